Source: an optimization exercise on an open RTL-to-GDS flow (aim: small area, a short achievable clock period and few clock cycles). Production flows keep margins and buffers that such runs may drop. In this exercise RTL edits were held to simulation tests only and were not proved equivalent to the original. Runs are listed by start time; runs that overlapped did not see each other's results, and the first one shown may already differ from the original design. The series may have gaps, and a smaller design here may also do less where the tests do not look. Power is estimated from default activity; no workload was simulated.

$ cat flow/run.sh
#!/bin/bash
# synth_recipe.tcl (not shown) runs the flow's synth.tcl, then flattens the netlist and writes it again
# the make line also repeats each setting of config.mk as NAME=value (left out here)
make -C /OpenROAD-flow-scripts/flow DESIGN_CONFIG=/design/flow/config.mk WORK_HOME=/design/flow/orfs CLKGATE_MAP_FILE= SYNTH_SCRIPT=/design/flow/synth_recipe.tcl finish
$ cat flow/config.mk
export PLATFORM = sky130hd
export DESIGN_NAME = riscv_pipeline
export DESIGN_NICKNAME = riscv_pipeline
export VERILOG_FILES = /design/flow/design.v
export SDC_FILE = /design/flow/constraint.sdc
export NUM_CORES = 8
export LEC_CHECK = 0
export CAP_MARGIN = 20
export CORE_MARGIN = 2
export CORE_UTILIZATION = 40
export PLACE_DENSITY = 0.6
export SLEW_MARGIN = 20
$ cat flow/constraint.sdc
create_clock -name core_clock -period 10.0 [get_ports {i_clk}]
set_input_delay 2.0000 -clock core_clock [delete_from_list [all_inputs] [get_ports {i_clk}]]
set_output_delay 2.0000 -clock core_clock [all_outputs]
set_load 0.01 [all_outputs]
$ cat flow/design.v
module first_reg (
    input  logic         i_clk,
    input  logic         i_rst,
    input  logic         StallD,
    input  logic         FlushD,
    input  logic [31:0]  instr,        
    input  logic [31:0]  pc,           
    input  logic [31:0]  pc_four,      
    output logic [31:0]  instr_D,       
    output logic [31:0]  pc_D,          
    output logic [31:0]  pc_four_D      
);
    always @(posedge i_clk or negedge i_rst) begin
        if (!i_rst) begin
            instr_D    <= 32'd0;
            pc_D       <= 32'd0;
            pc_four_D  <= 32'd0;
        end
        else if (StallD) begin
            instr_D    <= instr_D;
            pc_D       <= pc_D;
            pc_four_D  <= pc_four_D;
        end
        else if (FlushD) begin
            instr_D    <= 32'd0;
            pc_D       <= 32'd0;
            pc_four_D  <= 32'd0;
        end
        else begin
            instr_D    <= instr;
            pc_D       <= pc;
            pc_four_D  <= pc_four;
        end
    end
endmodule
module second_reg	 (
  input  logic         i_clk        ,
  input  logic         i_rst        ,
  input  logic [31:0]  pc_D         ,   
  input  logic [31:0]  pc_four_D    ,   
  input  logic [31:0]  ImmExtD      ,   
  input  logic [31:0]  rs1_data_D   ,   
  input  logic [31:0]  rs2_data_D   ,   
  input  logic [ 4:0]  rd_addr_D    ,   
  input  logic [ 4:0]  rs1_addr_D   ,   
  input  logic [ 4:0]  rs2_addr_D   ,   
  input  logic [ 2:0]  funct3_D     ,   
  input  logic [ 3:0]  alu_op_D     ,   
  input  logic [ 1:0]  wb_sel_D     ,   
  input  logic         mem_wren_D   ,   
  input  logic 		  br_sel       ,
  input  logic [ 6:0]  OP_D         ,
  input  logic         rd_wren_D    ,   
  input  logic         br_unsigned_D,   
  input  logic         op_a_sel_D   ,   
  input  logic         op_b_sel_D   ,   
  input  logic         slti_sel_D   ,   
  input  logic         FlushE       ,   
  output logic [31:0]  pc_E         ,
  output logic [31:0]  pc_four_E    ,
  output logic [31:0]  ImmExtE      ,
  output logic [31:0]  rs1_data_E   ,
  output logic [31:0]  rs2_data_E   ,
  output logic [ 4:0]  rd_addr_E    ,
  output logic [ 4:0]  rs1_addr_E   ,
  output logic [ 4:0]  rs2_addr_E   ,
  output logic [ 2:0]  funct3_E     ,
  output logic [ 3:0]  alu_op_E     ,
  output logic [ 1:0]  wb_sel_E     ,
  output logic         mem_wren_E   ,
  output logic         rd_wren_E    ,
  output logic 		  br_sel_E     ,
  output logic [ 6:0]  OP_E         ,
  output logic         br_unsigned_E,
  output logic         op_a_sel_E   ,
  output logic         op_b_sel_E   ,
  output logic         slti_sel_E
);
  always @(posedge i_clk or negedge i_rst) begin
    if (!i_rst) begin
      pc_E           <= 32'b0;
      pc_four_E      <= 32'b0;
      ImmExtE        <= 32'b0;
      rs1_data_E     <= 32'b0;
      rs2_data_E     <= 32'b0;
      rd_addr_E      <= 5'b0;
      rs1_addr_E     <= 5'b0;
      rs2_addr_E     <= 5'b0;
      funct3_E       <= 3'b0;
      alu_op_E       <= 4'b0;
      wb_sel_E       <= 2'b0;
      mem_wren_E     <= 1'b0;
      rd_wren_E      <= 1'b0;
      br_unsigned_E  <= 1'b0;
      op_a_sel_E     <= 1'b0;
      op_b_sel_E     <= 1'b0;
      br_sel_E       <= 1'b0;
		OP_E           <= 7'b0;
      slti_sel_E     <= 1'b0;
    end else if (FlushE) begin
      pc_E           <= 32'b0;
      pc_four_E      <= 32'b0;
      ImmExtE        <= 32'b0;
      rs1_data_E     <= 32'b0;
      rs2_data_E     <= 32'b0;
      rd_addr_E      <= 5'b0;
      rs1_addr_E     <= 5'b0;
      rs2_addr_E     <= 5'b0;
      funct3_E       <= 3'b0;
      alu_op_E       <= 4'b0;
      wb_sel_E       <= 2'b0;
      mem_wren_E     <= 1'b0;
      rd_wren_E      <= 1'b0;
      br_unsigned_E  <= 1'b0;
      op_a_sel_E     <= 1'b0;
      op_b_sel_E     <= 1'b0;
      br_sel_E       <= 1'b0;
		OP_E           <= 7'b0;
      slti_sel_E     <= 1'b0;
    end else begin
      pc_E           <= pc_D;
      pc_four_E      <= pc_four_D;
      ImmExtE        <= ImmExtD;
      rs1_data_E     <= rs1_data_D;
      rs2_data_E     <= rs2_data_D;
      rd_addr_E      <= rd_addr_D;
      rs1_addr_E     <= rs1_addr_D;
      rs2_addr_E     <= rs2_addr_D;
      funct3_E       <= funct3_D;
      alu_op_E       <= alu_op_D;
      wb_sel_E       <= wb_sel_D;
      mem_wren_E     <= mem_wren_D;
      rd_wren_E      <= rd_wren_D;
      br_unsigned_E  <= br_unsigned_D;
      op_a_sel_E     <= op_a_sel_D;
      br_sel_E       <= br_sel;
		OP_E           <= OP_D;
      op_b_sel_E     <= op_b_sel_D;
      slti_sel_E     <= slti_sel_D;
    end
  end
endmodule
module third_reg (
  input  logic         i_clk     ,
  input  logic         i_rst     ,
  input  logic [31:0]  alu_data_E,   
  input  logic [31:0]  pc_four_E ,   
  input  logic [ 2:0]  funct3_E  ,   
  input  logic         mem_wren_E,   
  input  logic [ 1:0]  wb_sel_E  ,   
  input  logic         rd_wren_E ,   
  input  logic [ 4:0]  rd_addr_E ,   
  input  logic [31:0]  ld_data_E ,   
  output logic [31:0]  alu_data_M,   
  output logic [31:0]  pc_four_M ,   
  output logic [ 2:0]  funct3_M  ,   
  output logic [ 4:0]  rd_addr_M ,   
  output logic         mem_wren_M,   
  output logic [ 1:0]  wb_sel_M  ,   
  output logic         rd_wren_M ,   
  output logic [31:0]  ld_data_M     
);
  always_ff @(posedge i_clk or negedge i_rst) begin
    if (!i_rst) begin
      alu_data_M      <= 32'b0;
      pc_four_M       <= 32'b0;
      funct3_M        <= 3'b0;
      mem_wren_M      <= 1'b0;
      wb_sel_M        <= 2'b0;
      rd_wren_M       <= 1'b0;
      rd_addr_M       <= 5'b0;
      ld_data_M       <= 32'b0;
    end else begin
      alu_data_M      <= alu_data_E;
      pc_four_M       <= pc_four_E;
      funct3_M        <= funct3_E;
      mem_wren_M      <= mem_wren_E;
      wb_sel_M        <= wb_sel_E;
      rd_wren_M       <= rd_wren_E;
      rd_addr_M       <= rd_addr_E;
      ld_data_M       <= ld_data_E;
    end
  end
endmodule
module fourth_reg	 (
  input  logic [31:0]  alu_data_M ,   
  input  logic [31:0]  read_data_M,   
  input  logic [31:0]  pc_four_M  ,   
  input  logic [ 4:0]  rd_addr_M  ,   
  input  logic	        i_rst      ,   
  input  logic	        i_clk      ,   
  input  logic [ 1:0]  wb_sel_M   ,   
  input  logic	        rd_wren_M  ,   
  output logic [31:0]  alu_data_W ,   
  output logic [31:0]  read_data_W,   
  output logic [31:0]  pc_four_W  ,   
  output logic [ 4:0]  rd_addr_W  ,   
  output logic [ 1:0]  wb_sel_W   ,   
  output logic 		  rd_wren_W      
);
  always_ff @(posedge i_clk or negedge i_rst) begin
    if (!i_rst) begin
      alu_data_W  <= 32'd0;
      read_data_W <= 32'd0;
      pc_four_W   <= 32'd0;
      rd_addr_W   <=  5'd0;
      wb_sel_W    <=  2'd0;
      rd_wren_W   <=  1'b0;
    end else begin
      alu_data_W  <= alu_data_M ;
      read_data_W <= read_data_M;
      pc_four_W   <= pc_four_M  ;
      rd_addr_W   <= rd_addr_M  ;
      wb_sel_W    <= wb_sel_M   ;
      rd_wren_W   <= rd_wren_M  ;
    end
  end
endmodule
module Address_Generator (
  input  logic         i_rst  ,
  input  logic         i_clk  ,
  input  logic         br_sel ,
  input  logic         StallF ,   
  input  logic [31:0]  pc_four,
  input  logic [31:0]  pc_bru ,
  output logic [31:0]  pc
);
  logic [31:0] nxt_pc;
  always_comb begin
    nxt_pc = br_sel ? pc_bru : pc_four;
  end
  always_ff @(posedge i_clk or negedge i_rst) begin
    if (!i_rst) begin
      pc <= 32'd0;  
    end else if(StallF) begin
      pc <= pc;   
    end else begin
      pc <= nxt_pc;
    end
  end
endmodule
module PCPlus4(
	input  logic [31:0]  pc,
	output logic [31:0]  pc_four
);
  always_comb begin
	 pc_four = pc + 4;
  end
endmodule
module ImmGen (
	input  logic [24:0]   imm    ,
	input  logic [ 2:0]   ImmSel ,
	output logic [31:0]   ImmExtD
);
  always_comb begin
    casex(ImmSel)
      3'b000:  ImmExtD = {{20{imm[24]}}, imm[24:13]};                             
		3'b001:  ImmExtD = {{20{imm[24]}}, imm[24:18], imm[4:0]};                   
		3'b010:  ImmExtD = {{20{imm[24]}}, imm[0],  imm[23:18], imm[4:1], 1'b0};    
		3'b011:  ImmExtD = {{12{imm[24]}}, imm[12:5],  imm[13], imm[23:14], 1'b0};  
		3'b100:  ImmExtD = {imm[24:5], 12'b000000000000 };                          
		default: ImmExtD = 32'd0;                                                   
    endcase
  end
endmodule
module decoder (
  input  logic [31:0]  instr_D ,
  output logic [ 4:0]  rs1_addr,
  output logic [ 4:0]  rs2_addr,
  output logic [ 4:0]  rd_addr ,
  output logic [ 6:0]  OP      ,
  output logic [ 2:0]  funct3  ,
  output logic         funct7  ,
  output logic         OPb5    ,
  output logic [24:0]  imm     ,
  output logic [ 6:0]  funct77
);
  always_comb begin
    rs1_addr = instr_D[19:15];
	 rs2_addr = instr_D[24:20];
	 rd_addr  = instr_D[11:7];
	 OP       = instr_D[6:0];
	 OPb5	 	 = instr_D[5];
	 funct3   = instr_D[14:12];
	 funct7   = instr_D[30];
	 imm      = instr_D[31:7];
	 funct77  = instr_D[31:25];
  end
endmodule
module Controller (
  input  logic [31:0]  instr_D    ,
  input  logic [ 6:0]  OP         ,
  input  logic [ 6:0]  funct77    ,
  input  logic [ 2:0]  funct3     ,
  input  logic         funct7     ,
  input	logic			  OPb5       ,
  output logic         mem_wren   ,
  output logic         rd_wren    ,
  output logic 		  op_a_sel   ,
  output logic 		  op_b_sel   ,
  output logic 		  br_sel     ,
  output logic	 		  br_unsigned,
  output logic 		  slti_sel   ,
  output logic 		  insn_vld   ,
  output logic [ 3:0]  alu_op     ,
  output logic [ 1:0]  wb_sel     ,
  output logic [ 2:0]  ImmSel     ,
  input  logic  i_clk,
  input  logic  i_rst,
  output logic [10:0]  cnt,
  output logic [10:0]  cnt_instr
);
  logic [1:0] alu_control;
  logic 		  br_sel_tmp;
  always_comb begin
    if (instr_D == 32'b0) begin
      insn_vld = 0;   
    end else begin
      case (OP)
        7'b0000011: insn_vld = 1;  
		  7'b0100011: insn_vld = 1;  
		  7'b0110011: insn_vld = 1;  
	     7'b1100011: insn_vld = 1;  
		  7'b0010011: insn_vld = 1;  
		  7'b1101111: insn_vld = 1;  
		  7'b1100111: insn_vld = 1;  
		  7'b0110111: insn_vld = 1;  
        7'b0010111: insn_vld = 1;  
        default: insn_vld = 0;   
      endcase
    end
  end
  assign cnt = 11'd0;
  assign cnt_instr = 11'd0;
  always_comb begin
    br_unsigned = 0;
    slti_sel = 0;
    if (OP == 7'b1100011) begin
      case(funct3)
	     3'b000:   br_unsigned =  0;  
		  3'b001:   br_unsigned =  0;  
		  3'b100:   br_unsigned =  0;   
		  3'b101:   br_unsigned =  0;   
		  3'b110:   br_unsigned =  1;   
		  3'b111:   br_unsigned =  1;  
		  default : br_unsigned =  0;
	   endcase
    end else if (OP == 7'b0110011) begin
		case(funct3)
		  3'b010:   br_unsigned =  0;  
		  3'b011:   br_unsigned =  1;  
		  default: br_unsigned = 0;
		endcase
    end else if (OP == 7'b0010011) begin
		case(funct3)
		  3'b010: begin
		    slti_sel = 1;
			 br_unsigned = 0;	 
		  end
		  3'b011: begin
		    slti_sel = 1;
		    br_unsigned = 1;	 
		  end
		  default: begin
		    slti_sel = 0;
		    br_unsigned = 0;
		  end
      endcase
    end else begin
      br_unsigned = 0;
    end
  end	
  always_comb begin
    casex (OP)
	   7'b0000011: begin         
		  mem_wren = 1'b0;
		  rd_wren = 1'b1;
		  op_a_sel = 1'b0;
		  op_b_sel = 1'b1;
		  br_sel = 1'b0;
		  wb_sel = 2'b01;
		  alu_control= 2'b00;
		  ImmSel    = 3'b000;
      end 
      7'b0100011: begin   
		  mem_wren = 1'b1;
		  rd_wren = 1'b0;
		  op_a_sel = 1'b0;
		  op_b_sel = 1'b1;
		  br_sel = 1'b0;
		  wb_sel = 2'b00;
		  alu_control= 2'b00;
		  ImmSel    = 3'b001;
      end
		7'b0110011: begin   
		  mem_wren = 1'b0;
		  rd_wren = 1'b1;
		  op_a_sel = 1'b0;
		  op_b_sel = 1'b0;
		  br_sel = 1'b0;
		  wb_sel = 2'b00;
		  alu_control= 2'b10;
		  ImmSel    = 3'b000;
      end
      7'b1100011: begin   
		  mem_wren = 1'b0;
		  rd_wren = 1'b0;
		  op_a_sel = 1'b1;
		  op_b_sel = 1'b1;
		  br_sel = 1'b0;
		  wb_sel = 2'b00;
		  alu_control= 2'b00;  
		  ImmSel    = 3'b010;
      end
      7'b0010011: begin   
		  mem_wren = 1'b0;
		  rd_wren = 1'b1;
		  op_a_sel = 1'b0;
		  op_b_sel = 1'b1;
		  br_sel = 1'b0;
		  wb_sel = 2'b00;
		  alu_control= 2'b10;
		  ImmSel    = 3'b000;
      end
      7'b1101111: begin  
		  mem_wren = 1'b0;
		  rd_wren = 1'b1;
		  op_a_sel = 1'b1;
		  op_b_sel = 1'b1;
		  br_sel = 1'b1;
		  wb_sel = 2'b11;
		  alu_control= 2'b11;
		  ImmSel    = 3'b011;
	   end
      7'b1100111: begin  
		  mem_wren = 1'b0;	
		  rd_wren = 1'b1;
		  op_a_sel = 1'b0;
		  op_b_sel = 1'b1;
		  br_sel = 1'b1;
		  wb_sel = 2'b11;
		  alu_control= 2'b11;
		  ImmSel    = 3'b000;
      end
      7'b0110111: begin  
		  mem_wren = 1'b0;
		  rd_wren = 1'b1;
		  op_a_sel = 1'b0;
		  op_b_sel = 1'b1;
		  br_sel = 1'b0;
		  wb_sel = 2'b00;
		  alu_control= 2'b01;
		  ImmSel = 3'b100;
      end
      7'b0010111: begin  
		  mem_wren = 1'b0;
		  rd_wren = 1'b1;
		  op_a_sel = 1'b1;
		  op_b_sel = 1'b1;
		  br_sel = 1'b0;
		  wb_sel = 2'b00;
		  alu_control= 2'b00;
		  ImmSel = 3'b100;
      end 
      default: begin
		  mem_wren = 1'b0;
		  rd_wren = 1'b0;
		  op_a_sel = 1'b0;
		  op_b_sel = 1'b0;
		  br_sel = 1'b0;
		  wb_sel = 2'b00;
		  alu_control= 2'b00;
		  ImmSel    = 3'b000;
		end 
    endcase
  end
  logic RtypeSub;
  assign RtypeSub = funct7 & OPb5;  
  always @ (*) begin
    case(alu_control)
      2'b00: alu_op = 4'b0000;  
		2'b01: alu_op = 4'b1100;  
		2'b11: alu_op = 4'b0000;  
	   default: begin
		  case(funct3)  
		    3'b000: 
			   if (RtypeSub)
				  alu_op = 4'b0001;  
				else
				  alu_op = 4'b0000;  
	       3'b001: alu_op = 4'b0100;  
			 3'b010: alu_op = 4'b0101;  
			 3'b011: alu_op = 4'b1000;  
			 3'b100: alu_op = 4'b1010;  
			 3'b101: 
			   if (~funct7)
				  alu_op = 4'b1011;	 
				else
				  alu_op = 4'b0111;   
			 3'b110: alu_op = 4'b0011;  
			 3'b111: alu_op = 4'b0010;  
			 default: alu_op = 4'b0000;  
			endcase
      end		
    endcase
	end
endmodule
module regfile (
  input  logic [ 4:0]  i_rs1_addr,
  input  logic [ 4:0]  i_rs2_addr,
  input  logic [ 4:0]  i_rd_addr ,
  input  logic [31:0]  i_rd_data ,
  input  logic         i_clk     ,
  input  logic         i_rd_wren ,
  input  logic         i_rst     ,
  output logic [31:0]  o_rs1_data,
  output logic [31:0]  o_rs2_data,
  output logic [31:0]  checkx1   ,   
  output logic [31:0]  checkx2   ,
  output logic [31:0]  checkx3   ,
  output logic [31:0]  checkx4   ,
  output logic [31:0]  checkx5   ,
  output logic [31:0]  checkx6   ,
  output logic [31:0]  checkx7
);
  logic [31:0] Registers[31:0];
  integer j;
  always_comb begin
    o_rs1_data = Registers[i_rs1_addr];
    o_rs2_data = Registers[i_rs2_addr];
    checkx1 = Registers[1];
    checkx2 = Registers[2];
    checkx3 = Registers[3];
    checkx4 = Registers[4];
    checkx5 = Registers[5];
    checkx6 = Registers[6];
	 checkx7 = Registers[7];
  end
  always_ff @(negedge i_clk or negedge i_rst) begin
    if (!i_rst) begin
      for(j = 0; j < 32;j = j + 1) begin
        Registers[j] <= 32'd0;
      end
    end else if (i_rd_wren && (|i_rd_addr)) begin     
      Registers[i_rd_addr] <= i_rd_data;
    end
  end
endmodule
module alu(
  input  logic [31:0]  i_operand_a, i_operand_b,   
  input  logic			  op_a_sel, op_b_sel      ,	
  input  logic [31:0]  pc                      ,
  input	logic	[31:0]  ImmExtE                 ,
  input  logic [ 3:0]  i_alu_op                ,   
  input	logic			  br_less                 ,
  input  logic         br_equal                ,
  input  logic         br_sel                  ,
  input  logic [ 6:0]  OP                      ,
  input  logic [ 2:0]  funct3                  ,
  output logic [31:0]  operand_a, operand_b    ,
  output logic         o_br_sel_final          ,
  output logic         is_branch               ,   
  output logic         is_jump                 ,   
  output logic [31:0]  o_alu_data  			         
);
  logic [31:0]   o_alu_data_temp;
  logic [31:0]   shift_temp;	
  assign operand_a = (op_a_sel)? pc : i_operand_a;
  assign operand_b = (op_b_sel)? ImmExtE : i_operand_b;
  always_comb begin
    is_branch = 1'b0;
	 is_jump = 1'b0;
	 o_br_sel_final = 1'b0;
    if (OP == 7'b1100011) begin  
	   is_branch = 1'b1;
		is_jump = 1'b0;
      case(funct3)
	     3'b000:   o_br_sel_final = (br_equal)? 1'b1 : 1'b0;  
		  3'b001:   o_br_sel_final = (~br_equal)? 1'b1 : 1'b0;  
		  3'b100:   o_br_sel_final = (br_less)? 1'b1 : 1'b0;   
		  3'b101:   o_br_sel_final = (!br_less | br_equal)? 1'b1 : 1'b0;   
		  3'b110:   o_br_sel_final = (br_less)? 1'b1 : 1'b0;   
		  3'b111:   o_br_sel_final = (!br_less | br_equal)? 1'b1 : 1'b0;  
		  default : o_br_sel_final =  1'b0;
      endcase
	 end else if ((OP == 7'b1101111) | (OP == 7'b1100111)) begin  
	   is_branch = 1'b0;
		is_jump = 1'b1;
	   o_br_sel_final = br_sel;
	 end else begin
	   is_branch = 1'b0;
		is_jump = 1'b0;
	   o_br_sel_final = br_sel;
	 end
  end
  always_comb begin
    shift_temp = operand_a;  
      case(i_alu_op)
        4'b0000: o_alu_data_temp =   operand_a + operand_b;   
        4'b0001: o_alu_data_temp =   operand_a + ~operand_b + 1;   
        4'b0010: o_alu_data_temp =   operand_a & operand_b;	   
        4'b0011: o_alu_data_temp =   operand_a | operand_b;    
		  4'b0100: begin    
		    if (operand_b[0]) shift_temp = {shift_temp[30:0], 1'b0};
          if (operand_b[1]) shift_temp = {shift_temp[29:0], 2'b00};
          if (operand_b[2]) shift_temp = {shift_temp[27:0], 4'b0000};
          if (operand_b[3]) shift_temp = {shift_temp[23:0], 8'b00000000};
          if (operand_b[4]) shift_temp = {shift_temp[15:0], 16'b0000000000000000};
          o_alu_data_temp = shift_temp;
        end 
        4'b0101: o_alu_data_temp =	(br_less) ? 32'd1 : 32'd0 ;  
		  4'b0111: begin
		    if (operand_b[0]) shift_temp = {shift_temp[31], shift_temp[31:1]};
          if (operand_b[1]) shift_temp = {{2{shift_temp[31]}}, shift_temp[31:2]};
          if (operand_b[2]) shift_temp = {{4{shift_temp[31]}}, shift_temp[31:4]};
          if (operand_b[3]) shift_temp = {{8{shift_temp[31]}}, shift_temp[31:8]};
          if (operand_b[4]) shift_temp = {{16{shift_temp[31]}}, shift_temp[31:16]};
          o_alu_data_temp = shift_temp;
		  end
        4'b1000: o_alu_data_temp =   (br_less) ? 32'd1 : 32'd0;  
        4'b1010: o_alu_data_temp =   operand_a ^ operand_b;  
        4'b1011: begin
		    if (operand_b[0]) shift_temp = {1'b0, shift_temp[31:1]};
          if (operand_b[1]) shift_temp = {2'b00, shift_temp[31:2]};
          if (operand_b[2]) shift_temp = {4'b0000, shift_temp[31:4]};
          if (operand_b[3]) shift_temp = {8'b00000000, shift_temp[31:8]};
          if (operand_b[4]) shift_temp = {16'b0000000000000000, shift_temp[31:16]};
          o_alu_data_temp = shift_temp;
		  end
		  4'b1100: o_alu_data_temp = operand_b;  
        default:  o_alu_data_temp = 32'b0;
		endcase
	end
	always_comb begin
	  o_alu_data = o_alu_data_temp;
	end
endmodule 
module brc(
  input  logic [31:0]  i_rs1_data,       
  input  logic [31:0]  i_rs2_data,       
  input  logic         i_br_un   ,       
  input  logic [31:0]  ImmExtE   ,
  input  logic			  i_slti_sel,
  output logic         o_br_less ,       
  output logic         o_br_equal        
);
  logic [31:0] eq_bits;              
  logic [32:0] sub_result;           
  logic [31:0] i_rs2_data_tmp;
  assign i_rs2_data_tmp = (i_slti_sel)? ImmExtE : i_rs2_data;
  assign eq_bits = ~(i_rs1_data ^ i_rs2_data_tmp);
  assign o_br_equal = &eq_bits;
  always_comb begin
    sub_result = {1'b0, i_rs1_data} + {1'b0, ~i_rs2_data_tmp} + 1;
    if (i_br_un) begin
      o_br_less = !sub_result[32];  
    end else begin
      o_br_less = (i_rs1_data[31] ^ i_rs2_data_tmp[31]) ? i_rs1_data[31] : sub_result[31];
    end
  end
endmodule
module branch_prediction (
  input  logic         i_clk           ,
  input  logic         i_rst           ,
  input  logic [31:0]  i_PC_F          ,   
  output logic         o_prediction    ,   
  output logic [31:0]  o_PCTarget_F    ,   
  input  logic [ 1:0]  i_index_D       ,
  input  logic [31:0]  i_PC_D          ,
  input  logic [31:0]  i_instr_D       ,
  input  logic [ 1:0]  i_index_E       ,   
  input  logic [27:0]  i_tag_E         ,   
  input  logic [31:0]  i_PCTarget_E    ,   
  input  logic         i_branch_E      ,   
  input  logic         i_branch_taken_E,   
  input  logic         i_jump_E        ,   
  input  logic [31:0]  i_pc_four_E     ,
  output logic         o_mispredict
);
  localparam INDEX_BITS = 2;           
  localparam TAG_BITS = 28;            
  localparam logic [1:0] STRONG_NOT_TAKEN = 2'b00;
  localparam logic [1:0] WEAK_NOT_TAKEN   = 2'b01;
  localparam logic [1:0] WEAK_TAKEN       = 2'b10;
  localparam logic [1:0] STRONG_TAKEN     = 2'b11;
  logic [TAG_BITS-1:0] BTB_tag    [0:(1 << INDEX_BITS)-1];   
  logic [31:0]         BTB_target [0:(1 << INDEX_BITS)-1];   
  logic [1:0]          BTB_state  [0:(1 << INDEX_BITS)-1];   
  logic [INDEX_BITS-1:0] index;
  logic [TAG_BITS-1:0] tag, i_tag_D;
  logic is_branch_D;
  assign index = i_PC_F[3:2];                  
  assign tag = i_PC_F[31:4];                   
  assign is_branch_D = (i_instr_D[6:0] == 7'b1100011);
  assign i_tag_D = i_PC_D[31:4]; 
  integer i;
  assign o_mispredict = ((i_tag_E == BTB_tag[i_index_E]) && i_branch_taken_E != BTB_state[i_index_E][1]) | i_jump_E ;
  always_comb begin
    o_prediction = 1'b0;                   
	 o_PCTarget_F = 32'h00000000;            
	   if (o_mispredict) begin
		  o_prediction = 1'b1;
		if (i_branch_taken_E)
		  o_PCTarget_F = i_PCTarget_E;
		else 
		  o_PCTarget_F = i_pc_four_E;
	   end else if ((BTB_tag[index] == tag)) begin
		  case (BTB_state[index])
		    STRONG_NOT_TAKEN, WEAK_NOT_TAKEN: o_prediction = 1'b0;
			 WEAK_TAKEN, STRONG_TAKEN: o_prediction = 1'b1;
		  endcase
		  if (o_prediction)
		    o_PCTarget_F = BTB_target[index];
		end
  end
  logic [1:0] state_num;
  always_ff @(posedge i_clk or negedge i_rst) begin
    if (!i_rst) begin
	   for (i = 0; i < (1 << INDEX_BITS); i = i + 1) begin
		  BTB_tag[i] <= {TAG_BITS{1'b0}};
		  BTB_target[i] <= 32'h00000000;
		  BTB_state[i] <= STRONG_NOT_TAKEN;
      end
	 end else if (is_branch_D) begin
	   if (BTB_tag[i_index_D] != i_tag_D) begin
	     BTB_tag[i_index_D] <= i_PC_D[31:4];  
	     BTB_state[i_index_D] <= STRONG_NOT_TAKEN;
		end  
	 end else if (i_branch_E) begin
	   state_num = BTB_state[i_index_E];
		case (state_num)
		  STRONG_NOT_TAKEN: begin
		    if (i_branch_taken_E) begin
			   state_num = state_num + 2'b01;
			 end else begin
				state_num = STRONG_NOT_TAKEN;
			 end
		  end
		  WEAK_NOT_TAKEN: begin
		    if (i_branch_taken_E) begin
		      state_num = state_num + 2'b01;
			 end else begin
				state_num = state_num - 2'b01;
			 end
		  end
		  WEAK_TAKEN: begin
		    if (i_branch_taken_E) begin
			   state_num = state_num + 2'b01;
			 end else begin
			   state_num = state_num - 2'b01;
			 end
		  end
		  STRONG_TAKEN: begin
		    if (i_branch_taken_E) begin
			   state_num = STRONG_TAKEN;
			 end else begin
			   state_num = state_num - 2'b01;
			 end
		  end
		  default: begin
		    state_num = STRONG_NOT_TAKEN;
			end
		 endcase
		 BTB_state[i_index_E] <= state_num;
		 if (i_branch_taken_E) begin
		   BTB_target[i_index_E] <= i_PCTarget_E;
		 end
	  end
  end
endmodule
module hazard (
  input  logic        i_rst      ,
  input  logic [4:0]  rs1_addr_E ,   
  input  logic [4:0]  rs2_addr_E ,   
  input  logic [4:0]  rd_addr_M  ,   
  input  logic [4:0]  rd_addr_W  ,   
  input  logic [4:0]  rs1_addr_D ,   
  input  logic [4:0]  rs2_addr_D ,   
  input  logic [4:0]  rd_addr_E  ,   
  input  logic [1:0]  wb_sel_E   ,   
  input  logic        rd_wren_M  ,   
  input  logic        rd_wren_W  ,   
  input  logic        br_sel     ,   
  input  logic        mispredict ,   
  output logic        StallF     ,   
  output logic        StallD     ,   
  output logic        FlushE     ,   
  output logic        FlushD     ,   
  output logic [1:0]  forward_A_E,   
  output logic [1:0]  forward_B_E    
);
  logic lw_stall;
   assign forward_A_E = (i_rst == 1'b0) ? 2'b00 : 
                         ((rd_wren_M == 1'b1) && (rd_addr_M != 5'h00) && (rd_addr_M == rs1_addr_E)) ? 2'b10 :
                         ((rd_wren_W == 1'b1) && (rd_addr_W != 5'h00) && (rd_addr_W == rs1_addr_E)) ? 2'b01 : 
                         2'b00;
  assign forward_B_E = (i_rst == 1'b0) ? 2'b00 : 
                         ((rd_wren_M == 1'b1) && (rd_addr_M != 5'h00) && (rd_addr_M == rs2_addr_E)) ? 2'b10 :
                         ((rd_wren_W == 1'b1) && (rd_addr_W != 5'h00) && (rd_addr_W == rs2_addr_E)) ? 2'b01 : 
                         2'b00;
  always_comb begin
      lw_stall = ((wb_sel_E == 2'b01) & ((rs1_addr_D == rd_addr_E) | (rs2_addr_D == rd_addr_E)));
      StallF  = lw_stall;
      StallD  = lw_stall;
      FlushE  = lw_stall | mispredict;
      FlushD  = mispredict;
  end
endmodule
module mux_1(
  input  logic [31:0] 	pc_four  ,
  input 	logic	[31:0] 	alu_data ,
  input 	logic	[31:0] 	ld_data_2,
  input 	logic	[ 1:0] 	wb_sel   ,
  output logic [31:0] 	wb_data
);
  always_comb begin
    case (wb_sel)
      2'b00: 	wb_data 	= alu_data;
	   2'b01: 	wb_data 	= ld_data_2;
		default: wb_data 	= pc_four;
	 endcase
  end
endmodule	
module mux5 #
(
  parameter WIDTH = 32
)
(
  input  logic [WIDTH-1:0] rs1_data_E ,   
  input  logic [WIDTH-1:0] wb_data_W  ,   
  input  logic [WIDTH-1:0] alu_data_M ,   
  input  logic [1:0]       forward_A_E,   
  output logic [WIDTH-1:0] src_A_E        
);
  assign src_A_E = forward_A_E[1] ? alu_data_M : 
                   (forward_A_E[0] ? wb_data_W : rs1_data_E);
endmodule
module mux4 #
(
  parameter WIDTH = 32
) 
(
  input  logic [WIDTH-1:0] rs2_data_E,    
  input  logic [WIDTH-1:0] wb_data_W,     
  input  logic [WIDTH-1:0] alu_data_M,    
  input  logic [1:0]       forward_B_E,   
  output logic [WIDTH-1:0] write_data_E   
);
  assign write_data_E = forward_B_E[1] ? alu_data_M : 
                          (forward_B_E[0] ? wb_data_W : rs2_data_E);
endmodule
module lsu (
  input  logic           i_clk      ,   
  input  logic           i_rst      ,   
  input  logic [31:0]    i_st_data  ,   
  input  logic [31:0]    i_lsu_addr ,   
  input  logic           i_lsu_wren ,   
  input  logic [2:0]     funct3     ,
  output logic [31:0]    o_ld_data  ,   
  input  logic [31:0]    i_mem_rdata,   
  output logic [31:0]    o_mem_addr ,   
  output logic           o_mem_we   ,   
  output logic [31:0]    o_mem_wdata    
);
  logic [31:0] sram_ld_data;
  logic [31:0] sram_st_data;
  logic [1:0]  byte_offset;
  localparam [31:0] SDRAM_START      = 32'h2000, SDRAM_END     = 32'h3FFF;
  localparam F3_B   = 3'b000;   
  localparam F3_H   = 3'b001;   
  localparam F3_W   = 3'b010;   
  localparam F3_BU  = 3'b100;   
  localparam F3_HU  = 3'b101;   
  assign byte_offset = i_lsu_addr[1:0];
  assign sram_ld_data = i_mem_rdata;
  assign o_mem_addr   = i_lsu_addr;
  assign o_mem_we     = i_lsu_wren && (i_lsu_addr >= SDRAM_START && i_lsu_addr <= SDRAM_END);
  assign o_mem_wdata  = sram_st_data;
  logic [31:0] ld_data;
  always_comb begin 
    case(i_lsu_addr[1:0]) 
      2'b00: ld_data = sram_ld_data;
      2'b01: ld_data = {8'b0, sram_ld_data[31:8]};
      2'b10: ld_data = {16'b0, sram_ld_data[31:16]};
      2'b11: ld_data = {24'b0, sram_ld_data[31:24]};
    endcase
  end
  always_comb begin
    o_ld_data = 32'b0;
      if (!i_lsu_wren) begin
		  if (i_lsu_addr >= SDRAM_START && i_lsu_addr <= SDRAM_END) begin
		    o_ld_data = ld_data;
			 case (funct3)
			   F3_W: begin  
				o_ld_data = ld_data;
			 end
			 F3_H: begin  
				if (byte_offset != 2'b11)
				  o_ld_data = {{16{ld_data[15]}},ld_data[15:0]};
				else
				  o_ld_data = 32'b0;  
			 end
			 F3_B: begin  
			   o_ld_data = {{24{ld_data[7]}},ld_data[7:0]};
			 end
			 F3_BU: begin  
			   o_ld_data = {24'b0,ld_data[7:0]};
			 end
			 F3_HU: begin  
			   if (byte_offset != 2'b11)
				  o_ld_data = {16'b0,ld_data[15:0]};
				else
				  o_ld_data = 32'b0;  
			 end
			 default : o_ld_data = 32'b0;  
		  endcase	
		  end else begin
		    o_ld_data = 32'b0;
		  end
	  end
  end
	 always_comb begin
		sram_st_data = sram_ld_data;
		if (i_lsu_addr >= SDRAM_START && i_lsu_addr <= SDRAM_END) begin
			case (byte_offset)
				2'b00: begin
					case (funct3)
						F3_W: begin  
							sram_st_data = i_st_data;
						end
						F3_H: begin  
							sram_st_data [15:0] = i_st_data [15:0];
						end
						F3_B: begin  
							sram_st_data [7:0] = i_st_data [7:0];
						end
						default: ; 
					endcase
				end
				2'b01: begin
					case (funct3)
						F3_W: begin  
							sram_st_data [31:8] = i_st_data [23:0];
						end
						F3_H: begin  
							sram_st_data [23:8] = i_st_data [15:0];
						end
						F3_B: begin  
							sram_st_data [15:8] = i_st_data [7:0];
						end
						default: ; 
					endcase
				end
				2'b10: begin
					case (funct3)
						F3_W: begin  
							sram_st_data [31:16] = i_st_data [15:0];
						end
						F3_H: begin  
							sram_st_data [31:16] = i_st_data [15:0];
						end
						F3_B: begin  
							sram_st_data [23:16] = i_st_data [7:0];
						end
						default: ; 
					endcase
				end
				2'b11: begin
					case (funct3)
						F3_W: begin  
							sram_st_data [31:24] = i_st_data [7:0];
						end
						F3_H: begin  
							sram_st_data [31:24] = i_st_data [7:0];
						end
						F3_B: begin  
							sram_st_data [31:24] = i_st_data [7:0];
						end
						default: ; 
					endcase
				end
			endcase
		end
	 end
endmodule
module riscv_pipeline(
	input  logic         i_clk,
	input  logic         i_rst,
	output logic [31:0]  o_imem_addr,
	input  logic [31:0]  i_imem_rdata,
	output logic [31:0]  o_dmem_addr,
	input  logic [31:0]  i_dmem_rdata,
	output logic         o_dmem_we,
	output logic [31:0]  o_dmem_wdata
);
	logic [10:0] cnt, cnt_instr;
	logic [ 3:0]  alu_op_E;
	logic         br_sel_final, br_unsigned_E, br_less;
	logic [ 4:0]  rd_addr_W;
	logic [ 1:0]  forward_A_E;
	logic [ 1:0]  forward_B_E;
	logic [31:0]  instr;
	logic [31:0]  pc;
	logic         prediction, mispredict, is_jump, flush_E, flush_D;
	logic [31:0]  PCTargetF;
	logic         stall_F;
	logic [ 1:0]  wb_sel_E, wb_sel;
	logic [ 4:0]  rs1_addr_E, rs2_addr_E;
	logic [31:0]  alu_data_E;
	logic [31:0]  checkx3;
	logic [31:0]  checkx1;  
   logic [31:0]  checkx2;
   logic [31:0]  checkx4;
   logic [31:0]  checkx5;  
	logic [31:0]  src_A_E, operand_a, rs1_data, rs2_data;
	logic [31:0]  write_data_E, operand_b;
	logic [31:0] pc_four, instr_D, pc_D, pc_four_D,instr_debug;
    logic [31:0] rs1_data_E , rs2_data_E, ImmExtD, ImmExtE, alu_data_W;
    logic [31:0] alu_data_M, pc_E, pc_M, pc_four_E, pc_four_M, pc_four_W;
    logic [31:0] wb_data, wb_data_W, ld_data_E, ld_data_M, read_data_M,read_data_W;
    logic [4:0]  rs1_addr, rs2_addr, rd_addr, rd_addr_E, rd_addr_M;
    logic [6:0]  OP, OP_E, funct77;
    logic [2:0]  funct3, ImmSel, funct3_E, funct3_M;
    logic [24:0] imm;
    logic        funct7, OPb5, br_equal, mem_wren, rd_wren;
    logic        op_a_sel, op_a_selD, op_a_selE, op_b_selE, op_b_selD, br_sel, br_sel_E, br_unsigned, slti_sel,slti_sel_E, insn_vld;
    logic [3:0]  alu_op;
    logic [1:0]   wb_sel_M, wb_sel_W;
    logic        mem_wren_E, mem_wren_M, rd_wren_E, rd_wren_M, rd_wren_W;
    logic        stall_D;
	 logic        is_branch;  
	 branch_prediction br_predict(
	   .i_clk           (i_clk       ),
		.i_rst           (i_rst       ),
		.i_PC_F          (pc          ),
		.o_PCTarget_F    (PCTargetF   ),
		.i_index_D       (pc_D[3:2]   ),
		.i_PC_D          (pc_D        ),
		.i_instr_D       (instr_D     ),
		.i_index_E       (pc_E[3:2]   ),
      .i_tag_E         (pc_E[31:4]  ),		
		.i_PCTarget_E    (alu_data_E  ),  
		.i_branch_E      (is_branch   ),    
		.i_branch_taken_E(br_sel_final),  
		.i_jump_E        (is_jump     ),        
		.o_prediction 	  (prediction  ),
		.i_pc_four_E     (pc_four_E   ),
		.o_mispredict    (mispredict  )
	 );
	 Address_Generator addr_gen (
        .i_rst(i_rst),
        .i_clk(i_clk),
        .br_sel(prediction),     
        .pc_four(pc_four),
        .pc_bru(PCTargetF),      
		  .StallF(stall_F),
        .pc(pc)
    );
    PCPlus4 pc_plus4 (
        .pc(pc),
        .pc_four(pc_four)
    );
    assign o_imem_addr = pc;
    assign instr = i_imem_rdata;
    assign instr_debug = instr;
    first_reg first_reg1 (
        .i_clk(i_clk),
        .i_rst(i_rst),
        .StallD(stall_D),     
        .FlushD(flush_D),     
        .instr(instr),
        .pc(pc),
        .pc_four(pc_four),
        .instr_D(instr_D),
        .pc_D(pc_D),
        .pc_four_D(pc_four_D)
    );
    decoder dec (
        .instr_D(instr_D),
        .rs1_addr(rs1_addr),
        .rs2_addr(rs2_addr),
        .rd_addr(rd_addr),
        .OP(OP),
        .funct3(funct3),
        .funct7(funct7),
        .OPb5(OPb5),
        .imm(imm),
        .funct77(funct77)
    );
    ImmGen imm_gen (
        .imm(imm),
        .ImmSel(ImmSel),
        .ImmExtD(ImmExtD)
    );
    regfile rf (
        .i_rs1_addr(rs1_addr),
        .i_rs2_addr(rs2_addr),
        .i_rd_addr(rd_addr_W),
        .i_rd_data(wb_data),
        .i_clk(i_clk),
        .i_rd_wren(rd_wren_W),
        .i_rst(i_rst),
        .o_rs1_data(rs1_data),
        .o_rs2_data(rs2_data),
		  .checkx1(checkx1),
		  .checkx2(checkx2),
		  .checkx3(checkx3),
		  .checkx4(checkx4),
		  .checkx5(checkx5)
    );
    Controller ctrl (
        .instr_D(instr_D),
        .OP(OP),
        .funct77(funct77),
        .funct3(funct3),
        .funct7(funct7),
        .OPb5(OPb5),
        .mem_wren(mem_wren),
        .rd_wren(rd_wren),
        .op_a_sel(op_a_selD),
        .op_b_sel(op_b_selD),
        .br_sel(br_sel),
        .br_unsigned(br_unsigned),
        .slti_sel(slti_sel),
        .insn_vld(insn_vld),
        .alu_op(alu_op),
        .wb_sel(wb_sel),
        .ImmSel(ImmSel),
		  .i_clk(i_clk),
		  .i_rst (i_rst),
		  .cnt(cnt),
		  .cnt_instr (cnt_instr)
    );
    second_reg second_reg2 (
        .i_clk(i_clk),
        .i_rst(i_rst),
		  .OP_D (OP),
        .pc_D(pc_D),
        .pc_four_D(pc_four_D),
        .ImmExtD(ImmExtD),
        .rs1_data_D(rs1_data),
        .rs2_data_D(rs2_data),
        .rd_addr_D(rd_addr),
        .rs1_addr_D(rs1_addr),
        .rs2_addr_D(rs2_addr),
        .funct3_D(funct3),
        .alu_op_D(alu_op),
        .wb_sel_D(wb_sel),
        .mem_wren_D(mem_wren),
        .rd_wren_D(rd_wren),
		  .br_sel(br_sel),
        .br_unsigned_D(br_unsigned),
        .op_a_sel_D(op_a_selD),
        .op_b_sel_D(op_b_selD),
        .slti_sel_D(slti_sel),
        .FlushE(flush_E),
        .pc_E(pc_E),
        .pc_four_E(pc_four_E),
        .ImmExtE(ImmExtE),
        .rs1_data_E(rs1_data_E),
        .rs2_data_E(rs2_data_E),
        .rd_addr_E(rd_addr_E),
        .rs1_addr_E(rs1_addr_E),
        .rs2_addr_E(rs2_addr_E),
        .funct3_E(funct3_E),
        .alu_op_E(alu_op_E),
        .wb_sel_E(wb_sel_E),
        .mem_wren_E(mem_wren_E),
        .rd_wren_E(rd_wren_E),
        .br_unsigned_E(br_unsigned_E),
		  .br_sel_E(br_sel_E),
		  .OP_E (OP_E),
        .op_a_sel_E(op_a_selE),
        .op_b_sel_E(op_b_selE),
        .slti_sel_E(slti_sel_E)
    );
    mux5 mux_a (
        .rs1_data_E(rs1_data_E),
        .wb_data_W(wb_data),
        .alu_data_M(alu_data_M),
        .forward_A_E(forward_A_E),
        .src_A_E(src_A_E)
    );
    mux4 mux_b (
        .rs2_data_E(rs2_data_E),
        .wb_data_W(wb_data),
        .alu_data_M(alu_data_M),
        .forward_B_E(forward_B_E),
        .write_data_E(write_data_E)
    );
    brc branch_comp (
        .i_rs1_data(src_A_E),
        .i_rs2_data(write_data_E),
        .i_br_un(br_unsigned_E),
        .ImmExtE(ImmExtE),
        .i_slti_sel(slti_sel_E),
        .o_br_less(br_less),
        .o_br_equal(br_equal)
    );
    alu alu_unit (
        .i_operand_a(src_A_E),
        .i_operand_b(write_data_E),
        .op_a_sel(op_a_selE),
        .op_b_sel(op_b_selE),
        .pc(pc_E),
        .ImmExtE(ImmExtE),
        .i_alu_op(alu_op_E),
        .br_less(br_less),
		  .br_equal (br_equal),
		  .br_sel (br_sel_E),
		  .OP (OP_E),
		  .funct3 (funct3_E),
		  .operand_a (operand_a),
		  .operand_b (operand_b),
        .o_br_sel_final (br_sel_final),
		  .is_branch (is_branch),   
		  .is_jump (is_jump),       
		  .o_alu_data(alu_data_E)
    );
    hazard hazard_unit (
		  .i_rst(i_rst),
        .rs1_addr_E(rs1_addr_E),
        .rs2_addr_E(rs2_addr_E),
        .rd_addr_M(rd_addr_M),
        .rd_addr_W(rd_addr_W),
        .rs1_addr_D(rs1_addr),
        .rs2_addr_D(rs2_addr),
        .rd_addr_E(rd_addr_E),
        .wb_sel_E(wb_sel_E),
        .rd_wren_M(rd_wren_M),
        .rd_wren_W(rd_wren_W),
        .br_sel(br_sel_final),
		  .mispredict(mispredict),  
        .StallF(stall_F),
        .StallD(stall_D),
        .FlushE(flush_E),
        .FlushD(flush_D),
        .forward_A_E(forward_A_E),
        .forward_B_E(forward_B_E)
    );
    third_reg third_reg1 (
        .i_clk(i_clk),
        .i_rst(i_rst),
        .alu_data_E(alu_data_E),
		  .rd_addr_E(rd_addr_E),
        .pc_four_E(pc_four_E),
        .funct3_E(funct3_E),
        .mem_wren_E(mem_wren_E),
        .wb_sel_E(wb_sel_E),
        .rd_wren_E(rd_wren_E),
        .rd_addr_M(rd_addr_M),
        .alu_data_M(alu_data_M),
        .pc_four_M(pc_four_M),
        .funct3_M(funct3_M),
		  .ld_data_E(write_data_E),
		  .ld_data_M(ld_data_M),
        .mem_wren_M(mem_wren_M),
        .wb_sel_M(wb_sel_M),
        .rd_wren_M(rd_wren_M)
    );
    lsu load_store_unit (
        .i_clk(i_clk),
        .i_rst(i_rst),
        .i_st_data(ld_data_M),   
        .i_lsu_addr(alu_data_M),    
        .i_lsu_wren(mem_wren_M),    
        .funct3(funct3_M),          
        .o_ld_data(read_data_M),    
		  .i_mem_rdata(i_dmem_rdata),
		  .o_mem_addr(o_dmem_addr),
		  .o_mem_we(o_dmem_we),
		  .o_mem_wdata(o_dmem_wdata)
    );
    fourth_reg fourth_reg1 (
        .alu_data_M(alu_data_M),
        .read_data_M(read_data_M),
        .pc_four_M(pc_four_M),
        .rd_addr_M(rd_addr_M),
        .i_rst(i_rst),
        .i_clk(i_clk),
        .wb_sel_M(wb_sel_M),
        .rd_wren_M(rd_wren_M),
        .alu_data_W(alu_data_W),
        .read_data_W(read_data_W),
        .pc_four_W(pc_four_W),
        .rd_addr_W(rd_addr_W),
        .wb_sel_W(wb_sel_W),
        .rd_wren_W(rd_wren_W)
    );
	  mux_1 wb_mux (
        .pc_four(pc_four_W),           
        .alu_data(alu_data_W),         
        .ld_data_2(read_data_W),       
        .wb_sel(wb_sel_W),             
        .wb_data(wb_data)              
    );
endmodule
==> results.json, run 1 <==
{
  "syn_area_um2": 96500,
  "core_area_um2": 240000,
  "cts_root_buffer": "clkbuf_16",
  "finalHoldViolCount": 0,
  "num_rows": 180,
  "rsz0062_at_grt": "no",
  "async_flop_share_pct": 100,
  "yosysSeqAreaShare_pct": 46.8,
  "worst_pin_slew_ns": 1.35,
  "crit_cells": 32,
  "htreeDepth": 4,
  "grt_usage_pct": 41.1,
  "antenna_found_initial": 45,
  "drc": 0,
  "synth_area_per_cell_um2": 9.51,
  "cts_tree": "built",
  "skew_ns": 0.146,
  "max_stage_delay_ns": 0.82,
  "cts_setup_buffers": 0,
  "cp-startpoint": "i_rst",
  "ys.flop_type": "dfrtn_1",
  "place_congestion": 1.06,
  "synth_edf_count": 0,
  "netlist_top_cells_area": "dfrtn_1 27%, dfrtp_1 20%, o21ai_0 6.7%",
  "grt_max_degree": 177,
  "worst-path-buf-inv": 3,
  "ios": 163,
  "grt_pass1_vias": 87200,
  "path_clk_slew_ns": 0.06,
  "dr_total_vias": 93800,
  "area_growth_pct": 13.9,
  "clock_path_buffers": 3,
  "vias_per_cell": 7.03,
  "drt-initial-drc-count": 16700,
  "drt-pass1-iter-count": 12,
  "yosysWarningCount": 20,
  "reg_top3": "rf.Registers x1024, br_predict.BTB_target x128, br_predict.BTB_tag x112",
  "grt_overflow": 0,
  "maxCapViolCount": 0,
  "finalSetupViolCount": 0,
  "antenna_left": 0,
  "synth_common_cells": "1552 x nand2_1, 1289 x o21ai_0, 1024 x dfrtn_1",
  "post-synth-top-area-cell": "dfrtn_1",
  "largest_reg_flops": 1024,
  "cp_slowest_cell": "nor3_2",
  "hold_path_class": "reg -> reg",
  "die-area_um2": 245000,
  "cts.sinks": 1805,
  "slew_violations": 0,
  "grt_pass1_wl_um": 708000,
  "wl_um": 516000,
  "cts_buffers": 193,
  "wl_per_cell_um": 38.7,
  "crit_path_end": "second_reg2.slti_sel_E",
  "tns_ns": 0,
  "crit_required_ns": 10.72,
  "fmax_mhz": 113,
  "critical_path_class": "in -> reg",
  "critPathTopFamily": "compound AO/OA/AOI/OAI gates",
  "end_kind": "flip-flop",
  "met2_usage_pct": 54.5,
  "synth_top_area_share_pct": 26.6,
  "port_buffers": 162,
  "reg2reg_setup_slack_ns": 1.29,
  "synthCells": 10100,
  "worstPathArrival_ns": 9.58,
  "synthDistinctLibCells": 98,
  "cts_resized": 0,
  "grt_use_met1_pct": 55.5,
  "busiest_layer": "met1",
  "regToRegStartpoint": "fourth_reg1.rd_addr_W[3]",
  "largest_register": "rf.Registers",
  "finalCriticalPeriod_ns": 8.86,
  "start_kind": "primary input",
  "r2r_end": "second_reg2.slti_sel_E",
  "period_share_pct": 88.6,
  "cp_max_fo": 65,
  "floorplan.initialDensity_pct": 40.2,
  "ys_seq_elements": 1805,
  "die-width_um": 495,
  "status": "complete, no violations",
  "dp_hpwl_um": 336000,
  "max_slew_margin_pct": 9.98,
  "yosys.cell_count.top_type": "nand2_1",
  "clk-insertion-delay-late_ns": 0.88,
  "die_h_um": 495,
  "globalRouteMet3Util_pct": 18.1,
  "nets": 10200,
  "reg2reg_depth": 30,
  "hold_buffers": 0,
  "drive_gt1_share_pct": 13.2
}
-- cell usage in the layout (no fill, tap or decap), types with 39 or more instances in the layout --
cell type / instances
ha_1: 131
a31oi_1: 46
a21oi_1: 344
mux2i_1: 207
a221oi_1: 349
a22oi_1: 367
a222oi_1: 64
clkbuf_8: 39
nand2_1: 1528
o31ai_1: 59
xnor2_1: 118
o32ai_1: 69
nand2b_1: 42
nand4_1: 183
clkbuf_16: 198
mux4_2: 135
a211oi_1: 53
nand3_1: 147
nor3_1: 96
nor2_4: 64
and2_1: 117
nor2_1: 412
buf_4: 369
clkdlybuf4s50_1: 161
a22o_1: 331
mux2_2: 244
xor2_1: 42
inv_1: 187
o211ai_1: 86
dfrtn_1: 1024
dfrtp_1: 772
o21ai_0: 1286
a21o_1: 48
-- through the flow --
| step | worst slack, ns | instances | hold WS [ns] | util (%) | instance area, um2 |
|---|---|---|---|---|---|
| after floorplan | 2.20 | 10100 | 0.331 | - | 96500 |
| after global placement | 0.552 | 12900 | 0.334 | 42.7 | 103000 |
| after detailed placement | 0.554 | 12900 | 0.335 | 42.7 | 103000 |
| after CTS | 1.38 | 13300 | 0.302 | 45.7 | 110000 |
| after global routing | 0.745 | 13300 | 0.319 | 45.7 | 110000 |
| final | 1.14 | 13300 | 0.301 | 45.7 | 110000 |
-- layer usage --
layer | up-vias | wire length [um]
met5 | - | 303
met4 | 40 | 35400
met3 | 2145 | 79100
met2 | 8014 | 200000
met1 | 46500 | 201000
li1 | 37100 | -
-- kinds of logic after synthesis --
kind of cell / count (synthesis) / share of synthesized area [%]
adders and majority gates: 139 / 1.82
xor gates and xnor gates: 160 / 1.45
AOI/OAI and AO/OA: 3471 / 24.1
buffers and inverters: 1135 / 4.58
muxes: 591 / 8.20
DFF: 1805 / 46.8
and+or+nand+nor: 2845 / 13.0
-- area by class of cell --
class | count | area, um2
fill | 22600 | 130000
sequential | 1805 | 45200
multi-input combinational | 7206 | 48000
antenna | 34 | 85.1
clock inverter | 95 | 1430
clock buffer | 266 | 5600
tap | 3185 | 3990
timing repair buffer | 561 | 4910
inverter | 194 | 731
-- worst min path at each step --
stage / start / end / slack [ns] / depth (start not counted)
after floorplan: third_reg1.pc_four_M[0] / fourth_reg1.pc_four_W[0] / 0.33 / 0
after global placement: third_reg1.pc_four_M[27] / fourth_reg1.pc_four_W[27] / 0.33 / 0
after detailed placement: third_reg1.pc_four_M[12] / fourth_reg1.pc_four_W[12] / 0.33 / 0
after CTS: third_reg1.pc_four_M[18] / fourth_reg1.pc_four_W[18] / 0.30 / 0
after global routing: third_reg1.pc_four_M[18] / fourth_reg1.pc_four_W[18] / 0.32 / 0
final: third_reg1.pc_four_M[18] / fourth_reg1.pc_four_W[18] / 0.30 / 0
-- worst reg2reg max path, delay by kind of cell, from the launching register on --
kind / cells / cell delay, ns
fa+ha+maj: 2 / 0.63
compound gates: 11 / 2.81
flops: 1 / 0.76
simple gates: 14 / 3.57
buf+inv: 3 / 0.85
Testbench counts, summed over its fixed seeds: cycles 40,750.
Power of run 1 is not shown: the default activity estimate is doubtful for this run.
==> inputs of run 2 (changes only) <==
==> flow/design.v (replaced) <==
module riscv_pipeline(
	input  logic         i_clk,
	input  logic         i_rst,
	output logic [31:0]  o_imem_addr,
	input  logic [31:0]  i_imem_rdata,
	output logic [31:0]  o_dmem_addr,
	input  logic [31:0]  i_dmem_rdata,
	output logic         o_dmem_we,
	output logic [31:0]  o_dmem_wdata
);
	logic [31:2] pc;
	logic        x_kill;    
	logic        x_wen;     
	logic        x_ld;      
	logic        x_st;      
	logic        x_br;      
	logic        x_jalr;    
	logic        x_link;    
	logic        x_alu;     
	logic        x_pred;    
	logic        x_sra;     
	logic        x_inv;     
	logic        x_fa, x_fb, x_fc;    
	logic [4:0]  x_rd;
	logic [2:0]  x_f3;
	logic [31:0] x_a, x_b, x_c;
	logic        m_wen, m_ld, m_st, m_sub, m_win;
	logic [4:0]  m_rd;
	logic [2:0]  m_f3;
	logic [31:0] m_res;     
	logic [31:0] m_c;       
	logic        s_pend;
	logic [12:2] s_addr;
	logic [31:0] rf [1:31];
	logic [31:1] rf_v;
	logic [31:0] ld_w, ld_r, m_result;
	assign ld_w = i_dmem_rdata >> {m_res[1:0], 3'b000};
	always_comb begin
		case (m_f3[1:0])
			2'b00:   ld_r = {{24{~m_f3[2] & ld_w[7]}}, ld_w[7:0]};
			2'b01:   ld_r = {{16{~m_f3[2] & ld_w[15]}}, ld_w[15:0]};
			default: ld_r = ld_w;
		endcase
	end
	assign m_result = m_ld ? ld_r : m_res;
	logic [3:0] mask;
	logic [31:0] merged;
	always_comb begin
		case (m_f3[1:0])
			2'b00:   mask = 4'b0001 << m_res[1:0];
			default: mask = m_res[1] ? 4'b1100 : 4'b0011;
		endcase
		for (int k = 0; k < 4; k++)
			merged[8*k +: 8] = mask[k] ? m_c[8*k +: 8] : i_dmem_rdata[8*k +: 8];
	end
	assign o_dmem_addr  = s_pend ? {19'd1, s_addr, 2'b00} : m_res;
	assign o_dmem_we    = s_pend | (m_st & ~m_sub & m_win);
	assign o_dmem_wdata = m_c;
	logic xv_wen, xv_ld, xv_st, xv_br, xv_jalr;
	assign xv_wen  = x_wen  & ~x_kill;
	assign xv_ld   = x_ld   & ~x_kill;
	assign xv_st   = x_st   & ~x_kill;
	assign xv_br   = x_br   & ~x_kill;
	assign xv_jalr = x_jalr & ~x_kill;
	logic [31:0] a, bf, b, cf;
	assign a  = x_fa ? m_res : x_a;
	assign bf = x_fb ? m_res : x_b;
	assign b  = bf ^ {32{x_inv}};
	assign cf = x_fc ? m_res : x_c;
	logic [32:0] sum;
	assign sum = {1'b0, a} + {1'b0, b} + {32'b0, x_inv};
	logic        c13, win0, win1;
	logic [31:13] ah, bh, kx0, kx1, g0, g1;
	assign c13 = ({1'b0, a[12:0]} + {1'b0, b[12:0]} + {13'b0, x_inv}) >> 13;
	assign ah  = a[31:13];
	assign bh  = b[31:13];
	always_comb begin
		for (int i = 13; i < 32; i++) begin
			kx0[i] = ah[i] ^ bh[i] ^ (i == 13);
			kx1[i] = ah[i] ^ bh[i] ^ (i == 13);
			if (i == 13) begin
				g0[i] = 1'b0;
				g1[i] = 1'b1;
			end else begin
				g0[i] = (ah[i-1] & bh[i-1]) | ((ah[i-1] | bh[i-1]) & ~(i-1 == 13));
				g1[i] = g0[i];
			end
		end
	end
	assign win0 = (kx0 == g0);
	assign win1 = (kx1 == g1);
	logic eq, lt_u, lt_s;
	assign eq   = (a == bf);
	assign lt_u = ~sum[32];
	assign lt_s = (a[31] ^ bf[31]) ? a[31] : sum[31];
	logic [31:0] sh_in, sh_r, sh_out;
	logic        left;
	assign left = ~x_f3[2];
	always_comb begin
		for (int i = 0; i < 32; i++) sh_in[i] = left ? a[31 - i] : a[i];
	end
	logic [63:0] sh_x;
	assign sh_x = {{32{x_sra & a[31]}}, sh_in} >> bf[4:0];
	assign sh_r = sh_x[31:0];
	always_comb begin
		for (int i = 0; i < 32; i++) sh_out[i] = left ? sh_r[31 - i] : sh_r[i];
	end
	logic [31:0] alu_r, res_x;
	always_comb begin
		case (x_f3)
			3'b000:  alu_r = sum[31:0];
			3'b010:  alu_r = {31'b0, lt_s};
			3'b011:  alu_r = {31'b0, lt_u};
			3'b100:  alu_r = a ^ bf;
			3'b110:  alu_r = a | bf;
			3'b111:  alu_r = a & bf;
			default: alu_r = sh_out;    
		endcase
	end
	assign res_x = x_link ? x_c : x_alu ? alu_r : sum[31:0];
	logic [31:0] c_rep;
	always_comb begin
		case (x_f3[1:0])
			2'b00:   c_rep = {4{cf[7:0]}};
			2'b01:   c_rep = {2{cf[15:0]}};
			default: c_rep = cf;
		endcase
	end
	logic taken, redirect;
	logic [31:2] target;
	always_comb begin
		case (x_f3[2:1])
			2'b00:   taken = eq ^ x_f3[0];
			2'b10:   taken = lt_s ^ x_f3[0];
			2'b11:   taken = lt_u ^ x_f3[0];
			default: taken = 1'b0;
		endcase
	end
	assign redirect = (xv_br & (taken ^ x_pred)) | xv_jalr;
	assign target   = x_jalr ? sum[31:2] : x_c[31:2];
	logic [31:0] ins;
	assign ins = i_imem_rdata;
	assign o_imem_addr = {pc, 2'b00};
	logic [4:0] rs1, rs2, rd;
	logic [2:0] f3;
	assign rs1 = ins[19:15];
	assign rs2 = ins[24:20];
	assign rd  = ins[11:7];
	assign f3  = ins[14:12];
	logic d_lui, d_auipc, d_jal, d_jalr, d_br, d_ld, d_st, d_opi, d_op;
	logic q;
	assign q       = ins[1] & ins[0];
	assign d_lui   = q & (ins[6:2] == 5'b01101);
	assign d_auipc = q & (ins[6:2] == 5'b00101);
	assign d_jal   = q & (ins[6:2] == 5'b11011);
	assign d_jalr  = q & (ins[6:2] == 5'b11001);
	assign d_br    = q & (ins[6:2] == 5'b11000);
	assign d_ld    = q & (ins[6:2] == 5'b00000);
	assign d_st    = q & (ins[6:2] == 5'b01000);
	assign d_opi   = q & (ins[6:2] == 5'b00100);
	assign d_op    = q & (ins[6:2] == 5'b01100);
	logic use1, use2;
	assign use1 = d_jalr | d_br | d_ld | d_st | d_opi | d_op;
	assign use2 = d_br | d_st | d_op;
	logic [31:0] imm_i, imm_s, imm_b, imm_u, imm_j;
	assign imm_i = {{20{ins[31]}}, ins[31:20]};
	assign imm_s = {{20{ins[31]}}, ins[31:25], ins[11:7]};
	assign imm_b = {{19{ins[31]}}, ins[31], ins[7], ins[30:25], ins[11:8], 1'b0};
	assign imm_u = {ins[31:12], 12'b0};
	assign imm_j = {{11{ins[31]}}, ins[31], ins[19:12], ins[20], ins[30:21], 1'b0};
	logic [31:0] rv1, rv2;
	always_comb begin
		rv1 = 32'b0;
		rv2 = 32'b0;
		for (int r = 1; r < 32; r++) begin
			if (rs1 == r[4:0] && rf_v[r]) rv1 = rf[r];
			if (rs2 == r[4:0] && rf_v[r]) rv2 = rf[r];
		end
		if (m_wen && m_rd == rs1) rv1 = m_result;
		if (m_wen && m_rd == rs2) rv2 = m_result;
	end
	logic fa, fb, fc;
	assign fa = use1 & xv_wen & (x_rd == rs1);
	assign fb = (d_op | d_br) & xv_wen & (x_rd == rs2);
	assign fc = d_st & xv_wen & (x_rd == rs2);
	logic stall;
	assign stall = (xv_ld & xv_wen & ((use1 & (x_rd == rs1)) | (use2 & (x_rd == rs2))))
	             | ((d_ld | d_st) & xv_st & (x_f3[1:0] != 2'b10));
	logic inv;
	assign inv = (d_op & ((f3 == 3'b000 & ins[30]) | f3 == 3'b010 | f3 == 3'b011))
	           | (d_opi & (f3 == 3'b010 | f3 == 3'b011))
	           | d_br;
	logic [31:0] a_d, b_d, c_d;
	assign a_d = (d_auipc | d_jal) ? {pc, 2'b00} : d_lui ? 32'b0 : rv1;
	always_comb begin
		if (d_op | d_br)          b_d = rv2;
		else if (d_st)            b_d = imm_s;
		else if (d_lui | d_auipc) b_d = imm_u;
		else if (d_jal)           b_d = imm_j;
		else                      b_d = imm_i;
	end
	logic [31:2] pc4, pc_b;
	logic        pred;
	assign pc4   = pc + 30'd1;
	assign pred  = d_br & (ins[31] | f3 == 3'b001);
	assign pc_b  = pc + imm_b[31:2];
	always_comb begin
		if (d_st)              c_d = rv2;
		else if (d_br & ~pred) c_d = {pc_b, 2'b00};
		else                   c_d = {pc4, 2'b00};
	end
	logic br_nop;
	assign br_nop = (imm_b == 32'd4);
	logic issue;
	assign issue = ~stall;
	logic [31:2] pc_next;
	always_comb begin
		if (redirect)           pc_next = target;
		else if (stall)         pc_next = pc;
		else if (pred)          pc_next = pc_b;
		else                    pc_next = pc4;
	end
	always_ff @(posedge i_clk or negedge i_rst) begin
		if (!i_rst) begin
			pc     <= '0;
			x_kill <= 1'b0;
			x_wen  <= 1'b0;
			x_ld   <= 1'b0;
			x_st   <= 1'b0;
			x_br   <= 1'b0;
			x_jalr <= 1'b0;
			m_wen  <= 1'b0;
			m_st   <= 1'b0;
			s_pend <= 1'b0;
		end else begin
			pc     <= pc_next;
			x_kill <= redirect;
			x_wen  <= issue & (d_lui | d_auipc | d_jal | d_jalr | d_ld | d_opi | d_op) & (rd != 5'd0);
			x_ld   <= issue & d_ld;
			x_st   <= issue & d_st;
			x_br   <= issue & d_br & ~br_nop;
			x_jalr <= issue & (d_jal | d_jalr);
			m_wen  <= xv_wen;
			m_st   <= xv_st;
			s_pend <= m_st & m_sub & m_win;
		end
	end
	always_ff @(posedge i_clk) begin
		x_link <= d_jal | d_jalr;
		x_alu  <= d_op | d_opi;
		x_pred <= pred;
		x_sra  <= ins[30];
		x_inv  <= inv;
		x_fa   <= fa;
		x_fb   <= fb;
		x_fc   <= fc;
		x_rd   <= rd;
		x_f3   <= f3;
		x_a    <= a_d;
		x_b    <= b_d;
		x_c    <= c_d;
		m_ld   <= x_ld;
		m_sub  <= x_f3[1:0] != 2'b10;
		m_win  <= c13 ? win1 : win0;
		m_rd   <= x_rd;
		m_f3   <= x_f3;
		m_res  <= res_x;
		m_c    <= (m_st & m_sub & m_win) ? merged : c_rep;
		s_addr <= m_res[12:2];
	end
	always_ff @(posedge i_clk or negedge i_rst) begin
		if (!i_rst) rf_v <= '0;
		else if (m_wen) rf_v[m_rd] <= 1'b1;
	end
	always_ff @(posedge i_clk) begin
		if (m_wen) rf[m_rd] <= m_result;
	end
endmodule
--- a/flow/config.mk
+++ b/flow/config.mk
@@ -7,6 +7,10 @@
 export LEC_CHECK = 0
-export CAP_MARGIN = 20
+export CAP_MARGIN = 30
 export CORE_MARGIN = 2
-export CORE_UTILIZATION = 40
-export PLACE_DENSITY = 0.6
-export SLEW_MARGIN = 20
+export CORE_UTILIZATION = 55
+export CTS_BUF_LIST = sky130_fd_sc_hd__clkbuf_16
+export CTS_CLUSTER_DIAMETER = 80
+export CTS_CLUSTER_SIZE = 25
+export PLACE_DENSITY = 0.65
+export SETUP_SLACK_MARGIN = 5
+export SLEW_MARGIN = 30
==> run 2 against run 1 <==
Clock-buffer cell count fell by 194; wire length fell by 37%; first-iteration DRC count fell by 26%; cell area fell by 34%; critical path type unchanged; critical endpoint is now x_b[25]; largest cell class is now registers.
==> results.json, run 2 <==
{
  "whs_path_depth": 0,
  "vias_per_cell": 8.05,
  "hold_path_class": "reg -> reg",
  "regToRegStartpoint": "m_res[13]",
  "worst_pin_slew_ns": 1.19,
  "async_flop_share_pct": 5.56,
  "synthCells": 5752,
  "tns_ns": 0,
  "placedCellCount": 7195,
  "antenna_found_initial": 20,
  "port_buffers": 160,
  "clk-insertion-delay-late_ns": 0.71,
  "wl_per_cell_um": 44.0,
  "total_power_uw": 12100,
  "finalSetupViolCount": 0,
  "reg2reg_depth": 17,
  "slew_violations": 0,
  "fillerInstances": 9562,
  "netlist_top_cells_area": "edfxtp_1 47%, dfxtp_1 5.1%, a22oi_1 3.9%",
  "antenna_left": 0,
  "synth_edf_count": 1024,
  "largest_reg_flops": 992,
  "die-area_um2": 121000,
  "fmax_mhz": 192,
  "ys.flop_type": "edfxtp_1",
  "drt-initial-drc-count": 12400,
  "synth_top_area_share_pct": 47.1,
  "clock_path_buffers": 3,
  "drc": 0,
  "skew_ns": 0.0520,
  "crit_required_ns": 10.55,
  "reg2reg_setup_slack_ns": 4.95,
  "synth_common_cells": "1024 x edfxtp_1, 384 x clkbuf_1, 367 x nor2_1",
  "path_clk_slew_ns": 0.10,
  "pre_cts_slack_ns": 3.13,
  "ios": 163,
  "grt_usage_pct": 51.9,
  "grt_pass1_vias": 54800,
  "cts.sinks": 1260,
  "worstHoldEndpoint": "m_ld",
  "mostFrequentLayoutCell": "edfxtp_1",
  "layout_common_cells": "1024 x edfxtp_1, 342 x nand2_1, 340 x nor2_1",
  "setup_slack_ns": 4.80,
  "floorplan.initialDensity_pct": 55.4,
  "synthDistinctLibCells": 90,
  "wl_um": 324000,
  "die_h_um": 349,
  "final_cells": 7365,
  "maxCapViolCount": 0,
  "hold_buffers": 0,
  "post-synth-top-area-cell": "edfxtp_1",
  "path_cells": "clkdlybuf4s15_2, nor2b_1, buf_4, and3_1, buf_4, nor2_2, a21oi_1, o21ai_0, nand4_1, a21oi_1, o21ai_0",
  "dr_total_vias": 59300,
  "critical_path_class": "in -> reg",
  "hp-start": "x_ld",
  "grt_pass1_wl_um": 436000,
  "max_slew_margin_pct": 20.8,
  "rsz0062_at_grt": "yes",
  "start_kind": "primary input",
  "drt-pass1-iter-count": 13,
  "finalHoldViolCount": 0,
  "yosys.cell_count.top_type": "edfxtp_1",
  "finalCriticalPeriod_ns": 5.20,
  "cts_root_buffer": "clkbuf_16",
  "placed_area_um2": 68900,
  "ys_seq_elements": 1260,
  "largest_register": "rf",
  "max_stage_delay_ns": 0.96,
  "period_share_pct": 52.0,
  "place_congestion": 1.09,
  "nets": 6003,
  "multi_input_area_um2": 28200,
  "worstPathArrival_ns": 5.75,
  "cp_max_fo": 15,
  "cts_tree": "built",
  "num_rows": 126,
  "yosysWarningCount": 1,
  "regArea_um2": 35900,
  "end_kind": "flip-flop",
  "yosysSeqAreaShare_pct": 54.9,
  "die-width_um": 349,
  "cts_buffers": 70,
  "htreeDepth": 3,
  "grt_max_degree": 70,
  "p_leak_uw": 0.0252,
  "area_growth_pct": 11.0,
  "powerDensity_nw_per_um2": 166,
  "drive_gt1_share_pct": 12.3,
  "grt_overflow": 0,
  "ir_worst_vdd_v": 0.000173,
  "r2r_end": "pc[2]",
  "status": "complete, no violations",
  "syn_area_um2": 65300,
  "synth_area_per_cell_um2": 11.3,
  "cp_slowest_cell": "nor2_2",
  "core_area_um2": 118000,
  "dp_hpwl_um": 207000,
  "final_cell_area_um2": 72500
}
run 2: cell count changes after synthesis, moves of 127 or more:
cell      before   now
nand2_1     1552   345
dfrtn_1     1024     0
edfxtp_1       0  1024
o21ai_0     1289   286
dfrtp_1      781    70
clkbuf_1     803   384
a22o_1       332   128
a221oi_1     349   157
mux2_2       244    53
dfxtp_1        0   166
o22ai_1       37   164
run 2: layout make-up:
class	count	area share (%)
Sequential cell	1260	49.5
Inverter	144	0.763
Clock inverter	35	0.530
Antenna cell	14	0.0483
Tap cell	1536	2.65
Multi-Input combinational cell	3890	38.9
Clock buffer	72	2.49
Timing Repair Buffer	414	5.17
run 2: power by group:
part,internal (uW),switching (uW)
Sequential,6000,458
Combinational,851,1470
Clock,1380,1900
Total,8220,3830
run 2: routing by layer:
layer | vias up | track usage, % | part of all wire (%)
met4 | 24 | 44.4 | 12
met1 | 28500 | 59.6 | 32
met2 | 6052 | 75.6 | 41
met3 | 1983 | 20.6 | 15
met5 | - | 0.720 | 0.11
li1 | 22800 | - | -
run 2: critical path: cells and delay by family:
family	cells	cell delay [ns]
compound gates	4	1.39
buf+inv	3	0.79
simple gates	4	1.51
run 2: how the worst max path moves through the flow:
stage | start | end | slack (ns) | cells after the start
3_3_place_gp | i_imem_rdata[21] | x_b[3] | 3.27 | 13
6_report | i_imem_rdata[22] | x_b[25] | 4.80 | 11
4_1_cts | x_fa | pc[2] | 4.86 | 18
5_1_grt | i_imem_rdata[22] | x_c[11] | 4.94 | 15
3_5_place_dp | i_imem_rdata[21] | x_b[3] | 3.13 | 13
2_1_floorplan | x_fb | pc[2] | 5.15 | 17
run 2: cell families after synthesis:
family	Yosys count	synth area share (%)
AO/OA/AOI/OAI	1949	21.1
XOR/XNOR	154	2.07
adder cells (fa/ha/maj)	157	3.04
buffers and inverters	604	3.63
flip-flops	1260	54.9
multiplexers	300	5.61
other	1	0.00574
AND/OR/NAND/NOR	1327	9.68
run 2: through the flow:
stage               hold slack [ns]  utilization [%]
floorplan                     0.329                -
global placement              0.356             58.4
detailed placement            0.358             58.5
CTS                           0.381             60.7
global route                  0.390             61.4
finish                        0.382             61.5
run 2: timing repair:
action	4_1_cts	5_1_grt
gates resized for setup	118	124
endpoints found under the setup margin	135	128
setup buffers	14	28
pin swaps	3	9
gates cloned	0	4
Testbench counts for the RTL of run 2, summed over its fixed seeds: cycles 35,767.
==> inputs of run 3 (changes only) <==
--- a/flow/design.v
+++ b/flow/design.v
@@ -170,13 +170,16 @@
 	assign imm_j = {{11{ins[31]}}, ins[31], ins[19:12], ins[20], ins[30:21], 1'b0};
-	logic [31:0] rv1, rv2;
-	always_comb begin
-		rv1 = 32'b0;
-		rv2 = 32'b0;
+	logic [991:0] rf_all;
+	logic [30:0]  sel1, sel2;
+	logic [31:0]  rd1, rd2, rv1, rv2;
+	always_comb begin
 		for (int r = 1; r < 32; r++) begin
-			if (rs1 == r[4:0] && rf_v[r]) rv1 = rf[r];
-			if (rs2 == r[4:0] && rf_v[r]) rv2 = rf[r];
+			rf_all[32*(r-1) +: 32] = rf[r];
+			sel1[r-1] = (rs1 == r[4:0]) & rf_v[r];
+			sel2[r-1] = (rs2 == r[4:0]) & rf_v[r];
 		end
-		if (m_wen && m_rd == rs1) rv1 = m_result;
-		if (m_wen && m_rd == rs2) rv2 = m_result;
-	end
+	end
+	rf_read read1 (.d(rf_all), .s(sel1), .q(rd1));
+	rf_read read2 (.d(rf_all), .s(sel2), .q(rd2));
+	assign rv1 = (m_wen && m_rd == rs1) ? m_result : rd1;
+	assign rv2 = (m_wen && m_rd == rs2) ? m_result : rd2;
 	logic fa, fb, fc;
@@ -203,5 +206,13 @@
 	logic        pred;
-	assign pc4   = pc + 30'd1;
+	logic [31:13] pc_hi_inc, pc_hi_dec;
+	logic [11:0]  lo_b;
+	assign pc_hi_inc = pc[31:13] + 19'd1;
+	assign pc_hi_dec = pc[31:13] - 19'd1;
+	assign pc4[12:2] = pc[12:2] + 11'd1;
+	assign pc4[31:13] = (&pc[12:2]) ? pc_hi_inc : pc[31:13];
 	assign pred  = d_br & (ins[31] | f3 == 3'b001);
-	assign pc_b  = pc + imm_b[31:2];
+	assign lo_b  = {1'b0, pc[12:2]} + {1'b0, imm_b[12:2]};
+	assign pc_b[12:2]  = lo_b[10:0];
+	assign pc_b[31:13] = ins[31] ? (lo_b[11] ? pc[31:13] : pc_hi_dec)
+	                             : (lo_b[11] ? pc_hi_inc : pc[31:13]);
 	always_comb begin
@@ -278 +289,11 @@
 endmodule
+module rf_read(
+	input  logic [991:0] d,
+	input  logic [30:0]  s,
+	output logic [31:0]  q
+);
+	always_comb begin
+		q = 32'b0;
+		for (int r = 0; r < 31; r++) q = q | (d[32*r +: 32] & {32{s[r]}});
+	end
+endmodule
==> flow/flow/run.sh (new file) <==
#!/bin/bash
set -euo pipefail
bash standard.sh \
	"BUFFER_PORTS_ARGS=-buffer_cell sky130_fd_sc_hd__buf_2" \
	"SETUP_SLACK_MARGIN=6.0" \
	finish > standard.log 2>&1
==> flow/standard.sh (new file) <==
#!/bin/bash
# synth_recipe.tcl (not shown) runs the flow's synth.tcl, then flattens the netlist and writes it again
# the make line also repeats each setting of config.mk as NAME=value (left out here)
make -C /OpenROAD-flow-scripts/flow DESIGN_CONFIG=/design/flow/config.mk WORK_HOME=/design/flow/orfs CLKGATE_MAP_FILE= SYNTH_SCRIPT=/design/flow/synth_recipe.tcl "${@:-finish}"
--- a/flow/config.mk
+++ b/flow/config.mk
@@ -14,3 +14,2 @@
 export PLACE_DENSITY = 0.65
-export SETUP_SLACK_MARGIN = 5
 export SLEW_MARGIN = 30
removed: flow/run.sh
==> run 3 against run 2 <==
Now fails the layout checks on capacitance limit, slew limit; worst hold slack improved by 0.024 ns; die area is 1.9% lower; synthesized cell count decreased by 4.2%; worst setup slack better by 0.81 ns; maximum frequency up 18%; critical path depth grew 8; global-route usage up 3.2 points; register-to-register slack gained 0.66 ns; clock power rose by 2%.
==> results.json, run 3 <==
{
  "status": "finished with violations",
  "violations": "capacitance limit, slew limit",
  "clock_path_buffers": 3,
  "mostFrequentLayoutCell": "edfxtp_1",
  "synthDistinctLibCells": 89,
  "finalHoldViolCount": 0,
  "wl_um": 341000,
  "tns_ns": 0,
  "reg2reg_setup_slack_ns": 5.61,
  "fmax_mhz": 228,
  "multi_input_area_um2": 29100,
  "async_flop_share_pct": 5.56,
  "finalHoldWorstSlack_ns": 0.406,
  "clk-insertion-delay-late_ns": 0.77,
  "drt-pass1-iter-count": 15,
  "yosys.area_share.xor_xnor_pct": 2.12,
  "end_kind": "flip-flop",
  "maxCapViolCount": 1,
  "grt_pass1_vias": 54600,
  "synth_mux_area_share_pct": 5.51,
  "core_area_um2": 116000,
  "reg2reg_depth": 19,
  "cts_root_buffer": "clkbuf_16",
  "wl_per_cell_um": 47.1,
  "largest_register": "rf",
  "path_cells": "buf_12, buf_16, buf_12, mux2i_4, buf_12, nand2_1, nand2_2, a21oi_2, fa_2, nand2b_4, a21oi_4, buf_6, nor2_1, o21ai_2, a41oi_2, nor2b_1, xnor2_2, mux2i_2, mux2i_1",
  "grt_pass1_wl_um": 451000,
  "skew_ns": 0.0896,
  "fillerInstances": 8853,
  "grt_overflow": 0,
  "synthCells": 5508,
  "grt_usage_pct": 55.1,
  "hp-start": "x_rd[1]",
  "synth_adder_area_share_pct": 2.81,
  "cts.sinks": 1260,
  "placedCellCount": 6881,
  "yosys.area_share.simple_pct": 9.81,
  "htreeDepth": 3,
  "period_share_pct": 43.9,
  "largest_reg_flops": 992,
  "cts_buffers": 70,
  "critical_path_class": "reg -> reg",
  "synth_top_family_by_area": "compound AO/OA/AOI/OAI gates",
  "yosys.cell_count.top_type": "edfxtp_1",
  "nets": 5845,
  "layout_common_cells": "1024 x edfxtp_1, 388 x a22oi_1, 297 x nand2_1",
  "final_cells": 7233,
  "hold_path_class": "reg -> reg",
  "start_kind": "flip-flop",
  "regToRegStartpoint": "x_fb",
  "max_stage_delay_ns": 0.69,
  "cp_max_fo": 8,
  "finalCriticalPeriod_ns": 4.39,
  "yosysSeqAreaShare_pct": 55.9,
  "whs_path_depth": 0,
  "num_rows": 125,
  "synth_common_cells": "1024 x edfxtp_1, 396 x clkbuf_1, 391 x a22oi_1",
  "powerDensity_nw_per_um2": 164,
  "synth_edf_count": 1024,
  "worstPathArrival_ns": 4.96,
  "synth_top_area_share_pct": 48.0,
  "r2r_end": "pc[14]",
  "regArea_um2": 35900,
  "dp_hpwl_um": 198000,
  "p_leak_uw": 0.0260,
  "port_buffers": 160,
  "ir_worst_vdd_v": 0.000175,
  "yosysWarningCount": 2,
  "antenna_left": 0,
  "synth_area_per_cell_um2": 11.6,
  "path_clk_slew_ns": 0.10,
  "worstHoldEndpoint": "m_rd[1]",
  "cp_slowest_cell": "mux2i_2",
  "place_congestion": 1.10,
  "area_growth_pct": 16.2,
  "die-width_um": 345,
  "dr_total_vias": 60700,
  "die-area_um2": 119000,
  "ys.flop_type": "edfxtp_1",
  "finalSetupViolCount": 0,
  "worst_pin_slew_ns": 1.87,
  "grt_max_degree": 69,
  "hold_buffers": 0,
  "slew_violations": 3,
  "drc": 0,
  "ios": 163,
  "cts_tree": "built",
  "floorplan.initialDensity_pct": 55.3,
  "rsz0062_at_grt": "yes",
  "antenna_found_initial": 45,
  "synth_compound_area_share_pct": 20.1,
  "critPathTopFamily": "multiplexers",
  "drive_gt1_share_pct": 21.7,
  "ys_seq_elements": 1260,
  "vias_per_cell": 8.39,
  "worst-path-buf-inv": 5,
  "max_slew_margin_pct": -24.8,
  "die_h_um": 345,
  "crit_path_frequent_cell": "buf_12",
  "syn_area_um2": 64000,
  "post-synth-top-area-cell": "edfxtp_1",
  "drt-initial-drc-count": 15600,
  "netlist_top_cells_area": "edfxtp_1 48%, dfxtp_1 5.2%, a22oi_1 4.6%",
  "crit_required_ns": 10.57
}
run 3: changes by cell type in the layout (fill, tap and decap cells not counted), moves of 40 or more:
cell             change
a21oi_1            -116
a221oi_1            +99
a22o_1             +137
a22oi_1             +51
and3_1              -43
buf_2              +145
clkdlybuf4s50_1    -144
mux2i_1             -40
nand2_1             -45
nor2_1              -73
o21ai_0             -79
o22ai_1            -137
run 3: layout make-up:
cell class	instances	area share, %
Timing Repair Buffer	524	6.26
Inverter	133	0.696
Sequential cell	1260	48.2
Clock inverter	36	0.579
Tap cell	1524	2.56
Antenna cell	35	0.118
Multi-Input combinational cell	3648	39.1
Clock buffer	73	2.46
run 3: power breakdown:
group          total (uW)  switching, uW  internal [uW]
Combinational        2430           1630            802
Sequential           6430            415           6020
Clock                3360           1900           1460
run 3: cells by family after synthesis:
group,count (synthesis)
AO/OA/AOI/OAI,1752
buffers and inverters,613
multiplexers,298
other,1
AND/OR/NAND/NOR,1287
XOR/XNOR,155
flip-flops,1260
adder cells (fa/ha/maj),142
run 3: stage by stage:
stage | instance area, um2 | worst slack [ns] | power [uW] | util (%)
global placement | 66700 | 4.06 | 8390 | 57.5
finish | 74400 | 5.61 | 12200 | 64.2
floorplan | 64400 | 5.88 | 7410 | -
global route | 74300 | 5.56 | 12400 | 64.1
CTS | 72200 | 5.72 | 11800 | 62.3
detailed placement | 66700 | 4.31 | 8400 | 57.6
run 3: what timing repair did:
action / in CTS / in global routing
gates resized for setup: 435 / 280
gates cloned: 17 / 10
pin swaps: 58 / 91
setup buffers: 104 / 77
endpoints found under the setup margin: 188 / 147
run 3: per-layer routing:
metal	GRT usage (%)	vias to the layer above	share of wire, %
li1	-	22100	-
met1	61.2	28600	30
met2	76.2	7235	39
met3	28.8	2716	18
met4	49.5	48	13
met5	2.96	-	0.22
run 3: how the worst max path moves through the flow:
stage	start	end	slack (ns)	depth (start not counted)
finish	x_fb	pc[14]	5.61	19
global route	x_fb	pc[21]	5.56	18
global placement	i_imem_rdata[3]	pc[14]	4.06	11
floorplan	i_imem_rdata[10]	pc[17]	5.88	12
detailed placement	i_imem_rdata[3]	pc[21]	4.31	10
CTS	x_fb	pc[21]	5.72	17
Testbench counts for the RTL of run 3, summed over its fixed seeds: cycles 35,767.
==> inputs of run 4 (changes only) <==
--- a/flow/design.v
+++ b/flow/design.v
@@ -15,3 +15,3 @@
 	logic        x_st;      
-	logic        x_br;      
+	logic [5:0]  x_rc;      
 	logic        x_jalr;    
@@ -19,3 +19,2 @@
 	logic        x_alu;     
-	logic        x_pred;    
 	logic        x_sra;     
@@ -58,3 +57,4 @@
 	assign o_dmem_wdata = m_c;
-	logic xv_wen, xv_ld, xv_st, xv_br, xv_jalr;
+	logic xv_wen, xv_ld, xv_st, xv_jalr;
+	logic [5:0] xv_rc;
 	assign xv_wen  = x_wen  & ~x_kill;
@@ -62,3 +62,3 @@
 	assign xv_st   = x_st   & ~x_kill;
-	assign xv_br   = x_br   & ~x_kill;
+	assign xv_rc   = x_rc   & {6{~x_kill}};
 	assign xv_jalr = x_jalr & ~x_kill;
@@ -67,3 +67,3 @@
 	assign bf = x_fb ? m_res : x_b;
-	assign b  = bf ^ {32{x_inv}};
+	assign b  = x_fb ? (m_res ^ {32{x_inv}}) : (x_b ^ {32{x_inv}});
 	assign cf = x_fc ? m_res : x_c;
@@ -93,4 +93,4 @@
 	assign eq   = (a == bf);
-	assign lt_u = ~sum[32];
-	assign lt_s = (a[31] ^ bf[31]) ? a[31] : sum[31];
+	assign lt_u = (a < bf);
+	assign lt_s = (a[31] ^ bf[31]) ? a[31] : lt_u;
 	logic [31:0] sh_in, sh_r, sh_out;
@@ -128,13 +128,6 @@
 	end
-	logic taken, redirect;
+	logic redirect;
 	logic [31:2] target;
-	always_comb begin
-		case (x_f3[2:1])
-			2'b00:   taken = eq ^ x_f3[0];
-			2'b10:   taken = lt_s ^ x_f3[0];
-			2'b11:   taken = lt_u ^ x_f3[0];
-			default: taken = 1'b0;
-		endcase
-	end
-	assign redirect = (xv_br & (taken ^ x_pred)) | xv_jalr;
+	assign redirect = (xv_rc[0] & eq) | (xv_rc[1] & ~eq) | (xv_rc[2] & lt_s) | (xv_rc[3] & ~lt_s)
+	                | (xv_rc[4] & lt_u) | (xv_rc[5] & ~lt_u) | xv_jalr;
 	assign target   = x_jalr ? sum[31:2] : x_c[31:2];
@@ -192,5 +185,3 @@
 	logic inv;
-	assign inv = (d_op & ((f3 == 3'b000 & ins[30]) | f3 == 3'b010 | f3 == 3'b011))
-	           | (d_opi & (f3 == 3'b010 | f3 == 3'b011))
-	           | d_br;
+	assign inv = d_op & (f3 == 3'b000) & ins[30];
 	logic [31:0] a_d, b_d, c_d;
@@ -224,2 +215,12 @@
 	assign br_nop = (imm_b == 32'd4);
+	logic [5:0] rc;
+	always_comb begin
+		rc = 6'b0;
+		case (f3[2:1])
+			2'b00:   rc[{2'd0, f3[0] ^ pred}] = 1'b1;
+			2'b10:   rc[{2'd1, f3[0] ^ pred}] = 1'b1;
+			2'b11:   rc[{2'd2, f3[0] ^ pred}] = 1'b1;
+			default: ;
+		endcase
+	end
 	logic issue;
@@ -240,3 +241,3 @@
 			x_st   <= 1'b0;
-			x_br   <= 1'b0;
+			x_rc   <= 6'b0;
 			x_jalr <= 1'b0;
@@ -251,3 +252,3 @@
 			x_st   <= issue & d_st;
-			x_br   <= issue & d_br & ~br_nop;
+			x_rc   <= {6{issue & d_br & ~br_nop}} & rc;
 			x_jalr <= issue & (d_jal | d_jalr);
@@ -261,3 +262,2 @@
 		x_alu  <= d_op | d_opi;
-		x_pred <= pred;
 		x_sra  <= ins[30];
--- a/flow/config.mk
+++ b/flow/config.mk
@@ -9,3 +9,3 @@
 export CORE_MARGIN = 2
-export CORE_UTILIZATION = 55
+export CORE_UTILIZATION = 50
 export CTS_BUF_LIST = sky130_fd_sc_hd__clkbuf_16
@@ -13,3 +13,3 @@
 export CTS_CLUSTER_SIZE = 25
-export PLACE_DENSITY = 0.65
+export PLACE_DENSITY = 0.6
 export SLEW_MARGIN = 30
==> run 4 against run 3 <==
The run now finishes clean; synthesized area rose by 1.2%; synthesized cell count fell by 0.13%; sequential share of layout area rose by 0.15 points; maximum frequency rose by 4.5%; die area rose by 11%; first-iteration DRC count fell by 5.4%; clock-buffer cell count rose by 2; power rose by 0.92%; clock skew fell by 0.011 ns; final cell count rose by 2.2%; critical endpoint is now x_b[16]; largest power group unchanged; highest routed layer unchanged.
==> results.json, run 4 <==
{
  "status": "complete, no violations",
  "yosysSeqAreaShare_pct": 55.4,
  "fmax_mhz": 238,
  "async_flop_share_pct": 5.93,
  "grt_max_degree": 67,
  "final_cells": 7393,
  "dp_hpwl_um": 214000,
  "synthDistinctLibCells": 93,
  "placedCellCount": 7116,
  "nets": 5822,
  "wl_per_cell_um": 47.1,
  "synth_edf_count": 1024,
  "crit_required_ns": 10.60,
  "post-synth-top-area-cell": "edfxtp_1",
  "synth_compound_area_share_pct": 20.3,
  "setup_slack_ns": 5.80,
  "wl_um": 348000,
  "place_congestion": 1.06,
  "grt_usage_pct": 50.8,
  "slew_violations": 0,
  "yosysWarningCount": 2,
  "max_slew_margin_pct": 22.5,
  "ir_worst_vdd_v": 0.000173,
  "netlist_top_cells_area": "edfxtp_1 47%, dfxtp_1 5.1%, a221oi_1 4.1%",
  "cts_root_buffer": "clkbuf_16",
  "cp_max_fo": 21,
  "max_stage_delay_ns": 0.33,
  "area_growth_pct": 14.8,
  "yosys.area_share.simple_pct": 9.05,
  "yosys.area_share.xor_xnor_pct": 2.09,
  "ios": 163,
  "cp_slowest_cell": "a221oi_1",
  "floorplan.initialDensity_pct": 50.2,
  "num_rows": 132,
  "cts_buffers": 74,
  "worstPathArrival_ns": 4.80,
  "dr_total_vias": 59800,
  "synth_mux_area_share_pct": 5.98,
  "die-width_um": 364,
  "skew_ns": 0.0783,
  "synthCells": 5501,
  "drive_gt1_share_pct": 20.5,
  "maxCapViolCount": 0,
  "period_share_pct": 42.0,
  "finalSetupViolCount": 0,
  "cts_tree": "built",
  "largest_reg_flops": 992,
  "ys_seq_elements": 1264,
  "yosys.cell_count.top_type": "edfxtp_1",
  "core_area_um2": 129000,
  "drc": 0,
  "end_kind": "flip-flop",
  "drt-pass1-iter-count": 17,
  "syn_area_um2": 64800,
  "critical_path_class": "in -> reg",
  "finalCriticalPeriod_ns": 4.20,
  "drt-initial-drc-count": 14700,
  "path_clk_slew_ns": 0.09,
  "total_power_uw": 12300,
  "reg2reg_setup_slack_ns": 5.81,
  "htreeDepth": 3,
  "tns_ns": 0,
  "antenna_found_initial": 25,
  "die_h_um": 364,
  "powerDensity_nw_per_um2": 166,
  "finalHoldViolCount": 0,
  "largest_register": "rf",
  "grt_pass1_vias": 54300,
  "synth_top_family_by_area": "compound AO/OA/AOI/OAI gates",
  "pre_cts_slack_ns": 4.20,
  "antenna_left": 0,
  "layout_common_cells": "1024 x edfxtp_1, 339 x a22oi_1, 295 x a22o_1",
  "clk-insertion-delay-late_ns": 0.79,
  "path_cells": "buf_2, and2_4, and4_2, buf_4, buf_12, a22o_1, a221oi_1, nand4_1, nor3_4, nand2_1, o21ai_2, a21oi_1",
  "synth_area_per_cell_um2": 11.8,
  "hold_buffers": 0,
  "start_kind": "primary input",
  "ys.flop_type": "edfxtp_1",
  "critPathTopFamily": "simple AND/OR/NAND/NOR gates",
  "synth_top_area_share_pct": 47.4,
  "port_buffers": 160,
  "vias_per_cell": 8.09,
  "synth_adder_area_share_pct": 3.36,
  "p_leak_uw": 0.0260,
  "rsz0062_at_grt": "yes",
  "worst_pin_slew_ns": 1.16,
  "mostFrequentLayoutCell": "edfxtp_1",
  "clock_path_buffers": 3,
  "grt_pass1_wl_um": 458000,
  "die-area_um2": 133000,
  "synth_common_cells": "1024 x edfxtp_1, 386 x clkbuf_1, 341 x a22oi_1",
  "cts.sinks": 1264,
  "worst-path-buf-inv": 3,
  "grt_overflow": 0,
  "hold_path_class": "reg -> reg"
}
## run 4: final timing paths
check                                      start      end  cells after the start
worst max-delay path            i_imem_rdata[21]  x_b[16]                     12
worst min-delay path                     x_rd[2]  m_rd[2]                      0
worst max register to register              x_fb   pc[24]                     16
worst min register to register           x_rd[2]  m_rd[2]                      0
max in group asynchronous                  i_rst   x_jalr                      2
min in group asynchronous                  i_rst   pc[23]                      1
## run 4: where the power goes
group          switching (uW)  internal, uW
combinational            1510           814
clock                    1940          1480
sequential                556          6030
## run 4: logic make-up after synthesis
kind of cell | count (synthesis)
and+or+nand+nor | 1199
muxes | 326
DFF | 1264
adders and majority gates | 172
AOI/OAI and AO/OA | 1765
other | 1
xor gates and xnor gates | 155
buffers and inverters | 619
## run 4: through the flow
step	hold slack (ns)	utilization, %	instance area [um2]
after floorplan	0.329	-	65000
after global placement	0.398	52.5	67900
after detailed placement	0.398	52.6	68000
after CTS	0.415	56.2	72500
after global routing	0.415	57.6	74300
final	0.418	57.6	74400
## run 4: layout make-up
| cell class | count | area [um2] |
|---|---|---|
| flip-flops and latches | 1264 | 36000 |
| well taps | 1742 | 2180 |
| fillers | 10600 | 54800 |
| multi-input cells | 3623 | 29200 |
| diodes | 23 | 57.6 |
| repair buffers | 481 | 4150 |
| inverters | 140 | 534 |
| clock inverters | 45 | 470 |
| clock buffers | 75 | 1880 |
## run 4: worst register-to-register path, delay by kind of cell, from the launching register on
family	cells	cell delay [ns]
adder cells (fa/ha/maj)	1	0.28
AO/OA/AOI/OAI	5	0.97
buffers and inverters	6	0.87
flip-flops	1	0.45
multiplexers	1	0.34
AND/OR/NAND/NOR	3	1.16
## run 4: per-layer routing
| layer | vias up | part of all wire, % | GRT usage (%) | wire length (um) |
|---|---|---|---|---|
| li1 | 22000 | - | - | - |
| met1 | 28500 | 32 | 57.6 | 110000 |
| met2 | 6794 | 40 | 71.7 | 140000 |
| met3 | 2427 | 16 | 23.7 | 55800 |
| met4 | 34 | 12 | 43.7 | 41900 |
| met5 | - | 0.17 | 3.05 | 608 |
## run 4: what timing repair did
action,in CTS,in global routing
pin swaps,34,61
setup endpoints to repair,176,138
buffers inserted,54,60
cloned,7,11
gates resized for setup,305,241
Testbench counts for the RTL of run 4, summed over its fixed seeds: cycles 35,767.

port drivers added, routing unchanged:
The results above use ideal ports. As a check the final layouts listed here were re-extracted and re-timed, cells and wires unchanged. Step 1 (the two cells are an assumption about what drives the block):
set clk [get_ports {i_clk}]
set_driving_cell -lib_cell sky130_fd_sc_hd__clkbuf_16 $clk
set_driving_cell -lib_cell sky130_fd_sc_hd__buf_2 [delete_from_list [all_inputs] $clk]
Step 2, shift: input delay + t, output delay - t, t = (earliest + latest rising clock arrival at the registers) / 2. This alone moves slack from input paths to output paths. a / b / c = ideal / step 1 / step 2; a / b = the first two.
run | shift t [ns] | slack for setup (ns) | hold slack, ns | worst data-port slew with drivers (ns)
run 2 | 0.764 | 4.803 / 4.855 / 4.091 | 0.382 / 0.382 / 0.382 | 0.05
run 3 | 0.796 | 5.614 / 5.614 / 5.039 | 0.406 / 0.406 / 0.406 | 0.07
run 4 | 0.830 | 5.805 / 5.808 / 4.988 | 0.418 / 0.418 / 0.418 | 0.14
For run 4, which loses most, drivers alone change the setup slack by +0.003 ns; drivers and shift together by -0.817 ns.
